This design comes from an exercise in tuning for small area on the open sky130 flow, not from production work.
The RTL was checked by simulation tests, not by an equivalence proof against the original design.
The runs stand in the order in which they began. Some may have run side by side, so a run need not build on the results above it, and the first need not be the original design.
Not every run is shown, and edits may drop behaviour that the tests do not exercise.
The clock cells of runs 5 to 8 come from the design's own scripts or RTL, not from TritonCTS.
The clock port is modelled as an ideal driver, which makes a skipped or thinned clock tree look cheaper than it is; a real chip needs a root buffer or a tree.
Power figures rest on the tool's default switching activity, not on a simulated workload.

===== flow/run.sh =====
#!/bin/bash
# synth_recipe.tcl (not shown) runs the flow's synth.tcl, then flattens the netlist and writes it again
# the make line also repeats each setting of config.mk as NAME=value (left out here)
make -C /OpenROAD-flow-scripts/flow DESIGN_CONFIG=/design/flow/config.mk WORK_HOME=/design/flow/orfs CLKGATE_MAP_FILE= SYNTH_SCRIPT=/design/flow/synth_recipe.tcl finish

===== flow/design.v =====
module maze_display(
	 input              clk,
	 input      [15:0]  cmd,
	 input      [9:0]   pixel_x,
	 input      [9:0]   pixel_y,
	 input              maze_done,
	 output     [7:0]   pixel_color
);
	 reg [7:0] grid [3:0] [4:0];
	 reg [3:0] wall_pos[3:0][4:0];
	 wire [7:0] unvisited;
	 wire [7:0] visited;
	 wire [7:0] wall;
	 wire [7:0] seven;
	 wire [7:0] twelve;
	 wire [7:0] seventeen;
	 wire [7:0] current;
	 wire [7:0] black;
	 wire [7:0] done;
	 wire [15:0] out;
	 wire 		DONE;
    wire [9:0]  PIXEL_COORD_X;  
    wire [9:0]  PIXEL_COORD_Y;  
    reg [7:0]  PIXEL_COLOR;    
	 assign out = cmd;
	 assign PIXEL_COORD_X = pixel_x;
	 assign PIXEL_COORD_Y = pixel_y;
	 assign DONE = maze_done;
	 assign pixel_color = PIXEL_COLOR;
	 assign unvisited = 8'b11111111;  
	 assign visited 	= 8'b11111100;  
	 assign wall 		= 8'b10001000;  
	 assign seven 		= 8'b11100000;  
	 assign twelve 	= 8'b00011100;  
	 assign seventeen = 8'b00000011;  
	 assign current 	= 8'b00111110;  
	 assign black  	= 8'b00000000;  
	 assign done 		= 8'b11101000;
    always @ (posedge clk) begin
		if (out[15:14] <= 2'd3 && out[13:11] < 3'd5) begin
			if (out[10:8] == 3'b000) begin
				grid[out[15:14]][out[13:11]] <= unvisited;
			end
			else if (out[10:8] == 3'b001) begin
				grid[out[15:14]][out[13:11]] <= visited;
			end
			else if (out[10:8] == 3'b010) begin
				grid[out[15:14]][out[13:11]] <= wall;
			end
			else if (out[10:8] == 3'b011) begin
				grid[out[15:14]][out[13:11]] <= seven;
			end
			else if (out[10:8] == 3'b100) begin
				grid[out[15:14]][out[13:11]] <= twelve;
			end
			else if (out[10:8] == 3'b101) begin
				grid[out[15:14]][out[13:11]] <= seventeen;
			end
			else if (out[10:8] == 3'b110) begin
				grid[out[15:14]][out[13:11]] <= current;
			end
			wall_pos[out[15:14]][out[13:11]] <= out[7:4];
		end
		if(PIXEL_COORD_X <= 10'd4 && PIXEL_COORD_Y >= 10'd0  && PIXEL_COORD_Y <= 10'd320)begin
			PIXEL_COLOR <= wall; 
		end
		else if (PIXEL_COORD_X >= 10'd254 && PIXEL_COORD_X <= 10'd258 && PIXEL_COORD_Y >= 10'd4 && PIXEL_COORD_Y <= 10'd317)begin
			PIXEL_COLOR <= wall; 
		end
		else if(PIXEL_COORD_X >= 10'd0 && PIXEL_COORD_X <= 10'd256	&& PIXEL_COORD_Y <= 10'd4 ) begin
			PIXEL_COLOR <= wall; 
		end
		else if (PIXEL_COORD_X >= 10'd0 && PIXEL_COORD_X <= 10'd256 && PIXEL_COORD_Y >= 10'd318 && PIXEL_COORD_Y <= 10'd320)begin
			PIXEL_COLOR <= wall; 
		end
		else if(PIXEL_COORD_X < 10'd64 &&  PIXEL_COORD_Y < 10'd64)begin  
			PIXEL_COLOR <= grid[2][0];
			if(wall_pos[2][0][2] ==  1'b1) begin 
				if (PIXEL_COORD_X >= 10'd0 && PIXEL_COORD_X <= 10'd64 && PIXEL_COORD_Y >= 10'd60 && PIXEL_COORD_Y <= 10'd64)begin
					PIXEL_COLOR <= wall; 
				end			
			end
			if(wall_pos[2][0][1] ==  1'b1) begin 
				if (PIXEL_COORD_X >= 10'd60 && PIXEL_COORD_X <= 10'd64 && PIXEL_COORD_Y >= 10'd0 && PIXEL_COORD_Y <= 10'd64)begin
					PIXEL_COLOR <= wall; 
				end
			end
		end
		else if(PIXEL_COORD_X < 10'd128 && PIXEL_COORD_X >= 10'd64 && PIXEL_COORD_Y < 10'd64) begin  
			PIXEL_COLOR <= grid[1][0];
			if(wall_pos[1][0][2] ==  1'b1) begin 
				if (PIXEL_COORD_X >= 10'd64 && PIXEL_COORD_X <= 10'd128 && PIXEL_COORD_Y >= 10'd60 && PIXEL_COORD_Y <= 10'd64)begin
					PIXEL_COLOR <= wall; 
				end
			end
			if(wall_pos[1][0][1] ==  1'b1) begin 
				if (PIXEL_COORD_X >= 10'd124 && PIXEL_COORD_X <= 10'd128 && PIXEL_COORD_Y >= 10'd0 && PIXEL_COORD_Y < 10'd64)begin
					PIXEL_COLOR <= wall; 
				end
			end
			if(wall_pos[1][0][3] ==  1'b1) begin 
				if (PIXEL_COORD_X >= 10'd64 && PIXEL_COORD_X <= 10'd68 && PIXEL_COORD_Y >= 10'd0 && PIXEL_COORD_Y < 10'd64)begin
					PIXEL_COLOR <= wall; 
				end
			end
		end
		else if(PIXEL_COORD_X < 10'd192 && PIXEL_COORD_X >= 10'd128 && PIXEL_COORD_Y < 10'd64) begin  
			PIXEL_COLOR <= grid[0][0];
			if(wall_pos[0][0][2] ==  1'b1) begin 
				if (PIXEL_COORD_X >= 10'd128 && PIXEL_COORD_X <= 10'd192 && PIXEL_COORD_Y >= 10'd60 && PIXEL_COORD_Y <= 10'd64)begin
					PIXEL_COLOR <= wall; 
				end
			end
			if(wall_pos[0][0][1] ==  1'b1) begin 
				if (PIXEL_COORD_X >= 10'd188 && PIXEL_COORD_X <= 10'd192 && PIXEL_COORD_Y >= 10'd0 && PIXEL_COORD_Y < 10'd64)begin
					PIXEL_COLOR <= wall; 
				end
			end
			if(wall_pos[0][0][3] ==  1'b1) begin 
				if (PIXEL_COORD_X >= 10'd128 && PIXEL_COORD_X <= 10'd132 && PIXEL_COORD_Y >= 10'd0 && PIXEL_COORD_Y < 10'd64)begin
					PIXEL_COLOR <= wall; 
				end
			end
		end
		else if(PIXEL_COORD_X < 10'd256 && PIXEL_COORD_X >= 10'd192 && PIXEL_COORD_Y < 10'd64)begin  
			PIXEL_COLOR <= grid[3][0];
			if(wall_pos[3][0][2] ==  1'b1) begin 
				if (PIXEL_COORD_X >= 10'd192 && PIXEL_COORD_X <= 10'd256 && PIXEL_COORD_Y >= 10'd60 && PIXEL_COORD_Y <= 10'd64)begin
					PIXEL_COLOR <= wall; 
				end
			end
			if(wall_pos[3][0][3] ==  1'b1) begin 
				if (PIXEL_COORD_X >= 10'd192 && PIXEL_COORD_X <= 10'd196 && PIXEL_COORD_Y >= 10'd0 && PIXEL_COORD_Y < 10'd64)begin
					PIXEL_COLOR <= wall; 
				end
			end
		end
		else if(PIXEL_COORD_X <= 10'd64 && PIXEL_COORD_Y <= 10'd128 && PIXEL_COORD_Y >= 10'd64)begin  
			PIXEL_COLOR <= grid[2][1];
			if(wall_pos[2][1][0] ==  1'b1) begin 
				if (PIXEL_COORD_X >= 10'd0 && PIXEL_COORD_X <= 10'd64 && PIXEL_COORD_Y >= 10'd64 && PIXEL_COORD_Y <= 10'd68)begin
					PIXEL_COLOR <= wall; 
				end
			end
			if(wall_pos[2][1][2] ==  1'b1) begin 
				if (PIXEL_COORD_X >= 10'd0 && PIXEL_COORD_X <= 10'd64 && PIXEL_COORD_Y >= 10'd124 && PIXEL_COORD_Y <= 10'd128)begin
					PIXEL_COLOR <= wall; 
				end
			end
			if(wall_pos[2][1][1] ==  1'b1) begin 
				if (PIXEL_COORD_X >= 10'd60 && PIXEL_COORD_X <= 10'd64 && PIXEL_COORD_Y >= 10'd64 && PIXEL_COORD_Y < 10'd128)begin
					PIXEL_COLOR <= wall; 
				end
			end			
		end
		else if(PIXEL_COORD_X < 10'd128 && PIXEL_COORD_X >= 10'd64 && PIXEL_COORD_Y < 10'd128 && PIXEL_COORD_Y >= 10'd64)begin  
			PIXEL_COLOR <= grid[1][1];
			if(wall_pos[1][1][0] ==  1'b1) begin 
				if (PIXEL_COORD_X >= 10'd64 && PIXEL_COORD_X <= 10'd128 && PIXEL_COORD_Y >= 10'd64 && PIXEL_COORD_Y <= 10'd68)begin
					PIXEL_COLOR <= wall; 
				end
			end
			if(wall_pos[1][1][2] ==  1'b1) begin 
				if (PIXEL_COORD_X >= 10'd64 && PIXEL_COORD_X <= 10'd128 && PIXEL_COORD_Y >= 10'd124 && PIXEL_COORD_Y <= 10'd128)begin
					PIXEL_COLOR <= wall; 
				end
			end
			if(wall_pos[1][1][1] ==  1'b1) begin 
				if (PIXEL_COORD_X >= 10'd124 && PIXEL_COORD_X <= 10'd128 && PIXEL_COORD_Y >= 10'd64 && PIXEL_COORD_Y < 10'd128)begin
					PIXEL_COLOR <= wall; 
				end
			end
			if(wall_pos[1][1][3] ==  1'b1) begin 
				if (PIXEL_COORD_X >= 10'd64 && PIXEL_COORD_X <= 10'd68 && PIXEL_COORD_Y >= 10'd64 && PIXEL_COORD_Y < 10'd128)begin
					PIXEL_COLOR <= wall; 
				end
			end			
		end
		else if(PIXEL_COORD_X < 10'd192 && PIXEL_COORD_X >= 10'd128 && PIXEL_COORD_Y <= 10'd128 && PIXEL_COORD_Y >= 10'd64)begin  
			PIXEL_COLOR <= grid[0][1];
			if(wall_pos[0][1][0] ==  1'b1) begin 
				if (PIXEL_COORD_X >= 10'd128 && PIXEL_COORD_X <= 10'd192 && PIXEL_COORD_Y >= 10'd64 && PIXEL_COORD_Y <= 10'd68)begin
					PIXEL_COLOR <= wall; 
				end
			end
			if(wall_pos[0][1][2] ==  1'b1) begin 
				if (PIXEL_COORD_X >= 10'd128 && PIXEL_COORD_X <= 10'd192 && PIXEL_COORD_Y >= 10'd124 && PIXEL_COORD_Y <= 10'd128)begin
					PIXEL_COLOR <= wall; 
				end
			end
			if(wall_pos[0][1][1] ==  1'b1) begin 
				if (PIXEL_COORD_X >= 10'd188 && PIXEL_COORD_X <= 10'd192 && PIXEL_COORD_Y >= 10'd64 && PIXEL_COORD_Y <= 10'd128)begin
					PIXEL_COLOR <= wall; 
				end
			end
			if(wall_pos[0][1][3] ==  1'b1) begin 
				if (PIXEL_COORD_X >= 10'd128 && PIXEL_COORD_X <= 10'd132 && PIXEL_COORD_Y >= 10'd64 && PIXEL_COORD_Y <= 10'd128)begin
					PIXEL_COLOR <= wall; 
				end
			end			
		end
		else if(PIXEL_COORD_X <= 10'd256 && PIXEL_COORD_X >= 10'd192 && PIXEL_COORD_Y <= 10'd128 && PIXEL_COORD_Y >= 10'd64)begin  
			PIXEL_COLOR <= grid[3][1];
			if(wall_pos[3][1][0] ==  1'b1) begin 
				if (PIXEL_COORD_X >= 10'd192 && PIXEL_COORD_X <= 10'd256 && PIXEL_COORD_Y >= 10'd64 && PIXEL_COORD_Y <= 10'd68)begin
					PIXEL_COLOR <= wall; 
				end
			end
			if(wall_pos[3][1][2] ==  1'b1) begin 
				if (PIXEL_COORD_X >= 10'd192 && PIXEL_COORD_X <= 10'd256 && PIXEL_COORD_Y >= 10'd124 && PIXEL_COORD_Y <= 10'd128)begin
					PIXEL_COLOR <= wall; 
				end
			end
			if(wall_pos[3][1][3] ==  1'b1) begin 
				if (PIXEL_COORD_X >= 10'd192 && PIXEL_COORD_X <= 10'd196 && PIXEL_COORD_Y >= 10'd64 && PIXEL_COORD_Y < 10'd128)begin
					PIXEL_COLOR <= wall; 
				end
			end
		end
		else if(PIXEL_COORD_X <= 10'd64 && PIXEL_COORD_Y <= 10'd192 && PIXEL_COORD_Y >= 10'd128)begin  
			PIXEL_COLOR <= grid[2][2];
			if(wall_pos[2][2][0] ==  1'b1) begin 
				if (PIXEL_COORD_X >= 10'd0 && PIXEL_COORD_X <= 10'd64 && PIXEL_COORD_Y >= 10'd128 && PIXEL_COORD_Y <= 10'd132)begin
					PIXEL_COLOR <= wall; 
				end
			end
			if(wall_pos[2][2][2] ==  1'b1) begin 
				if (PIXEL_COORD_X >= 10'd0 && PIXEL_COORD_X <= 10'd64 && PIXEL_COORD_Y >= 10'd188 && PIXEL_COORD_Y <= 10'd192)begin
					PIXEL_COLOR <= wall; 
				end
			end
			if(wall_pos[2][2][1] ==  1'b1) begin 
				if (PIXEL_COORD_X >= 10'd60 && PIXEL_COORD_X <= 10'd64 && PIXEL_COORD_Y >= 10'd128 && PIXEL_COORD_Y < 10'd192)begin
					PIXEL_COLOR <= wall; 
				end
			end
		end
		else if(PIXEL_COORD_X <= 10'd128 && PIXEL_COORD_X >= 10'd64 && PIXEL_COORD_Y <= 10'd192 && PIXEL_COORD_Y >= 10'd128)begin  
			PIXEL_COLOR <= grid[1][2];
			if(wall_pos[1][2][0] ==  1'b1) begin 
				if (PIXEL_COORD_X >= 10'd64 && PIXEL_COORD_X <= 10'd128 && PIXEL_COORD_Y >= 10'd128 && PIXEL_COORD_Y <= 10'd132)begin
					PIXEL_COLOR <= wall; 
				end
			end
			if(wall_pos[1][2][2] ==  1'b1) begin 
				if (PIXEL_COORD_X >= 10'd64 && PIXEL_COORD_X <= 10'd128 && PIXEL_COORD_Y >= 10'd188 && PIXEL_COORD_Y <= 10'd192)begin
					PIXEL_COLOR <= wall; 
				end
			end
			if(wall_pos[1][2][1] ==  1'b1) begin 
				if (PIXEL_COORD_X >= 10'd124 && PIXEL_COORD_X <= 10'd128 && PIXEL_COORD_Y >= 10'd128 && PIXEL_COORD_Y <= 10'd192)begin
					PIXEL_COLOR <= wall; 
				end
			end
			if(wall_pos[1][2][3] ==  1'b1) begin 
				if (PIXEL_COORD_X >= 10'd64 && PIXEL_COORD_X <= 10'd68 && PIXEL_COORD_Y >= 10'd128 && PIXEL_COORD_Y <= 10'd192)begin
					PIXEL_COLOR <= wall; 
				end
			end
		end
		else if(PIXEL_COORD_X < 10'd192 && PIXEL_COORD_X >= 10'd128 && PIXEL_COORD_Y < 10'd192 && PIXEL_COORD_Y >= 10'd128)begin  
			PIXEL_COLOR <= grid[0][2];
			if(wall_pos[0][2][0] ==  1'b1) begin 
				if (PIXEL_COORD_X >= 10'd128 && PIXEL_COORD_X <= 10'd192 && PIXEL_COORD_Y >= 10'd128 && PIXEL_COORD_Y <= 10'd132)begin
					PIXEL_COLOR <= wall; 
				end
			end
			if(wall_pos[0][2][2] ==  1'b1) begin 
				if (PIXEL_COORD_X >= 10'd128 && PIXEL_COORD_X <= 10'd192 && PIXEL_COORD_Y >= 10'd188 && PIXEL_COORD_Y <= 10'd192)begin
					PIXEL_COLOR <= wall; 
				end
			end
			if(wall_pos[0][2][1] ==  1'b1) begin 
				if (PIXEL_COORD_X >= 10'd188 && PIXEL_COORD_X <= 10'd192 && PIXEL_COORD_Y >= 10'd128 && PIXEL_COORD_Y <= 10'd192)begin
					PIXEL_COLOR <= wall; 
				end
			end
			if(wall_pos[0][2][3] ==  1'b1) begin 
				if (PIXEL_COORD_X >= 10'd128 && PIXEL_COORD_X <= 10'd132 && PIXEL_COORD_Y >= 10'd128 && PIXEL_COORD_Y <= 10'd192)begin
					PIXEL_COLOR <= wall; 
				end
			end
		end
		else if(PIXEL_COORD_X < 10'd256 && PIXEL_COORD_X >= 10'd192 && PIXEL_COORD_Y < 10'd192 && PIXEL_COORD_Y >= 10'd128)begin  
			PIXEL_COLOR <= grid[3][2];
			if(wall_pos[3][2][0] ==  1'b1) begin 
				if (PIXEL_COORD_X >= 10'd192 && PIXEL_COORD_X <= 10'd256 && PIXEL_COORD_Y >= 10'd128 && PIXEL_COORD_Y <= 10'd132)begin
					PIXEL_COLOR <= wall; 
				end
			end
			if(wall_pos[3][2][2] ==  1'b1) begin 
				if (PIXEL_COORD_X >= 10'd192 && PIXEL_COORD_X <= 10'd256 && PIXEL_COORD_Y >= 10'd188 && PIXEL_COORD_Y <= 10'd192)begin
					PIXEL_COLOR <= wall; 
				end
			end
			if(wall_pos[3][2][3] ==  1'b1) begin 
				if (PIXEL_COORD_X >= 10'd192 && PIXEL_COORD_X <= 10'd196 && PIXEL_COORD_Y >= 10'd128 && PIXEL_COORD_Y <= 10'd192)begin
					PIXEL_COLOR <= wall; 
				end
			end
		end
		else if(PIXEL_COORD_X < 10'd64 && PIXEL_COORD_Y < 10'd256 && PIXEL_COORD_Y >= 10'd192)begin  
			PIXEL_COLOR <= grid[2][3];
			if(wall_pos[2][3][0] ==  1'b1) begin 
				if (PIXEL_COORD_X >= 10'd0 && PIXEL_COORD_X <= 10'd64 && PIXEL_COORD_Y >= 10'd192 && PIXEL_COORD_Y <= 10'd196)begin
					PIXEL_COLOR <= wall; 
				end
			end
			if(wall_pos[2][3][2] ==  1'b1) begin 
				if (PIXEL_COORD_X >= 10'd0 && PIXEL_COORD_X <= 10'd64 && PIXEL_COORD_Y >= 10'd252 && PIXEL_COORD_Y <= 10'd256)begin
					PIXEL_COLOR <= wall; 
				end
			end
			if(wall_pos[2][3][1] ==  1'b1) begin 
				if (PIXEL_COORD_X >= 10'd60 && PIXEL_COORD_X <= 10'd64 && PIXEL_COORD_Y >= 10'd192 && PIXEL_COORD_Y < 10'd256)begin
					PIXEL_COLOR <= wall; 
				end
			end
		end
		else if(PIXEL_COORD_X < 10'd128 && PIXEL_COORD_X >= 10'd64 && PIXEL_COORD_Y < 10'd256 && PIXEL_COORD_Y >= 10'd192)begin  
			PIXEL_COLOR <= grid[1][3];
			if(wall_pos[1][3][0] ==  1'b1) begin 
				if (PIXEL_COORD_X >= 10'd64 && PIXEL_COORD_X <= 10'd128 && PIXEL_COORD_Y >= 10'd192 && PIXEL_COORD_Y <= 10'd196)begin
					PIXEL_COLOR <= wall; 
				end
			end
			if(wall_pos[1][3][2] ==  1'b1) begin 
				if (PIXEL_COORD_X >= 10'd64 && PIXEL_COORD_X <= 10'd128 && PIXEL_COORD_Y >= 10'd252 && PIXEL_COORD_Y <= 10'd256)begin
					PIXEL_COLOR <= wall; 
				end
			end
			if(wall_pos[1][3][1] ==  1'b1) begin 
				if (PIXEL_COORD_X >= 10'd124 && PIXEL_COORD_X <= 10'd128 && PIXEL_COORD_Y >= 10'd192 && PIXEL_COORD_Y <= 10'd256)begin
					PIXEL_COLOR <= wall; 
				end
			end
			if(wall_pos[1][3][3] ==  1'b1) begin 
				if (PIXEL_COORD_X >= 10'd64 && PIXEL_COORD_X <= 10'd68 && PIXEL_COORD_Y >= 10'd192&& PIXEL_COORD_Y <= 10'd256)begin
					PIXEL_COLOR <= wall; 
				end
			end
		end
		else if(PIXEL_COORD_X < 10'd192 && PIXEL_COORD_X >= 10'd128 && PIXEL_COORD_Y < 10'd256 && PIXEL_COORD_Y >= 10'd192)begin  
			PIXEL_COLOR <= grid[0][3];
			if(wall_pos[0][3][0] ==  1'b1) begin 
				if (PIXEL_COORD_X >= 10'd128 && PIXEL_COORD_X <= 10'd192 && PIXEL_COORD_Y >= 10'd192 && PIXEL_COORD_Y <= 10'd196)begin
					PIXEL_COLOR <= wall; 
				end
			end
			if(wall_pos[0][3][2] ==  1'b1) begin 
				if (PIXEL_COORD_X >= 10'd128 && PIXEL_COORD_X <= 10'd192 && PIXEL_COORD_Y >= 10'd252 && PIXEL_COORD_Y <= 10'd256)begin
					PIXEL_COLOR <= wall; 
				end
			end
			if(wall_pos[0][3][1] ==  1'b1) begin 
				if (PIXEL_COORD_X >= 10'd188 && PIXEL_COORD_X <= 10'd192 && PIXEL_COORD_Y >= 10'd192 && PIXEL_COORD_Y <= 10'd256)begin
					PIXEL_COLOR <= wall; 
				end
			end
			if(wall_pos[0][3][3] ==  1'b1) begin 
				if (PIXEL_COORD_X >= 10'd128 && PIXEL_COORD_X <= 10'd132 && PIXEL_COORD_Y >= 10'd192 && PIXEL_COORD_Y <= 10'd256)begin
					PIXEL_COLOR <= wall; 
				end
			end
		end
		else if(PIXEL_COORD_X < 10'd256 && PIXEL_COORD_X >= 10'd192 && PIXEL_COORD_Y < 10'd256 && PIXEL_COORD_Y >= 10'd192)begin  
			PIXEL_COLOR <= grid[3][3];
			if(wall_pos[3][3][0] ==  1'b1) begin 
				if (PIXEL_COORD_X >= 10'd192 && PIXEL_COORD_X <= 10'd256 && PIXEL_COORD_Y >= 10'd192 && PIXEL_COORD_Y <= 10'd196)begin
					PIXEL_COLOR <= wall; 
				end
			end
			if(wall_pos[3][3][2] ==  1'b1) begin 
				if (PIXEL_COORD_X >= 10'd192 && PIXEL_COORD_X <= 10'd256 && PIXEL_COORD_Y >= 10'd252 && PIXEL_COORD_Y <= 10'd256)begin
					PIXEL_COLOR <= wall; 
				end
			end
			if(wall_pos[3][3][3] ==  1'b1) begin 
				if (PIXEL_COORD_X >= 10'd192 && PIXEL_COORD_X <= 10'd196 && PIXEL_COORD_Y >= 10'd192 && PIXEL_COORD_Y <= 10'd256)begin
					PIXEL_COLOR <= wall; 
				end
			end
		end
		else if(PIXEL_COORD_X < 10'd64 && PIXEL_COORD_Y < 10'd320 && PIXEL_COORD_Y >= 10'd256)begin  
			PIXEL_COLOR <= grid[2][4];
			if(wall_pos[2][4][0] ==  1'b1) begin 
				if (PIXEL_COORD_X >= 10'd0 && PIXEL_COORD_X <= 10'd64 && PIXEL_COORD_Y >= 10'd256 && PIXEL_COORD_Y <= 10'd260)begin
					PIXEL_COLOR <= wall; 
				end
			end
			if(wall_pos[2][4][1] ==  1'b1) begin 
				if (PIXEL_COORD_X >= 10'd60 && PIXEL_COORD_X <= 10'd64 && PIXEL_COORD_Y >= 10'd256 && PIXEL_COORD_Y < 10'd320)begin
					PIXEL_COLOR <= wall; 
				end
			end
		end
		else if(PIXEL_COORD_X < 10'd128 && PIXEL_COORD_X >= 10'd64 && PIXEL_COORD_Y < 10'd320 && PIXEL_COORD_Y >= 10'd256)begin  
			PIXEL_COLOR <= grid[1][4];
			if(wall_pos[1][4][0] ==  1'b1) begin 
				if (PIXEL_COORD_X >= 10'd64 && PIXEL_COORD_X <= 10'd128 && PIXEL_COORD_Y >= 10'd256 && PIXEL_COORD_Y <= 10'd260)begin
					PIXEL_COLOR <= wall; 
				end
			end
			if(wall_pos[1][4][1] ==  1'b1) begin 
				if (PIXEL_COORD_X >= 10'd124 && PIXEL_COORD_X <= 10'd128 && PIXEL_COORD_Y >= 10'd256 && PIXEL_COORD_Y <= 10'd320)begin
					PIXEL_COLOR <= wall; 
				end
			end
			if(wall_pos[1][4][3] == 1'b1) begin 
				if (PIXEL_COORD_X >= 10'd64 && PIXEL_COORD_X <= 10'd68 && PIXEL_COORD_Y >= 10'd256 && PIXEL_COORD_Y <= 10'd320)begin
					PIXEL_COLOR <= wall; 
				end
			end
		end
		else if(PIXEL_COORD_X < 10'd192 && PIXEL_COORD_X >= 10'd128 && PIXEL_COORD_Y < 10'd320 && PIXEL_COORD_Y >= 10'd256)begin  
			PIXEL_COLOR <= grid[0][4];
			if(wall_pos[0][4][0] ==  1'b1) begin 
				if (PIXEL_COORD_X >= 10'd128 && PIXEL_COORD_X <= 10'd192 && PIXEL_COORD_Y >= 10'd256 && PIXEL_COORD_Y <= 10'd260)begin
					PIXEL_COLOR <= wall; 
				end
			end
			if(wall_pos[0][4][1] ==  1'b1) begin 
				if (PIXEL_COORD_X >= 10'd188 && PIXEL_COORD_X <= 10'd192 && PIXEL_COORD_Y >= 10'd256 && PIXEL_COORD_Y <= 10'd320)begin
					PIXEL_COLOR <= wall; 
				end
			end
			if(wall_pos[0][4][3] ==  1'b1) begin 
				if (PIXEL_COORD_X >= 10'd128 && PIXEL_COORD_X <= 10'd132 && PIXEL_COORD_Y >= 10'd256 && PIXEL_COORD_Y <= 10'd320)begin
					PIXEL_COLOR <= wall; 
				end
			end
		end
		else if(PIXEL_COORD_X < 10'd256 && PIXEL_COORD_X >= 10'd192 && PIXEL_COORD_Y < 10'd320 && PIXEL_COORD_Y >= 10'd256)begin  
			PIXEL_COLOR <= grid[3][4];
			if(wall_pos[3][4][0] ==  1'b1) begin 
				if (PIXEL_COORD_X >= 10'd192 && PIXEL_COORD_X <= 10'd256 && PIXEL_COORD_Y >= 10'd256 && PIXEL_COORD_Y <= 10'd260)begin
					PIXEL_COLOR <= wall; 
				end
			end
			if(wall_pos[3][4][3] ==  1'b1) begin 
				if (PIXEL_COORD_X >= 10'd192 && PIXEL_COORD_X <= 10'd196 && PIXEL_COORD_Y >= 10'd256 && PIXEL_COORD_Y <= 10'd320)begin
					PIXEL_COLOR <= wall; 
				end
			end
		end
		else if (PIXEL_COORD_X >= 10'd384 && PIXEL_COORD_X < 10'd448 && PIXEL_COORD_Y <= 10'd192 && PIXEL_COORD_Y >= 10'd128) begin
			if (DONE) begin
				PIXEL_COLOR <= done;
			end
			else begin
				PIXEL_COLOR <= black;
			end
		end
		else begin
			PIXEL_COLOR <=  8'b000_000_00;  
		end
	 end
endmodule

===== flow/config.mk =====
export PLATFORM = sky130hd
export DESIGN_NAME = maze_display
export DESIGN_NICKNAME = maze_display
export VERILOG_FILES = /design/flow/design.v
export SDC_FILE = /design/flow/constraint.sdc
export NUM_CORES = 4
export LEC_CHECK = 0
export CAP_MARGIN = 20
export CORE_MARGIN = 2
export CORE_UTILIZATION = 40
export SLEW_MARGIN = 20

===== flow/constraint.sdc =====
create_clock -name core_clock -period 10.0 [get_ports {clk}]
set_input_delay 2.0000 -clock core_clock [delete_from_list [all_inputs] [get_ports {clk}]]
set_output_delay 2.0000 -clock core_clock [all_outputs]
set_load 0.01 [all_outputs]

==> results by group, run 1 <==
Finish
  – Layout Nets: approximately 890
  – Final instance area: around 11000 um^2
  – Diode count: 0
  – Fraction of layout instances using a drive strength above 1: about 8.7%
  – Area growth, synth to finish: 15.5%

Synthesis
  – Post-synthesis register bit count: roughly 210
  – Post-synthesis sequential area ratio: 63.6%
  – Post-synth top area cell: edfxtp_1
  – Share of flip-flops with an asynchronous set or reset: 0%
  – Mean Syn Cell Area: approximately 12 um^2
  – Distinct cells, synth: 86
  – Synth warnings: 1
  – Top_reg_cell synth: edfxtp_1
  – Post-Syn Area: between 9000 and 10000 um^2
  – Post-synth top area share: between 60 and 70%
  – Post-Syn Instances: between 700 and 800
  – Syn nets: about 840
  – Dominant cells by area after synthesis: edfxtp_1 62%, nor2_1 2.9%, nand2_1 2.4%
  – EDFF count, synth: just over 200

Drt
  – DR iter-0 viols: 884
  – DR WL met2: between 10000 and 15000 um
  – Via count: ~7400
  – Vias per cell: approximately 6.2
  – Top Layer Used: met4
  – Met1 Wirelength: approximately 13000 um
  – Post-route ant nets: 0
  – Drt wl/cell: ~26 um
  – Routed WL: 30700 um
  – # DRC: 0
  – First drt pass iteration count: 6
  – Metal3 WL: about 2700 um

Placed design
  – I/O Buffers: 41
  – Hpwl dp: between 20000 and 25000 um
  – Gp weighted congestion: around 1.0
  – Area post-placement: between 10000 and 15000 um^2

Timing
  – Final setup viols: 0
  – Clock Skew: ~12 ps
  – Setup tns final: 0 ps
  – Tcrit/Tclk final: between 50% and 60%
  – Final min period: between 5000 and 6000 ps
  – Final Hold Violating Endpoints: 0
  – Achievable Freq: between 0.15 and 0.2 GHz
  – Worst-margin pin slew: around 1200 ps
  – Final Max Tran Viols: 0
  – Headroom to the max-slew limit: 22.8%
  – RSZ-0062 raised after global routing: no

Worst setup path
  – Startpoint Class: input port
  – Crit Path Max Fanout: 18
  – Worst path bufs/invs: 1
  – Worst setup EP type: flop
  – Slowest-stage cell, CP: clkdlybuf4s50_1
  – Worst EP required: between 10000 and 15000 ps
  – Critical path class: in2reg
  – Critical path's largest stage delay: between 1000 and 1500 ps
  – Top delay family on crit path: compound AO/OA/AOI/OAI gates
  – CP Data Arrival Time: 5800 ps
  – CP cell instances: clkdlybuf4s50_1, a21boi_1, nor3_1, a2111oi_2, a22oi_1, a41oi_1, o21ai_0, o211ai_1

Floorplan
  – Row cnt: 57
  – Ports: 46
  – Core box area: between 20000 and 25000 um^2
  – Initial Util: 40.5%
  – Full die area: roughly 26000 um^2
  – Die Ht: between 150 and 200 um
  – Die Wd: roughly 160 um

Clock network
  – Clk sinks: around 210
  – Clock Latency Late Sink: ~500 ps
  – Worst-path clk slew: around 60 ps
  – Setup Fix Bufs, Post-CTS: 0
  – CTS tree: yes
  – Post-CTS sizing: 0
  – Maximum clock path buffer count: 3
  – CTS Root Cell: clkbuf_16
  – CTS Hold Bufs: 0
  – TritonCTS Buffers: 23
  – H-tree levels: 1

Power
  – Leak: ~3.8 nW
  – Switching part of the total power: between 20% and 30%
  – Internal: approximately 1.6 mW
  – Switching pwr: around 0.49 mW
  – Flop pwr share: about half
  – Peak supply drop: ~100 uV
  – Pwr/cell area: about 180 nW/um^2
  – Clk pwr share: 41.2%
  – Logic pwr share: between 8 and 9%

Status
  – Status: no timing/DRC/antenna violations

Global route
  – Initial antenna violation count: 0
  – All-Layer GR Usage: 23.9%
  – Largest net degree at the start of global routing: 21
  – Grt total ovfl: 0
  – Vias in the first global route: a little over 7000
  – First-pass GRT wire length: about 46000 um

Job
  – Maxcap violations: 0

Hold path
  – Min-Delay Path Class: reg2reg
-- cells by family (layout without fill, tap and decap cells) --
family                     count (synthesis)  after routing  share of synthesized area, %
DFF                                      209            209                          63.6
and+or+nand+nor                          331            331                          18.4
adders and majority gates                  9              9                          1.23
xor gates and xnor gates                   4              4                         0.359
buffers and inverters                     47            111                          2.08
AOI/OAI and AO/OA                        191            191                          14.3
-- path summary, 6_finish.rpt --
path / to / start / cells after the start / slack (ps)
hold reg to reg: PIXEL_COLOR[4] / grid[13][4] / 2 / 640
setup / recovery: PIXEL_COLOR[6] / pixel_y[6] / 8 / 4620
hold / removal: PIXEL_COLOR[4] / grid[13][4] / 2 / 640
setup reg to reg: PIXEL_COLOR[5] / wall_pos[15][1] / 7 / 7490
-- flip-flops by register name (all words and copies together) (netlist names) --
name / cells
PIXEL_COLOR: 7
grid: 140
wall_pos: 62
-- layout by cell type (no fill, tap or decap), types with 4 or more instances in the layout --
master           instances
a31oi_1                 14
a21oi_1                 30
nand2b_1                 6
a32o_1                   8
nand4_1                 22
o31ai_1                  5
clkbuf_16               23
a222oi_1                 5
and2_1                   8
nor4b_2                  4
nand3_1                 46
a22oi_1                 11
o211ai_1                 7
a32oi_1                  8
a2111oi_0                4
and3_1                  15
clkinv_2                 6
a221oi_1                 6
o21ai_1                 11
o21ai_0                 29
or3_1                   10
dfxtp_1                  7
nor2_1                  75
ha_1                     8
a211oi_1                 5
buf_4                   13
inv_1                   16
nor4_1                  12
clkdlybuf4s50_1         41
nor2b_1                 10
edfxtp_1               202
nand2_1                 62
nor3_1                  22
a221o_1                  5
-- cell type report --
class                   count  area (um^2)
flip-flops and latches    209         6210
fillers                  2228        12800
clock buffers              26          587
clock inverters            15          160
repair buffers             54          508
multi-input cells         535         3350
well taps                 324          405
inverters                  16         60.1
-- synthesized netlist by cell type, drive strengths merged (9+ instances only) --
cell and n:
edfxtp 202, nor2 75, nand2 63, nand3 46, o21ai 40, a21oi 31, nor3 24, nand4 22
clkbuf 17, inv 16, and3 15, a31oi 14, buf 14, nor4 14, a22oi 11, nor2b 10
or3 10, a32o 9, and2 9
-- power by group through the flow --
stage	combinational [mW]	clock (mW)	sequential (mW)
detailed placement	0.168	0	1.05
global placement	0.166	0	1.05
finish	0.173	0.845	1.03
global route	0.184	0.889	1.04
CTS	0.169	0.851	1.03
floorplan	0.0880	0	1.05
-- worst min-delay path: cells and delay by family (launching register included) --
family         cells  cell delay [ps]
AO/OA/AOI/OAI      2              280
flip-flops         1              320
-- per-stage QoR --
stage	power (mW)	instances	hold slack (ps)	setup WS, ps	util, %
after detailed placement	1.22	1138	640	4140	43.7
after CTS	2.05	1179	653	4650	46.8
after floorplan	1.13	791	507	5400	-
after global placement	1.22	1138	616	4170	43.7
final	2.05	1179	643	4620	46.8
after global routing	2.11	1179	674	4420	46.8
-- routing by layer --
layer / up-vias / GRT usage (%)
li1: 3265 / -
met1: 3642 / 33.0
met2: 386 / 38.4
met3: 71 / 4.99
met4: 0 / 7.33
met5: - / 0
==> run 2, diff against run 1 <==
==> flow/design.v (replaced) <==
module maze_display(
    input              clk,
    input      [15:0]  cmd,
    input      [9:0]   pixel_x,
    input      [9:0]   pixel_y,
    input              maze_done,
    output     [7:0]   pixel_color
);
    function [3:0] wmask(input integer c, input integer r);
        begin
            wmask = 4'b1111;
            if (r == 0) wmask[0] = 1'b0;
            if (r == 4) wmask[2] = 1'b0;
            if (c == 2) wmask[3] = 1'b0;
            if (c == 3) wmask[1] = 1'b0;
        end
    endfunction
    reg [2:0] colr [0:19];
    reg [3:0] wall [0:19];
    wire [2:0] code = cmd[10:8];
    genvar gc, gr;
    generate
        for (gr = 0; gr < 5; gr = gr + 1) begin : row
            for (gc = 0; gc < 4; gc = gc + 1) begin : col
                wire we = (cmd[15:14] == gc) && (cmd[13:11] == gr);
                always @(posedge clk)
                    if (we && code != 3'd7) colr[gr*4+gc] <= code;
                always @(posedge clk)
                    if (we) wall[gr*4+gc] <= cmd[7:4];
            end
        end
    endgenerate
    wire [9:0] x = pixel_x;
    wire [9:0] y = pixel_y;
    wire [5:0] xl = x[5:0];
    wire [5:0] yl = y[5:0];
    wire x64  = (x == 10'd64);
    wire x128 = (x == 10'd128);
    wire y128 = (y == 10'd128);
    wire y192 = (y == 10'd192);
    wire xlt65  = (x < 10'd65);
    wire xlt128 = (x < 10'd128);
    wire xlt129 = (x < 10'd129);
    wire ymid1 = (y >= 10'd64)  && (y < 10'd193);    
    wire ymid2 = (y >= 10'd129) && (y < 10'd193);    
    wire sc0 = (x < 10'd64) || (x64 && ymid1);
    wire sc1 = (x > 10'd64 && x < 10'd128) || (x64 && !ymid1) || (x128 && ymid2);
    wire sc2 = (x > 10'd128 && x < 10'd192) || (x128 && !ymid2);
    wire sc3 = (x >= 10'd192) && (x < 10'd257);
    wire y128a = y128 && (xlt65 || !xlt128);    
    wire y128b = y128 && !xlt65 && xlt128;      
    wire r0 = (y < 10'd64);
    wire r1 = (y >= 10'd64 && y < 10'd128) || y128a;
    wire r2 = (y > 10'd128 && y < 10'd192) || y128b || (y192 && xlt129);
    wire r3 = (y > 10'd192 && y < 10'd256) || (y192 && !xlt129);
    wire r4 = (y >= 10'd256) && (y < 10'd318);
    wire [3:0] sc = {sc3, sc2, sc1, sc0};
    wire [4:0] rr = {r4, r3, r2, r1, r0};
    localparam [7:0] MAPC = {2'd3, 2'd0, 2'd1, 2'd2};
    reg [2:0] mc;
    reg [3:0] mw;
    integer i, j;
    always @* begin
        mc = 3'd0;
        mw = 4'd0;
        for (j = 0; j < 5; j = j + 1)
            for (i = 0; i < 4; i = i + 1)
                if (rr[j] && sc[i]) begin
                    mc = mc | colr[j*4 + MAPC[2*i +: 2]];
                    mw = mw | (wall[j*4 + MAPC[2*i +: 2]] & wmask(MAPC[2*i +: 2], j));
                end
    end
    wire incell = (|rr) && (|sc);
    wire yq = y128a || (y192 && xlt129);
    wire dN = (yl <= 6'd4) && !yq;
    wire dS = (yl >= 6'd60) || yq;
    wire dE = ((xl >= 6'd60) && !((y128 || y192) && xlt65))
            || (x64 && ymid1 && !y128 && !y192)
            || (x128 && ymid2);
    wire dW = (xl <= 6'd4) && !(x128 && ymid2) && !(y128 && x >= 10'd192);
    wire hit = (dN && mw[0]) || (dE && mw[1]) || (dS && mw[2]) || (dW && mw[3]);
    wire ww = (x <= 10'd4 && y <= 10'd320)
           || (x >= 10'd254 && x <= 10'd258 && y >= 10'd4 && y <= 10'd317)
           || (x <= 10'd256 && y <= 10'd4)
           || (x <= 10'd256 && y >= 10'd318 && y <= 10'd320);
    wire dn = (x >= 10'd384) && (x < 10'd448) && (y >= 10'd128) && (y <= 10'd192);
    reg [2:0] k;
    reg       z;
    always @(posedge clk) begin
        z <= !(ww || incell || (dn && maze_done));
        k <= (ww || hit) ? 3'd2 : (incell ? mc : 3'd7);
    end
    reg [7:0] pc;
    always @* begin
        case (k)
            3'd0: pc = 8'hFF;
            3'd1: pc = 8'hFC;
            3'd2: pc = 8'h88;
            3'd3: pc = 8'hE0;
            3'd4: pc = 8'h1C;
            3'd5: pc = 8'h03;
            3'd6: pc = 8'h3E;
            default: pc = 8'hE8;
        endcase
    end
    assign pixel_color = z ? 8'h00 : pc;
endmodule
==> run 2 against run 1 <==
Area after synthesis fell by 42%; largest power group is now clock; critical path type unchanged; clock skew fell by 8.1 ps; critical endpoint is now k[2]; core utilization rose by 2.7 points; still clean; clock power fell by 29%; largest cell class unchanged.
==> results by group, run 2 <==
Synthesis
  – Largest family of logic cells by synthesized area: compound AO/OA/AOI/OAI gates
  – Mean Syn Cell Area: 12.6 um^2 (+1.9%)
  – Syn nets: 488 (-42%)
  – Post-Syn Area: 5660 um^2 (-42%)
  – Share of flip-flops with an asynchronous set or reset: 0% (unchanged)
  – Distinct cells, synth: 62 (-28%)
  – Compound-cell area share of the yosys netlist: 16.0% (+1.7 points)
  – Mux cell area share after synthesis: 0.575% (+0.57 points)
  – Adder-Cell Fraction of Synth Area: 0% (-1.2 points)
  – Post-Synth Simple-Gate Area: 15.2% (-3.2 points)
  – Post-synthesis register bit count: 126 (-40%)
  – Post-synth top area share: 64.7% (+2.6 points)
  – EDFF count, synth: 122 (-40%)
  – Top_reg_cell synth: edfxtp_1
  – Most frequent cells after synthesis: 122 x edfxtp_1, 70 x nor2_1, 25 x nand2_1
  – Top-count cell post-synth: edfxtp_1
  – Post-synthesis sequential area ratio: 66.1% (+2.6 points)
  – Dominant cells by area after synthesis: edfxtp_1 65%, nor2_1 4.6%, a22oi_1 2.8%
  – Post-Syn Instances: 450 (-43%)
  – Synth warnings: 3 (+2)
  – Post-Synth XOR/XNOR Area: 0.309% (-0.049 points)
  – Post-synth top area cell: edfxtp_1

Worst setup path
  – Crit Path Max Fanout: 13 (-5)
  – Critical path class: in2reg
  – Startpoint Class: input port
  – Cells on worst reg2reg path: 7 (unchanged)
  – Worst EP required: 10270 ps (-150 ps)
  – CP Data Arrival Time: 6050 ps (+250 ps)
  – Worst setup EP type: flop

Clock network
  – CTS Hold Bufs: 0 (unchanged)
  – Post-CTS sizing: 0 (unchanged)
  – Worst-path clk slew: 60 ps (about the same)
  – Clock Latency Late Sink: 410 ps (-100 ps)
  – Clk sinks: 126 (-40%)
  – Maximum clock path buffer count: 2 (-1)
  – CTS tree: yes
  – TritonCTS Buffers: 17 (-26%)
  – Setup Fix Bufs, Post-CTS: 0 (unchanged)
  – CTS Root Cell: clkbuf_16
  – H-tree levels: 4 (+3)

Global route
  – First-pass GRT wire length: 24000 um (-48%)
  – All-Layer GR Usage: 22.1% (-1.9 points)
  – Initial antenna violation count: 0 (unchanged)
  – Vias in the first global route: 4211 (-41%)
  – Grt total ovfl: 0 (unchanged)
  – Largest net degree at the start of global routing: 22 (+4.8%)

Finish
  – Commonest non-fill, non-tap cell in the layout: edfxtp_1
  – Layout Nets: 533 (-40%)
  – Fraction of layout instances using a drive strength above 1: 10.8% (+2.2 points)
  – Filler Cell Count: 1187 (-47%)
  – Core Util, Final: 49.5% (+2.7 points)
  – Final instance area: 6850 um^2 (-39%)
  – Most frequent cells in the layout: 122 x edfxtp_1, 70 x nor2_1, 41 x clkdlybuf4s50_1
  – Area growth, synth to finish: 20.9%
  – Number of flip-flops under the largest register name: 62 (-56%)
  – Diode count: 0 (unchanged)

Timing
  – Final Hold Violating Endpoints: 0 (unchanged)
  – Final min period: 5780 ps (+396 ps)
  – Achievable Freq: 0.173 GHz (-6.8%)
  – Worst-margin pin slew: 1110 ps (-47.1 ps)
  – Final setup viols: 0 (unchanged)
  – RSZ-0062 raised after global routing: no
  – Clock Skew: 4.24 ps (-8.07 ps)
  – Final Max Tran Viols: 0 (unchanged)
  – Headroom to the max-slew limit: 25.8% (+3.0 points)
  – Setup tns final: 0 ps (unchanged)
  – Tcrit/Tclk final: 57.8% (+4.0 points)
  – Hold WS: 764 ps (+122 ps)

Drt
  – Vias per cell: 6.14 (-1.7%)
  – DR iter-0 viols: 692 (-22%)
  – # DRC: 0 (unchanged)
  – Routed WL: 15900 um (-48%)
  – Drt wl/cell: 23.2 um (-11%)
  – First drt pass iteration count: 10 (+4)
  – Post-route ant nets: 0 (unchanged)
  – Via count: 4226 (-43%)

Power
  – Peak supply drop: 85.2 uV (-17%)
  – Leak: 2.03 nW (-46%)
  – Pwr/cell area: 186 nW/um^2 (+2.3%)
  – Total power: 1.27 mW (-38%)

Placed design
  – Gp weighted congestion: 0.901 (-11%)
  – I/O Buffers: 41 (unchanged)
  – Hpwl dp: 10900 um (-50%)
  – Area post-placement: 6260 um^2 (-41%)

Hold path
  – Depth of the worst hold-timing path: 4 (+2)
  – Min-Delay Path Class: reg2reg

Floorplan
  – Die Wd: 123 um (-23%)
  – Initial Util: 40.9% (+0.45 points)
  – Ports: 46 (unchanged)
  – Core box area: 13800 um^2 (-43%)
  – Die Ht: 123 um (-23%)
  – Row cnt: 43 (-25%)
  – Full die area: 15100 um^2 (-41%)

Status
  – Status: no timing/DRC/antenna violations

Job
  – Maxcap violations: 0 (unchanged)
[run 2: cell types whose count changed after synthesis, sizes merged, moves of 12 or more]
cell,change
and3,-13
nor3,-16
nand2,-38
buf,-12
inv,-13
nand3,-36
edfxtp,-80
nand4,-16
o21ai,-28
[run 2: stage by stage]
step,cells,worst slack (ps)
after floorplan,450,5310
after global routing,688,4160
after CTS,688,4390
after detailed placement,656,3970
after global placement,656,3900
final,688,4220
[run 2: layout make-up]
type                    instances  area (um^2)  share of cell area (%)
clock inverters                15          163                    2.38
flip-flops and latches        126         3740                    54.7
inverters                       3         11.3                   0.164
multi-input cells             301         1830                    26.7
well taps                     180          225                    3.29
repair buffers                 46          448                    6.54
clock buffers                  17          425                    6.21
[run 2: worst paths after layout]
path                                   from  slack [ps]   end
worst min register to register  colr[18][1]         760  k[1]
worst min-delay path            colr[18][1]         760  k[1]
worst max-delay path             pixel_x[7]        4220  k[2]
worst max register to register   wall[4][3]        7260  k[1]
[run 2: layer usage]
| metal | GRT usage [%] | routed length [um] |
|---|---|---|
| met4 | 8.88 | 416 |
| met5 | 0 | 0 |
| met3 | 5.95 | 1400 |
| met1 | 29.6 | 6670 |
| met2 | 34.2 | 7450 |
[run 2: critical path, cell delays in order]
cell and delay [ps]:
clkdlybuf4s50_1 640, nor4b_2 960, o21ai_0 410, a21boi_0 900, o21ai_0 330, a21oi_1 220, nor4_1 80, o221ai_1 370
nor4_1 130
[run 2: power breakdown]
part	internal (mW)	leakage, nW	switching (mW)
sequential	0.591	1.13	0.00490
clock	0.369	0.280	0.232
combinational	0.0282	0.620	0.0491
[run 2: cell families (layout without fill, tap and decap cells)]
kind of cell / Yosys count / in the layout
flip-flops: 126 / 126
AO/OA/AOI/OAI: 125 / 125
XOR/XNOR: 2 / 2
buffers and inverters: 23 / 81
AND/OR/NAND/NOR: 171 / 171
multiplexers: 3 / 3
==> run 3, diff against run 2 <==
--- a/flow/design.v
+++ b/flow/design.v
@@ -31,28 +31,38 @@
         end
     endgenerate
-    wire [9:0] x = pixel_x;
-    wire [9:0] y = pixel_y;
-    wire [5:0] xl = x[5:0];
-    wire [5:0] yl = y[5:0];
-    wire x64  = (x == 10'd64);
-    wire x128 = (x == 10'd128);
-    wire y128 = (y == 10'd128);
-    wire y192 = (y == 10'd192);
-    wire xlt65  = (x < 10'd65);
-    wire xlt128 = (x < 10'd128);
-    wire xlt129 = (x < 10'd129);
-    wire ymid1 = (y >= 10'd64)  && (y < 10'd193);    
-    wire ymid2 = (y >= 10'd129) && (y < 10'd193);    
-    wire sc0 = (x < 10'd64) || (x64 && ymid1);
-    wire sc1 = (x > 10'd64 && x < 10'd128) || (x64 && !ymid1) || (x128 && ymid2);
-    wire sc2 = (x > 10'd128 && x < 10'd192) || (x128 && !ymid2);
-    wire sc3 = (x >= 10'd192) && (x < 10'd257);
-    wire y128a = y128 && (xlt65 || !xlt128);    
-    wire y128b = y128 && !xlt65 && xlt128;      
-    wire r0 = (y < 10'd64);
-    wire r1 = (y >= 10'd64 && y < 10'd128) || y128a;
-    wire r2 = (y > 10'd128 && y < 10'd192) || y128b || (y192 && xlt129);
-    wire r3 = (y > 10'd192 && y < 10'd256) || (y192 && !xlt129);
-    wire r4 = (y >= 10'd256) && (y < 10'd318);
+    wire [3:0] bx = pixel_x[9:6];
+    wire [3:0] by = pixel_y[9:6];
+    wire [5:0] xl = pixel_x[5:0];
+    wire [5:0] yl = pixel_y[5:0];
+    wire bx0 = (bx == 4'd0), bx1 = (bx == 4'd1), bx2 = (bx == 4'd2), bx3 = (bx == 4'd3);
+    wire bx4 = (bx == 4'd4), bx6 = (bx == 4'd6);
+    wire by0 = (by == 4'd0), by1 = (by == 4'd1), by2 = (by == 4'd2), by3 = (by == 4'd3);
+    wire by4 = (by == 4'd4), by5 = (by == 4'd5);
+    wire xl0   = (xl == 6'd0);
+    wire xlle4 = (xl[5:3] == 3'd0) && !(xl[2] && (xl[1] || xl[0]));
+    wire xlge60 = (xl[5:2] == 4'hF);
+    wire yl0   = (yl == 6'd0);
+    wire ylle4 = (yl[5:3] == 3'd0) && !(yl[2] && (yl[1] || yl[0]));
+    wire ylge60 = (yl[5:2] == 4'hF);
+    wire x64  = bx1 && xl0;
+    wire x128 = bx2 && xl0;
+    wire y128 = by2 && yl0;
+    wire y192 = by3 && yl0;
+    wire xlt65  = bx0 || x64;
+    wire xlt128 = bx0 || bx1;
+    wire xlt129 = xlt128 || x128;
+    wire ymid1 = by1 || by2 || y192;            
+    wire ymid2 = (by2 && !yl0) || y192;         
+    wire sc0 = bx0 || (x64 && ymid1);
+    wire sc1 = (bx1 && !(x64 && ymid1)) || (x128 && ymid2);
+    wire sc2 = bx2 && !(x128 && ymid2);
+    wire sc3 = bx3;
+    wire y128a = y128 && !(!xlt65 && xlt128);   
+    wire yq = y128a || (y192 && xlt129);        
+    wire r0 = by0;
+    wire r1 = by1 || y128a;
+    wire r2 = (by2 && !y128a) || (y192 && xlt129);
+    wire r3 = by3 && !(y192 && xlt129);
+    wire r4 = by4;
     wire [3:0] sc = {sc3, sc2, sc1, sc0};
     wire [4:0] rr = {r4, r3, r2, r1, r0};
@@ -72,17 +82,18 @@
     end
     wire incell = (|rr) && (|sc);
-    wire yq = y128a || (y192 && xlt129);
-    wire dN = (yl <= 6'd4) && !yq;
-    wire dS = (yl >= 6'd60) || yq;
-    wire dE = ((xl >= 6'd60) && !((y128 || y192) && xlt65))
+    wire dN = ylle4 && !yq;
+    wire dS = ylge60 || yq;
+    wire dE = (xlge60 && !((y128 || y192) && xlt65))
             || (x64 && ymid1 && !y128 && !y192)
             || (x128 && ymid2);
-    wire dW = (xl <= 6'd4) && !(x128 && ymid2) && !(y128 && x >= 10'd192);
+    wire dW = xlle4 && !(x128 && ymid2) && !(y128 && bx3);
     wire hit = (dN && mw[0]) || (dE && mw[1]) || (dS && mw[2]) || (dW && mw[3]);
-    wire ww = (x <= 10'd4 && y <= 10'd320)
-           || (x >= 10'd254 && x <= 10'd258 && y >= 10'd4 && y <= 10'd317)
-           || (x <= 10'd256 && y <= 10'd4)
-           || (x <= 10'd256 && y >= 10'd318 && y <= 10'd320);
-    wire dn = (x >= 10'd384) && (x < 10'd448) && (y >= 10'd128) && (y <= 10'd192);
+    wire ylt5 = by0 || by1 || by2 || by3 || by4;
+    wire xle256 = bx0 || bx1 || bx2 || bx3 || (bx4 && xl0);
+    wire ww = (bx0 && xlle4 && (ylt5 || (by5 && yl0)))
+           || (((bx3 && xl[5:1] == 5'h1F) || (bx4 && xl[5:2] == 4'd0 && !(xl[1] && xl[0])))
+               && !(by0 && yl[5:2] == 4'd0) && (by0 || by1 || by2 || by3 || (by4 && !(yl[5:1] == 5'h1F))))
+           || (xle256 && ((by0 && ylle4) || (by4 && yl[5:1] == 5'h1F) || (by5 && yl0)));
+    wire dn = bx6 && (by2 || y192);
     reg [2:0] k;
     reg       z;
==> flow/flow/run.sh (new file) <==
#!/bin/bash
# Own layout flow: the standard flow (standard.sh) with
#  - synthesis: the standard script, but ABC maps the logic for area (flow/synth.tcl);
#  - port buffers: the smallest buffer (buf_1) instead of the default choice;
#  - clock tree: small clock buffers and no dummy loads.
# Each step's full output goes to a log file in the work folder.
set -euo pipefail
W=$PWD
F=$W/flow
export MY_ABC_SCRIPTS="$F/a_amap2.abc $F/a_mapa.abc $F/a_nfa.abc"
bash standard.sh SYNTH_SCRIPT=$F/synth.tcl synth > $W/log_synth.txt 2>&1
bash standard.sh SYNTH_SCRIPT=$F/synth.tcl \
  BUFFER_PORTS_ARGS="-buffer_cell sky130_fd_sc_hd__buf_1" \
  CTS_ARGS="-sink_clustering_enable -repair_clock_nets -dont_use_dummy_load -buf_list {sky130_fd_sc_hd__clkbuf_2 sky130_fd_sc_hd__clkbuf_4}" \
  finish > $W/log_layout.txt 2>&1
==> flow/flow/a_amap2.abc (new file) <==
strash
balance
rewrite
refactor
balance
rewrite
rewrite -z
balance
refactor -z
rewrite -z
balance
balance
rewrite
refactor
balance
rewrite
rewrite -z
balance
refactor -z
rewrite -z
balance
dch -f
amap
==> flow/flow/a_mapa.abc (new file) <==
strash
dch -f
map -a
==> flow/flow/a_nfa.abc (new file) <==
&get -n
&st
&dch -f
&nf -R 1000
&put
==> flow/flow/synth.tcl (new file) <==
# synth_recipe.tcl (the standard synthesis) with one change: the ABC step maps the
# combinational logic with each script in MY_ABC_SCRIPTS and keeps the smallest result.
# Flip-flops are mapped by dfflibmap before ABC runs, so their cells and names are the
# standard synthesis's.
proc synth {args} { yosys synth -nofsm -noshare {*}$args }
proc abc {args} {
  set i [lsearch -exact $args -script]
  set libs {}
  foreach lib $::env(LIB_FILES) { append libs "-liberty $lib " }
  set best ""; set bestarea 1e18
  yosys design -save preabc
  foreach s $::env(MY_ABC_SCRIPTS) {
    yosys design -load preabc
    set a2 [lreplace $args [expr {$i+1}] [expr {$i+1}] $s]
    if {[catch {yosys abc {*}$a2} err]} { puts "MYABC $s failed"; continue }
    yosys opt_clean -purge
    set st [yosys tee -q -s result.string stat {*}$libs]
    if {![regexp {Chip area for module '\\[^']*': ([0-9.]+)} $st -> area]} { continue }
    puts "MYABC $s area $area"
    if {$area < $bestarea} { set bestarea $area; set best $s }
  }
  puts "MYABC best $best $bestarea"
  yosys design -load preabc
  set a2 [lreplace $args [expr {$i+1}] [expr {$i+1}] $best]
  yosys abc {*}$a2
}
source $::env(SCRIPTS_DIR)/synth.tcl
# left out here: clear keep_hierarchy, flatten, clean up, hide names made inside functions, write 1_2_yosys.v
==> flow/standard.sh (new file) <==
#!/bin/bash
# synth_recipe.tcl (not shown) runs the flow's synth.tcl, then flattens the netlist and writes it again
# the make line also repeats each setting of config.mk as NAME=value (left out here)
make -C /OpenROAD-flow-scripts/flow DESIGN_CONFIG=/design/flow/config.mk WORK_HOME=/design/flow/orfs CLKGATE_MAP_FILE= SYNTH_SCRIPT=/design/flow/synth_recipe.tcl "${@:-finish}"
removed: flow/run.sh
==> run 3 against run 2 <==
Still clean; non-clock buffer count is 2 lower; global-route usage decreased by 2.6 points; setup slack improved by 230 ps; area after synthesis decreased by 9.2%; power down 32%; highest routed layer unchanged.
==> results by group, run 3 <==
Synthesis
  – Synth warnings: 3 (unchanged)
  – Post-Syn Area: 5140 um^2 (-9.2%)
  – Distinct cells, synth: 36 (-42%)
  – Top-count cell post-synth: edfxtp_1
  – Post-Syn Instances: 379 (-16%)
  – Post-synth top area share: 71.2% (+6.5 points)
  – Post-synth top area cell: edfxtp_1
  – Syn nets: 417 (-15%)
  – EDFF count, synth: 122 (unchanged)
  – Share of flip-flops with an asynchronous set or reset: 0% (unchanged)
  – Post-synthesis sequential area ratio: 72.8% (+6.7 points)
  – Mean Syn Cell Area: 13.6 um^2 (+7.8%)
  – Post-synthesis register bit count: 126 (unchanged)
  – Most frequent cells after synthesis: 122 x edfxtp_1, 70 x nor2_1, 30 x nor3_1
  – Dominant cells by area after synthesis: edfxtp_1 71%, nor2_1 5.1%, a222oi_1 3.7%
  – Top_reg_cell synth: edfxtp_1

Floorplan
  – Die Wd: 117 um (-4.5%)
  – Die Ht: 117 um (-4.5%)
  – Row cnt: 41 (-4.7%)
  – Initial Util: 40.9% (about the same)
  – Full die area: 13800 um^2 (-8.9%)
  – Core box area: 12600 um^2 (-9.1%)
  – Ports: 46 (unchanged)

Job
  – Maxcap violations: 0 (unchanged)

Global route
  – Largest net degree at the start of global routing: 22 (unchanged)
  – Met1 usage in global routing: 26.1% (-3.6 points)
  – Met3 usage: 6.27% (+0.32 points)
  – GRT Max-Usage Layer: met2
  – All-Layer GR Usage: 19.4% (-2.6 points)
  – Initial antenna violation count: 1 (+1)
  – Vias in the first global route: 3557 (-16%)
  – Routing usage on met2: 30.1% (-4.1 points)
  – First-pass GRT wire length: 20000 um (-17%)
  – Grt total ovfl: 0 (unchanged)

Worst setup path
  – Crit Path Max Fanout: 7 (-6)
  – Top delay family on crit path: simple AND/OR/NAND/NOR gates
  – CP cell instances: buf_1, clkinv_1, nand4_1, nor3_1, clkinv_1, nor3_1, nor3_1, nor3_1, clkinv_1, a31oi_1, nor2_1, a222oi_1, nand3_1, a2111oi_0, o311ai_1, or4_1
  – Worst path bufs/invs: 4 (+3)
  – Cells on worst reg2reg path: 6 (-1)
  – Worst EP required: 10400 ps (+130 ps)
  – CP most frequent cell: nor3_1
  – Critical path class: in2reg
  – Slowest-stage cell, CP: or4_1
  – Startpoint Class: input port
  – Number of cells on the critical path: 16 (+7)
  – Critical path's largest stage delay: 490 ps (-470 ps)
  – CP Data Arrival Time: 5950 ps (-100 ps)
  – Worst setup EP type: flop

Timing
  – Tcrit/Tclk final: 55.5% (-2.3 points)
  – RSZ-0062 raised after global routing: no
  – Worst-margin pin slew: 860 ps (-248 ps)
  – Final Worst Setup Slack: 4450 ps (+226 ps)
  – Final Hold Violating Endpoints: 0 (unchanged)
  – Final Max Tran Viols: 0 (unchanged)
  – Setup tns final: 0 ps (unchanged)
  – Final setup viols: 0 (unchanged)
  – Clock Skew: 34.8 ps (+30.5 ps)
  – Achievable Freq: 0.180 GHz (+4.1%)
  – Final min period: 5550 ps (-226 ps)
  – Headroom to the max-slew limit: 42.5% (+17 points)

Drt
  – Post-route ant nets: 0 (unchanged)
  – Drt wl/cell: 21.1 um (-9.0%)
  – Routed WL: 12900 um (-19%)
  – First drt pass iteration count: 5 (-5)
  – # DRC: 0 (unchanged)
  – DR iter-0 viols: 433 (-37%)
  – Via count: 3659 (-13%)
  – Vias per cell: 5.98 (-2.7%)

Finish
  – Layout Nets: 479 (-10%)
  – Fraction of layout instances using a drive strength above 1: 4.56% (-6.3 points)
  – Filler Cell Count: 1141 (-3.9%)
  – Area growth, synth to finish: 10.0%
  – Most frequent cells in the layout: 122 x edfxtp_1, 70 x nor2_1, 41 x buf_1
  – Multi-input gate area: 1300 um^2 (-29%)
  – Core Util, Final: 45.0% (-4.5 points)
  – Number of flip-flops under the largest register name: 62 (unchanged)
  – Commonest non-fill, non-tap cell in the layout: edfxtp_1
  – Seq. cell area: 3740 um^2 (unchanged)

Placed design
  – Gp weighted congestion: 0.898 (-0.33%)
  – Hpwl dp: 9050 um (-17%)
  – I/O Buffers: 41 (unchanged)
  – Setup WS pre-CTS: 3860 ps (-112 ps)

Status
  – Status: no timing/DRC/antenna violations

Clock network
  – Clk sinks: 126 (unchanged)
  – Worst-path clk slew: 110 ps (+50 ps)
  – Clock Latency Late Sink: 520 ps (+110 ps)
  – Maximum clock path buffer count: 2 (unchanged)
  – CTS tree: yes
  – CTS Hold Bufs: 0 (unchanged)
  – H-tree levels: 4 (unchanged)
  – Post-CTS sizing: 0 (unchanged)
  – CTS Root Cell: clkbuf_4
  – TritonCTS Buffers: 17 (unchanged)
  – Setup Fix Bufs, Post-CTS: 0 (unchanged)

Power
  – Leak: 1.66 nW (-18%)
  – Pwr/cell area: 152 nW/um^2 (-18%)
  – Peak supply drop: 45.0 uV (-47%)

Hold path
  – Min-Delay Path Class: reg2reg
  – Depth of the worst hold-timing path: 2 (-2)
[run 3: changes by cell type in the layout (fill, tap and decap cells not counted), sizes merged, moves of 6 or more]
cell / delta
buf: +39
nor3: +22
clkdlybuf4s50: -41
nor4b: -6
clkinv: +17
a222oi: +9
a22oi: -6
nor4: -7
a21oi: -17
o22ai: -6
inv: -6
o21ai: -8
[run 3: area by class of cell]
class	count	share of cell area, %
Multi-Input combinational cell	228	23.0
Clock buffer	17	2.26
Timing Repair Buffer	44	3.12
Antenna cell	1	0.0442
Sequential cell	126	66.2
Tap cell	172	3.80
Inverter	24	1.59
[run 3: worst min-delay path, stage by stage (launching register included)]
cell and delay [ps]:
edfxtp_1 330, nand2_1 40, a31oi_1 130
[run 3: path summary, 6_finish.rpt]
check	slack [ps]	to	from
max reg2reg	7670	k[1]	wall[16][0]
max	4450	k[1]	pixel_y[4]
min	520	k[2]	colr[10][2]
min reg2reg	520	k[2]	colr[10][2]
[run 3: report_power, final]
group          internal, mW  leakage (nW)  switching, mW
combinational       0.00988         0.451         0.0327
clock                0.0775        0.0782          0.149
sequential            0.589          1.13        0.00323
total                 0.676          1.66          0.185
[run 3: routing by layer]
layer  part of all wire [%]  up-vias
met1                     42     1809
met5                      0        -
met4                    1.7        0
met3                    9.5       16
li1                       -     1642
met2                     47      192
[run 3: per-stage QoR]
stage	instance area [um^2]	power (mW)	hold slack (ps)	cells
floorplan	5140	0.622	477	379
CTS	5650	0.863	524	611
finish	5660	0.861	520	612
global placement	5530	0.645	519	594
global route	5660	0.894	586	612
detailed placement	5530	0.646	517	594
[run 3: cell families after synthesis]
logic type	count (synthesis)	share of synthesized area [%]
compound gates	77	12.2
simple gates	151	13.1
buf+inv	25	1.90
flops	126	72.8
==> run 4, diff against run 3 <==
--- a/flow/design.v
+++ b/flow/design.v
@@ -18,5 +18,17 @@
     reg [2:0] colr [0:19];
     reg [3:0] wall [0:19];
-    wire [2:0] code = cmd[10:8];
+    reg [2:0] code;
+    always @* begin
+        case (cmd[10:8])
+            3'd0: code = 3'd5;    
+            3'd1: code = 3'd1;    
+            3'd2: code = 3'd7;    
+            3'd3: code = 3'd3;    
+            3'd4: code = 3'd6;    
+            3'd5: code = 3'd2;    
+            3'd6: code = 3'd4;    
+            default: code = 3'bxxx;   
+        endcase
+    end
     genvar gc, gr;
     generate
@@ -25,5 +37,5 @@
                 wire we = (cmd[15:14] == gc) && (cmd[13:11] == gr);
                 always @(posedge clk)
-                    if (we && code != 3'd7) colr[gr*4+gc] <= code;
+                    if (we && cmd[10:8] != 3'd7) colr[gr*4+gc] <= code;
                 always @(posedge clk)
                     if (we) wall[gr*4+gc] <= cmd[7:4];
@@ -68,18 +80,107 @@
     wire [4:0] rr = {r4, r3, r2, r1, r0};
     localparam [7:0] MAPC = {2'd3, 2'd0, 2'd1, 2'd2};
-    reg [2:0] mc;
-    reg [3:0] mw;
-    integer i, j;
-    always @* begin
-        mc = 3'd0;
-        mw = 4'd0;
-        for (j = 0; j < 5; j = j + 1)
-            for (i = 0; i < 4; i = i + 1)
-                if (rr[j] && sc[i]) begin
-                    mc = mc | colr[j*4 + MAPC[2*i +: 2]];
-                    mw = mw | (wall[j*4 + MAPC[2*i +: 2]] & wmask(MAPC[2*i +: 2], j));
-                end
-    end
-    wire incell = (|rr) && (|sc);
+    wire [19:0] sel;
+    genvar si, sj;
+    generate for (sj = 0; sj < 5; sj = sj + 1) begin : sr
+        for (si = 0; si < 4; si = si + 1) begin : sc_
+            assign sel[sj*4+si] = rr[sj] & sc[si];
+        end
+    end endgenerate
+    wire [2:0] mc;
+    wire [3:0] mw;
+    wire g0_0;
+    maze_aoi222 u_g0_0 (.a0(sel[0]), .b0(colr[2][0]), .a1(sel[1]), .b1(colr[1][0]), .a2(sel[2]), .b2(colr[0][0]), .y(g0_0));
+    wire g0_1;
+    maze_aoi222 u_g0_1 (.a0(sel[3]), .b0(colr[3][0]), .a1(sel[4]), .b1(colr[6][0]), .a2(sel[5]), .b2(colr[5][0]), .y(g0_1));
+    wire g0_2;
+    maze_aoi222 u_g0_2 (.a0(sel[6]), .b0(colr[4][0]), .a1(sel[7]), .b1(colr[7][0]), .a2(sel[8]), .b2(colr[10][0]), .y(g0_2));
+    wire g0_3;
+    maze_aoi222 u_g0_3 (.a0(sel[9]), .b0(colr[9][0]), .a1(sel[10]), .b1(colr[8][0]), .a2(sel[11]), .b2(colr[11][0]), .y(g0_3));
+    wire g0_4;
+    maze_aoi222 u_g0_4 (.a0(sel[12]), .b0(colr[14][0]), .a1(sel[13]), .b1(colr[13][0]), .a2(sel[14]), .b2(colr[12][0]), .y(g0_4));
+    wire g0_5;
+    maze_aoi222 u_g0_5 (.a0(sel[15]), .b0(colr[15][0]), .a1(sel[16]), .b1(colr[18][0]), .a2(sel[17]), .b2(colr[17][0]), .y(g0_5));
+    wire g0_6;
+    maze_aoi22 u_g0_6 (.a0(sel[18]), .b0(colr[16][0]), .a1(sel[19]), .b1(colr[19][0]), .y(g0_6));
+    assign mc[0] = !(g0_0 & g0_1 & g0_2 & g0_3 & g0_4 & g0_5 & g0_6);
+    wire g1_0;
+    maze_aoi222 u_g1_0 (.a0(sel[0]), .b0(colr[2][1]), .a1(sel[1]), .b1(colr[1][1]), .a2(sel[2]), .b2(colr[0][1]), .y(g1_0));
+    wire g1_1;
+    maze_aoi222 u_g1_1 (.a0(sel[3]), .b0(colr[3][1]), .a1(sel[4]), .b1(colr[6][1]), .a2(sel[5]), .b2(colr[5][1]), .y(g1_1));
+    wire g1_2;
+    maze_aoi222 u_g1_2 (.a0(sel[6]), .b0(colr[4][1]), .a1(sel[7]), .b1(colr[7][1]), .a2(sel[8]), .b2(colr[10][1]), .y(g1_2));
+    wire g1_3;
+    maze_aoi222 u_g1_3 (.a0(sel[9]), .b0(colr[9][1]), .a1(sel[10]), .b1(colr[8][1]), .a2(sel[11]), .b2(colr[11][1]), .y(g1_3));
+    wire g1_4;
+    maze_aoi222 u_g1_4 (.a0(sel[12]), .b0(colr[14][1]), .a1(sel[13]), .b1(colr[13][1]), .a2(sel[14]), .b2(colr[12][1]), .y(g1_4));
+    wire g1_5;
+    maze_aoi222 u_g1_5 (.a0(sel[15]), .b0(colr[15][1]), .a1(sel[16]), .b1(colr[18][1]), .a2(sel[17]), .b2(colr[17][1]), .y(g1_5));
+    wire g1_6;
+    maze_aoi22 u_g1_6 (.a0(sel[18]), .b0(colr[16][1]), .a1(sel[19]), .b1(colr[19][1]), .y(g1_6));
+    assign mc[1] = !(g1_0 & g1_1 & g1_2 & g1_3 & g1_4 & g1_5 & g1_6);
+    wire g2_0;
+    maze_aoi222 u_g2_0 (.a0(sel[0]), .b0(colr[2][2]), .a1(sel[1]), .b1(colr[1][2]), .a2(sel[2]), .b2(colr[0][2]), .y(g2_0));
+    wire g2_1;
+    maze_aoi222 u_g2_1 (.a0(sel[3]), .b0(colr[3][2]), .a1(sel[4]), .b1(colr[6][2]), .a2(sel[5]), .b2(colr[5][2]), .y(g2_1));
+    wire g2_2;
+    maze_aoi222 u_g2_2 (.a0(sel[6]), .b0(colr[4][2]), .a1(sel[7]), .b1(colr[7][2]), .a2(sel[8]), .b2(colr[10][2]), .y(g2_2));
+    wire g2_3;
+    maze_aoi222 u_g2_3 (.a0(sel[9]), .b0(colr[9][2]), .a1(sel[10]), .b1(colr[8][2]), .a2(sel[11]), .b2(colr[11][2]), .y(g2_3));
+    wire g2_4;
+    maze_aoi222 u_g2_4 (.a0(sel[12]), .b0(colr[14][2]), .a1(sel[13]), .b1(colr[13][2]), .a2(sel[14]), .b2(colr[12][2]), .y(g2_4));
+    wire g2_5;
+    maze_aoi222 u_g2_5 (.a0(sel[15]), .b0(colr[15][2]), .a1(sel[16]), .b1(colr[18][2]), .a2(sel[17]), .b2(colr[17][2]), .y(g2_5));
+    wire g2_6;
+    maze_aoi22 u_g2_6 (.a0(sel[18]), .b0(colr[16][2]), .a1(sel[19]), .b1(colr[19][2]), .y(g2_6));
+    assign mc[2] = !(g2_0 & g2_1 & g2_2 & g2_3 & g2_4 & g2_5 & g2_6);
+    wire g3_0;
+    maze_aoi222 u_g3_0 (.a0(sel[4]), .b0(wall[6][0]), .a1(sel[5]), .b1(wall[5][0]), .a2(sel[6]), .b2(wall[4][0]), .y(g3_0));
+    wire g3_1;
+    maze_aoi222 u_g3_1 (.a0(sel[7]), .b0(wall[7][0]), .a1(sel[8]), .b1(wall[10][0]), .a2(sel[9]), .b2(wall[9][0]), .y(g3_1));
+    wire g3_2;
+    maze_aoi222 u_g3_2 (.a0(sel[10]), .b0(wall[8][0]), .a1(sel[11]), .b1(wall[11][0]), .a2(sel[12]), .b2(wall[14][0]), .y(g3_2));
+    wire g3_3;
+    maze_aoi222 u_g3_3 (.a0(sel[13]), .b0(wall[13][0]), .a1(sel[14]), .b1(wall[12][0]), .a2(sel[15]), .b2(wall[15][0]), .y(g3_3));
+    wire g3_4;
+    maze_aoi222 u_g3_4 (.a0(sel[16]), .b0(wall[18][0]), .a1(sel[17]), .b1(wall[17][0]), .a2(sel[18]), .b2(wall[16][0]), .y(g3_4));
+    wire g3_5;
+    assign g3_5 = !(sel[19] & wall[19][0]);
+    assign mw[0] = !(g3_0 & g3_1 & g3_2 & g3_3 & g3_4 & g3_5);
+    wire g4_0;
+    maze_aoi222 u_g4_0 (.a0(sel[0]), .b0(wall[2][1]), .a1(sel[1]), .b1(wall[1][1]), .a2(sel[2]), .b2(wall[0][1]), .y(g4_0));
+    wire g4_1;
+    maze_aoi222 u_g4_1 (.a0(sel[4]), .b0(wall[6][1]), .a1(sel[5]), .b1(wall[5][1]), .a2(sel[6]), .b2(wall[4][1]), .y(g4_1));
+    wire g4_2;
+    maze_aoi222 u_g4_2 (.a0(sel[8]), .b0(wall[10][1]), .a1(sel[9]), .b1(wall[9][1]), .a2(sel[10]), .b2(wall[8][1]), .y(g4_2));
+    wire g4_3;
+    maze_aoi222 u_g4_3 (.a0(sel[12]), .b0(wall[14][1]), .a1(sel[13]), .b1(wall[13][1]), .a2(sel[14]), .b2(wall[12][1]), .y(g4_3));
+    wire g4_4;
+    maze_aoi222 u_g4_4 (.a0(sel[16]), .b0(wall[18][1]), .a1(sel[17]), .b1(wall[17][1]), .a2(sel[18]), .b2(wall[16][1]), .y(g4_4));
+    assign mw[1] = !(g4_0 & g4_1 & g4_2 & g4_3 & g4_4);
+    wire g5_0;
+    maze_aoi222 u_g5_0 (.a0(sel[0]), .b0(wall[2][2]), .a1(sel[1]), .b1(wall[1][2]), .a2(sel[2]), .b2(wall[0][2]), .y(g5_0));
+    wire g5_1;
+    maze_aoi222 u_g5_1 (.a0(sel[3]), .b0(wall[3][2]), .a1(sel[4]), .b1(wall[6][2]), .a2(sel[5]), .b2(wall[5][2]), .y(g5_1));
+    wire g5_2;
+    maze_aoi222 u_g5_2 (.a0(sel[6]), .b0(wall[4][2]), .a1(sel[7]), .b1(wall[7][2]), .a2(sel[8]), .b2(wall[10][2]), .y(g5_2));
+    wire g5_3;
+    maze_aoi222 u_g5_3 (.a0(sel[9]), .b0(wall[9][2]), .a1(sel[10]), .b1(wall[8][2]), .a2(sel[11]), .b2(wall[11][2]), .y(g5_3));
+    wire g5_4;
+    maze_aoi222 u_g5_4 (.a0(sel[12]), .b0(wall[14][2]), .a1(sel[13]), .b1(wall[13][2]), .a2(sel[14]), .b2(wall[12][2]), .y(g5_4));
+    wire g5_5;
+    assign g5_5 = !(sel[15] & wall[15][2]);
+    assign mw[2] = !(g5_0 & g5_1 & g5_2 & g5_3 & g5_4 & g5_5);
+    wire g6_0;
+    maze_aoi222 u_g6_0 (.a0(sel[1]), .b0(wall[1][3]), .a1(sel[2]), .b1(wall[0][3]), .a2(sel[3]), .b2(wall[3][3]), .y(g6_0));
+    wire g6_1;
+    maze_aoi222 u_g6_1 (.a0(sel[5]), .b0(wall[5][3]), .a1(sel[6]), .b1(wall[4][3]), .a2(sel[7]), .b2(wall[7][3]), .y(g6_1));
+    wire g6_2;
+    maze_aoi222 u_g6_2 (.a0(sel[9]), .b0(wall[9][3]), .a1(sel[10]), .b1(wall[8][3]), .a2(sel[11]), .b2(wall[11][3]), .y(g6_2));
+    wire g6_3;
+    maze_aoi222 u_g6_3 (.a0(sel[13]), .b0(wall[13][3]), .a1(sel[14]), .b1(wall[12][3]), .a2(sel[15]), .b2(wall[15][3]), .y(g6_3));
+    wire g6_4;
+    maze_aoi222 u_g6_4 (.a0(sel[17]), .b0(wall[17][3]), .a1(sel[18]), .b1(wall[16][3]), .a2(sel[19]), .b2(wall[19][3]), .y(g6_4));
+    assign mw[3] = !(g6_0 & g6_1 & g6_2 & g6_3 & g6_4);
+    wire incell = (bx[3:2] == 2'd0) && (by0 || by1 || by2 || by3 || by4);
     wire dN = ylle4 && !yq;
     wire dS = ylge60 || yq;
@@ -100,19 +201,25 @@
     always @(posedge clk) begin
         z <= !(ww || incell || (dn && maze_done));
-        k <= (ww || hit) ? 3'd2 : (incell ? mc : 3'd7);
+        k <= mc | {3{ww || hit}};
     end
     reg [7:0] pc;
     always @* begin
         case (k)
-            3'd0: pc = 8'hFF;
+            3'd0: pc = 8'hE8;
             3'd1: pc = 8'hFC;
-            3'd2: pc = 8'h88;
+            3'd2: pc = 8'h03;
             3'd3: pc = 8'hE0;
-            3'd4: pc = 8'h1C;
-            3'd5: pc = 8'h03;
-            3'd6: pc = 8'h3E;
-            default: pc = 8'hE8;
+            3'd4: pc = 8'h3E;
+            3'd5: pc = 8'hFF;
+            3'd6: pc = 8'h1C;
+            default: pc = 8'h88;
         endcase
     end
     assign pixel_color = z ? 8'h00 : pc;
 endmodule
+module maze_aoi222(input a0, input b0, input a1, input b1, input a2, input b2, output y);
+    assign y = !((a0 & b0) | (a1 & b1) | (a2 & b2));
+endmodule
+module maze_aoi22(input a0, input b0, input a1, input b1, output y);
+    assign y = !((a0 & b0) | (a1 & b1));
+endmodule
==> flow/flow/run.sh (replaced) <==
#!/bin/bash
# Own layout flow: the standard flow (standard.sh) with
#  - synthesis: the standard script, but ABC maps the logic for area (flow/synth.tcl);
#  - port buffers: the smallest buffer (buf_1) instead of the default choice;
#  - clock tree: small clock buffers and no dummy loads.
# Each step's full output goes to a log file in the work folder.
set -euo pipefail
W=$PWD
F=$W/flow
DEF_CTS='-sink_clustering_enable -repair_clock_nets -dont_use_dummy_load -buf_list {sky130_fd_sc_hd__clkbuf_2 sky130_fd_sc_hd__clkbuf_4}'
export MY_ABC_SCRIPTS="$(ls $F/x_*.abc | tr "\n" " ")"
bash standard.sh SYNTH_SCRIPT=$F/synth.tcl SYNTH_HIERARCHICAL=1 synth > $W/log_synth.txt 2>&1
bash standard.sh SYNTH_SCRIPT=$F/synth.tcl SYNTH_HIERARCHICAL=1 \
  BUFFER_PORTS_ARGS="-buffer_cell sky130_fd_sc_hd__buf_1" \
  CTS_ARGS="${MY_CTS_ARGS:-$DEF_CTS}" \
  "${@:-finish}" > $W/log_layout.txt 2>&1
--- a/flow/flow/synth.tcl
+++ b/flow/flow/synth.tcl
@@ -16,5 +16,7 @@
     yosys opt_clean -purge
     set st [yosys tee -q -s result.string stat {*}$libs]
-    if {![regexp {Chip area for module '\\[^']*': ([0-9.]+)} $st -> area]} { continue }
+    if {![regexp {Chip area for top module '\\[^']*': ([0-9.]+)} $st -> area]} {
+      if {![regexp {Chip area for module '\\[^']*': ([0-9.]+)} $st -> area]} { continue }
+    }
     puts "MYABC $s area $area"
     if {$area < $bestarea} { set bestarea $area; set best $s }
==> flow/flow/x_c2_amap.abc (new file) <==
strash
balance
rewrite -l
refactor -l
balance -l
rewrite -l
rewrite -z -l
balance -l
refactor -z -l
rewrite -z -l
balance -l
dch -f
amap
==> flow/flow/x_c2_nf.abc (new file) <==
strash
balance
rewrite -l
refactor -l
balance -l
rewrite -l
rewrite -z -l
balance -l
refactor -z -l
rewrite -z -l
balance -l
&get -n
&dch -f
&nf -R 1000
&put
==> flow/flow/x_g_nf.abc (new file) <==
strash
&get -n
&st
&syn2
&synch2
&put
&get -n
&dch -f
&nf -R 1000
&put
==> flow/flow/x_gd_nf.abc (new file) <==
strash
&get -n
&st
&dc2
&put
&get -n
&dch -f
&nf -R 1000
&put
==> flow/flow/x_ifr_nf.abc (new file) <==
strash
ifraig
dc2
balance
rewrite
refactor
balance
rewrite
rewrite -z
balance
refactor -z
rewrite -z
balance
&get -n
&dch -f
&nf -R 1000
&put
==> flow/flow/x_ifr_nfp.abc (new file) <==
strash
ifraig
dc2
balance
rewrite
refactor
balance
rewrite
rewrite -z
balance
refactor -z
rewrite -z
balance
&get -n
&nf -p -R 1000
&put
==> flow/flow/x_r1_nf.abc (new file) <==
strash
balance
rewrite
refactor
balance
rewrite
rewrite -z
balance
refactor -z
rewrite -z
balance
&get -n
&dch -f
&nf -R 1000
&put
==> flow/flow/x_r2_nfp.abc (new file) <==
strash
balance
rewrite
refactor
balance
rewrite
rewrite -z
balance
refactor -z
rewrite -z
balance
balance
rewrite
refactor
balance
rewrite
rewrite -z
balance
refactor -z
rewrite -z
balance
&get -n
&nf -p -R 1000
&put
removed: flow/flow/a_amap2.abc
removed: flow/flow/a_mapa.abc
removed: flow/flow/a_nfa.abc
==> run 4 against run 3 <==
Largest cell class unchanged; largest power group unchanged; critical path type unchanged; cell count is 5.7% lower; still clean; synthesized cell count decreased by 8.2%; first-iteration DRC count fell by 2.1%.
==> results by group, run 4 <==
Status
  – Status: no timing/DRC/antenna violations

Timing
  – Clock Skew: 20.1 ps (-14.7 ps)
  – Final Worst Setup Slack: 4520 ps (+74.6 ps)
  – Final Max Tran Viols: 0 (unchanged)
  – Tcrit/Tclk final: 54.8% (-0.75 points)
  – Final setup viols: 0 (unchanged)
  – Final min period: 5480 ps (-74.6 ps)
  – Final Hold Violating Endpoints: 0 (unchanged)
  – Worst-margin pin slew: 890 ps (+30.4 ps)
  – Setup tns final: 0 ps (unchanged)
  – Achievable Freq: 0.183 GHz (+1.4%)
  – RSZ-0062 raised after global routing: no
  – Headroom to the max-slew limit: 40.6% (-1.9 points)

Hold path
  – Hold Path End: k[0]
  – Min-Delay Path Class: reg2reg
  – Min-delay src: colr[13][0]
  – Depth of the worst hold-timing path: 3 (+1)

Clock network
  – Setup Fix Bufs, Post-CTS: 0 (unchanged)
  – TritonCTS Buffers: 17 (unchanged)
  – Clk sinks: 126 (unchanged)
  – CTS tree: yes
  – Maximum clock path buffer count: 2 (unchanged)
  – Post-CTS sizing: 0 (unchanged)
  – CTS Root Cell: clkbuf_4
  – H-tree levels: 4 (unchanged)
  – Worst-path clk slew: 80 ps (-30 ps)
  – CTS Hold Bufs: 0 (unchanged)
  – Clock Latency Late Sink: 490 ps (-30 ps)

Drt
  – First drt pass iteration count: 5 (unchanged)
  – Post-route ant nets: 0 (unchanged)
  – Vias per cell: 5.92 (-0.98%)
  – Routed WL: 11900 um (-7.7%)
  – DR iter-0 viols: 424 (-2.1%)
  – # DRC: 0 (unchanged)
  – Via count: 3416 (-6.6%)
  – Drt wl/cell: 20.6 um (-2.1%)

Worst setup path
  – Cells on worst reg2reg path: 7 (+1)
  – Crit Path Max Fanout: 7 (unchanged)
  – RR Startpoint: wall[13][3]
  – CP most frequent cell: a21oi_1
  – CP Data Arrival Time: 5860 ps (-90 ps)
  – R2r setup slk: 7820 ps (+150 ps)
  – CP cell instances: buf_1, or3_1, or4_1, a21oi_1, a21oi_1, nor3_1, o21a_1, nor2_1, a222oi_1, and3_1, a31oi_1, o311a_1, a21oi_1, nand4_1, or3_1
  – Startpoint Class: input port
  – Critical path's largest stage delay: 480 ps (about the same)
  – Worst path bufs/invs: 1 (-3)
  – Worst setup EP type: flop
  – Critical path class: in2reg
  – Slowest-stage cell, CP: or4_1
  – Worst EP required: 10380 ps (-20 ps)
  – FF-to-FF End: k[2]
  – Top delay family on crit path: simple AND/OR/NAND/NOR gates

Finish
  – Core Util, Final: 44.6% (-0.42 points)
  – Post-route insts no fill: 577 (-5.7%)
  – Area growth, synth to finish: 9.81%
  – Final instance area: 5560 um^2 (-1.7%)
  – Diode count: 0 (-1)
  – Fraction of layout instances using a drive strength above 1: 4.44% (-0.11 points)
  – Filler Cell Count: 1143 (+0.18%)
  – Layout Nets: 445 (-7.1%)
  – Most frequent cells in the layout: 122 x edfxtp_1, 50 x nor2_1, 41 x buf_1
  – Multi-input gate area: 1310 um^2 (+0.38%)
  – Seq. cell area: 3740 um^2 (unchanged)
  – Number of flip-flops under the largest register name: 62 (unchanged)
  – Commonest non-fill, non-tap cell in the layout: edfxtp_1

Global route
  – Largest net degree at the start of global routing: 21 (-4.5%)
  – All-Layer GR Usage: 18.8% (-0.68 points)
  – Vias in the first global route: 3293 (-7.4%)
  – First-pass GRT wire length: 18000 um (-9.8%)
  – Grt total ovfl: 0 (unchanged)
  – Initial antenna violation count: 0 (-1)

Synthesis
  – Distinct cells, synth: 32 (-11%)
  – Post-synth top area cell: edfxtp_1
  – Post-synthesis register bit count: 126 (unchanged)
  – Syn nets: 386 (-7.4%)
  – EDFF count, synth: 122 (unchanged)
  – Synth warnings: 11 (+8)
  – Most frequent cells after synthesis: 122 x edfxtp_1, 50 x nor2_1, 38 x a222oi_1
  – Dominant cells by area after synthesis: edfxtp_1 72%, a222oi_1 7.5%, nor2_1 3.7%
  – Post-synthesis sequential area ratio: 74.0% (+1.2 points)
  – Share of flip-flops with an asynchronous set or reset: 0% (unchanged)
  – Post-Syn Instances: 348 (-8.2%)
  – Post-Syn Area: 5060 um^2 (-1.6%)
  – Top_reg_cell synth: edfxtp_1
  – Post-synth top area share: 72.4% (+1.1 points)
  – Mean Syn Cell Area: 14.5 um^2 (+7.2%)
  – Top-count cell post-synth: edfxtp_1

Floorplan
  – Die Ht: 116 um (-0.77%)
  – Full die area: 13600 um^2 (-1.5%)
  – Ports: 46 (unchanged)
  – Core box area: 12500 um^2 (-0.82%)
  – Row cnt: 41 (unchanged)
  – Initial Util: 40.6% (-0.32 points)
  – Die Wd: 116 um (-0.77%)

Power
  – Leak: 1.62 nW (-2.9%)
  – Peak supply drop: 71.4 uV (+59%)
  – Pwr/cell area: 154 nW/um^2 (+1.4%)

Placed design
  – Area post-placement: 5430 um^2 (-1.7%)
  – Setup WS pre-CTS: 4110 ps (+257 ps)
  – I/O Buffers: 41 (unchanged)
  – Hpwl dp: 8530 um (-5.8%)
  – Inst Count DP: 560 (-5.7%)
  – Gp weighted congestion: 0.850 (-5.4%)

Job
  – Maxcap violations: 0 (unchanged)
[run 4: worst max-delay path by stage]
stage / start / endpoint / slack, ps / cells after the start
finish: pixel_y[3] / k[2] / 4520 / 15
global route: pixel_y[3] / k[0] / 4400 / 15
CTS: pixel_y[3] / k[2] / 4650 / 15
detailed placement: pixel_y[3] / k[2] / 4110 / 15
global placement: pixel_y[3] / k[2] / 4100 / 15
floorplan: pixel_y[3] / k[0] / 4960 / 14
[run 4: where the power goes]
group / switching, mW / internal, mW
clock network: 0.143 / 0.0775
registers: 0.00334 / 0.591
logic: 0.0338 / 0.00961
total: 0.180 / 0.679
[run 4: worst register-to-register path, stage by stage (launching register included)]
cell and delay [ps]:
edfxtp_1 400, a222oi_1 400, and3_1 270, a31oi_1 100, o311a_1 130, a21oi_1 130
nand4_1 200, or3_1 420
[run 4: Yosys stat by module (local to each module, per instance)]
module,cell area (um^2),cells inside,flops+latches
maze_display,4660,307,126
maze_aoi22,7.51,1,0
maze_aoi222,10.0,1,0
[run 4: cell type report]
cell class / count / area share (%)
Clock buffer: 17 / 2.30
Tap cell: 172 / 3.87
Inverter: 3 / 0.203
Sequential cell: 126 / 67.4
Timing Repair Buffer: 41 / 2.77
Multi-Input combinational cell: 218 / 23.5
[run 4: routing by layer]
layer / wire length, um / vias up / track usage [%] / share of wire (%)
met2: 5780 / 131 / 30.1 / 49
met4: 306 / 0 / 9.76 / 2.6
met5: 0 / - / 0 / 0
met3: 852 / 25 / 4.46 / 7.2
met1: 4970 / 1679 / 23.8 / 42
li1: - / 1581 / - / -
[run 4: logic make-up (layout without fill, tap and decap cells)]
group                     Yosys count  after routing  synth area share [%]
xor gates and xnor gates            1              1                 0.173
AOI/OAI and AO/OA                  71             71                  11.5
buffers and inverters               4             61                 0.371
and+or+nand+nor                   146            146                  14.0
DFF                               126            126                  74.0
[run 4: stage by stage]
stage | hold slack, ps | power [mW]
5_1_grt | 601 | 0.893
4_1_cts | 566 | 0.866
3_5_place_dp | 570 | 0.650
3_3_place_gp | 570 | 0.649
6_report | 567 | 0.858
2_1_floorplan | 519 | 0.625
==> run 5, diff against run 4 <==
==> flow/flow/run.sh (replaced) <==
#!/bin/bash
# Own layout flow: the standard flow (standard.sh) with
#  - synthesis: the standard script, but ABC maps the logic for area (flow/synth.tcl);
#  - port buffers: the smallest buffer (buf_1) instead of the default choice;
#  - clock tree: built by flow/cts.tcl: the flip-flops are split into four
#    groups by location, each driven by one clkbuf_16 that the clock port drives.
# Each step's full output goes to a log file in the work folder.
set -euo pipefail
W=$PWD
F=$W/flow
export MY_ABC_SCRIPTS="$(ls $F/x_*.abc | tr "\n" " ")"
bash standard.sh SYNTH_SCRIPT=$F/synth.tcl SYNTH_HIERARCHICAL=1 synth > $W/log_synth.txt 2>&1
ARGS=(SYNTH_SCRIPT=$F/synth.tcl SYNTH_HIERARCHICAL=1 BUFFER_PORTS_ARGS="-buffer_cell sky130_fd_sc_hd__buf_1")
bash standard.sh "${ARGS[@]}" place > $W/log_place.txt 2>&1
MY_RESULTS=$W/orfs/results/sky130hd/maze_display/base MY_LIB=$FLOW_HOME/platforms/sky130hd/lib/sky130_fd_sc_hd__tt_025C_1v80.lib \
  MY_PLATFORM_DIR=$FLOW_HOME/platforms/sky130hd MY_CLK=clk MY_CLKBUF=sky130_fd_sc_hd__clkbuf_16 MY_NGROUP=4 \
  openroad -no_init -exit $F/cts.tcl > $W/log_cts.txt 2>&1
bash standard.sh "${ARGS[@]}" finish > $W/log_layout.txt 2>&1
==> flow/flow/cts.tcl (new file) <==
# Clock tree step in place of ORFS's CTS: reads the placed design, builds the
# clock tree by hand (below), legalizes the placement and writes what ORFS's
# CTS step writes (4_1_cts.odb, 4_cts.sdc).
set R $::env(MY_RESULTS)
read_liberty $::env(MY_LIB)
read_db $R/3_place.odb
read_sdc $R/3_place.sdc
source $::env(MY_PLATFORM_DIR)/setRC.tcl
# Clock tree made by hand: the flip-flops are split into NGROUP groups by
# recursive bisection of their placed locations, and each group is driven by
# one clock buffer placed at the group's centre; the clock port drives the
# NGROUP buffers.
proc split_groups {flops n} {
  if {$n <= 1 || [llength $flops] < 2} { return [list $flops] }
  set xs {}; set ys {}
  foreach f $flops { set l [$f getLocation]; lappend xs [lindex $l 0]; lappend ys [lindex $l 1] }
  set w [expr {[tcl::mathfunc::max {*}$xs] - [tcl::mathfunc::min {*}$xs]}]
  set h [expr {[tcl::mathfunc::max {*}$ys] - [tcl::mathfunc::min {*}$ys]}]
  set k [expr {$w >= $h ? 0 : 1}]
  set sorted [lsort -command [list cmp_loc $k] $flops]
  set n1 [expr {$n / 2}]
  set cut [expr {int(round([llength $sorted] * double($n1) / $n))}]
  return [concat [split_groups [lrange $sorted 0 [expr {$cut-1}]] $n1] \
                 [split_groups [lrange $sorted $cut end] [expr {$n - $n1}]]]
}
proc cmp_loc {k a b} {
  set la [lindex [$a getLocation] $k]; set lb [lindex [$b getLocation] $k]
  if {$la < $lb} { return -1 } elseif {$la > $lb} { return 1 }
  return [string compare [$a getName] [$b getName]]
}
set block [ord::get_db_block]
set db [ord::get_db]
set clknet [$block findNet $::env(MY_CLK)]
set flops {}
foreach it [$clknet getITerms] {
  lappend flops [$it getInst]
}
set flops [lsort -command {cmp_loc 0} $flops]
puts "clock sinks: [llength $flops]"
set master [$db findMaster $::env(MY_CLKBUF)]
set groups [split_groups $flops $::env(MY_NGROUP)]
set gi 0
foreach g $groups {
  set sx 0; set sy 0
  foreach f $g { set l [$f getLocation]; incr sx [lindex $l 0]; incr sy [lindex $l 1] }
  set cx [expr {$sx / [llength $g]}]; set cy [expr {$sy / [llength $g]}]
  set buf [odb::dbInst_create $block $master "clkbuf_manual_$gi"]
  set net [odb::dbNet_create $block "clk_manual_$gi"]
  $net setSigType CLOCK
  [$buf findITerm A] connect $clknet
  [$buf findITerm X] connect $net
  foreach f $g {
    set it [$f findITerm CLK]
    $it disconnect
    $it connect $net
  }
  $buf setLocation $cx $cy
  $buf setPlacementStatus PLACED
  puts "group $gi: [llength $g] flops, buffer at $cx $cy"
  incr gi
}

set_propagated_clock [all_clocks]
detailed_placement
check_placement -verbose
estimate_parasitics -placement
report_clock_skew
report_worst_slack -min
report_worst_slack -max
report_check_types -max_slew -max_capacitance -violators
write_db $R/4_1_cts.odb
write_sdc -no_timestamp $R/4_cts.sdc
==> flow/flow/x_ifrdeep.abc (new file) <==
strash
ifraig
dc2
balance
rewrite
refactor
balance
rewrite
rewrite -z
balance
refactor -z
rewrite -z
balance
&get -n
&deepsyn -I 10 -J 20 -S 1
&put
&get -n
&dch -f
&nf -R 1000
&put
==> run 5 against run 4 <==
Cell count down 3.3%; hold slack improved by 10 ps; clock power down 12%; sequential power is essentially flat.
==> results by group, run 5 <==
Status
  – Status: no timing/DRC/antenna violations

Clock network
  – Clock Latency Late Sink: 170 ps (-320 ps)
  – Worst-path clk slew: 110 ps (+30 ps)

Worst setup path
  – Worst EP required: 10060 ps (-320 ps)
  – CP cell instances: buf_1, or3_1, nor4_1, nor2b_1, o311a_1, nor2_1, a211o_1, a21boi_0, nor4_1, a21oi_1, nor2_1, a222oi_1, nand4_1, a21oi_1, a21oi_1, a311oi_1, o221ai_1, or3_1
  – CP most frequent cell: a21oi_1
  – R2r setup slk: 7640 ps (-180 ps)
  – Crit Path Max Fanout: 7 (unchanged)
  – Startpoint Class: input port
  – FF-to-FF End: k[2]
  – Worst path bufs/invs: 1 (unchanged)
  – CP Data Arrival Time: 7370 ps (+1510 ps)
  – Worst setup EP type: flop
  – Critical path class: in2reg
  – RR Startpoint: wall[6][0]
  – Crit path from: pixel_y[3]
  – Slowest-stage cell, CP: a21boi_0
  – Cells on worst reg2reg path: 7 (unchanged)
  – Top delay family on crit path: compound AO/OA/AOI/OAI gates
  – Critical path's largest stage delay: 540 ps (+60 ps)

Synthesis
  – EDFF count, synth: 122 (unchanged)
  – Synth warnings: 11 (unchanged)
  – Syn nets: 379 (-1.8%)
  – Dominant cells by area after synthesis: edfxtp_1 73%, a222oi_1 7.5%, nor2_1 3.6%
  – Post-synth top area cell: edfxtp_1
  – Top_reg_cell synth: edfxtp_1
  – Mean Syn Cell Area: 14.8 um^2 (+1.7%)
  – Post-Syn Instances: 341 (-2.0%)
  – Distinct cells, synth: 35 (+9.4%)
  – Share of flip-flops with an asynchronous set or reset: 0% (unchanged)
  – Post-synthesis sequential area ratio: 74.2% (+0.28 points)
  – Post-Syn Area: 5040 um^2 (-0.37%)
  – Top-count cell post-synth: edfxtp_1
  – Post-synthesis register bit count: 126 (unchanged)
  – Post-synth top area share: 72.7% (+0.27 points)
  – Most frequent cells after synthesis: 122 x edfxtp_1, 49 x nor2_1, 38 x a222oi_1

Power
  – Peak supply drop: 115 uV (+61%)
  – Logic pwr share: 5.3% (+0.2 points)
  – Leak: 1.59 nW (-1.5%)
  – Internal: 0.676 mW (-0.38%)
  – Switching pwr: 0.156 mW (-13%)
  – Total power: 0.832 mW (-3.1%)
  – Switching part of the total power: 18.7% (-2.2 points)
  – Pwr/cell area: 151 nW/um^2 (-2.3%)
  – Clk pwr share: 23.2% (-2.4 points)
  – Flop pwr share: 71.5% (+2.2 points)

Finish
  – Commonest non-fill, non-tap cell in the layout: edfxtp_1
  – Most frequent cells in the layout: 122 x edfxtp_1, 49 x nor2_1, 41 x buf_1
  – Fraction of layout instances using a drive strength above 1: 1.30% (-3.1 points)
  – Layout Nets: 426 (-4.3%)
  – Area growth, synth to finish: 9.31%
  – Post-route insts no fill: 558 (-3.3%)
  – Diode count: 0 (unchanged)
  – Core Util, Final: 44.2% (-0.37 points)
  – Number of flip-flops under the largest register name: 62 (unchanged)

Hold path
  – Depth of the worst hold-timing path: 3 (unchanged)
  – Min-Delay Path Class: reg2reg
  – Hold Path End: k[1]
  – Min-delay src: colr[13][1]

Timing
  – Final setup viols: 0 (unchanged)
  – RSZ-0062 raised after global routing: no
  – Headroom to the max-slew limit: 44.4% (+3.8 points)
  – Final Max Tran Viols: 0 (unchanged)
  – Achievable Freq: 0.137 GHz (-25%)
  – Setup tns final: 0 ps (unchanged)
  – Tcrit/Tclk final: 73.0% (+18 points)
  – Clock Skew: 8.95 ps (-11.1 ps)
  – Final Hold Violating Endpoints: 0 (unchanged)
  – Worst-margin pin slew: 834 ps (-56.0 ps)
  – Final min period: 7300 ps (+1830 ps)

Placed design
  – Gp weighted congestion: 0.850 (about the same)
  – Hpwl dp: 8210 um (-3.7%)
  – I/O Buffers: 41 (unchanged)
  – Inst Count DP: 554 (-1.1%)

Floorplan
  – Die Wd: 116 um (-0.18%)
  – Die Ht: 116 um (-0.18%)
  – Ports: 46 (unchanged)
  – Full die area: 13500 um^2 (-0.36%)
  – Core box area: 12500 um^2 (unchanged)
  – Row cnt: 41 (unchanged)
  – Initial Util: 40.4% (-0.15 points)

Job
  – Maxcap violations: 0 (unchanged)

Drt
  – Post-route ant nets: 0 (unchanged)
  – # DRC: 0 (unchanged)
  – First drt pass iteration count: 5 (unchanged)
  – Routed WL: 11400 um (-4.4%)
  – Via count: 3331 (-2.5%)
  – DR iter-0 viols: 478 (+13%)
  – Drt wl/cell: 20.4 um (-1.1%)
  – Vias per cell: 5.97 (+0.83%)

Global route
  – Vias in the first global route: 3197 (-2.9%)
  – Initial antenna violation count: 0 (unchanged)
  – All-Layer GR Usage: 16.9% (-1.8 points)
  – Largest net degree at the start of global routing: 33 (+57%)
  – Grt total ovfl: 0 (unchanged)
  – First-pass GRT wire length: 17500 um (-2.9%)
run 5: cell types whose count changed in the layout (fill, tap and decap cells not counted), moves of 4 or more:
cell | before | now
clkbuf_16 | 0 | 4
or3_1 | 5 | 9
nand2_1 | 20 | 14
a21oi_1 | 15 | 9
clkbuf_4 | 17 | 0
run 5: metrics by stage:
stage	hold WS, ps	setup slack [ps]	instance area [um^2]
finish	578	2700	5510
global route	624	2230	5510
detailed placement	556	2590	5410
global placement	561	2680	5410
floorplan	519	3860	5040
run 5: layer usage:
metal | wire length (um) | GRT usage [%]
met1 | 5160 | 25.8
met4 | 248 | 2.86
met2 | 5050 | 27.1
met5 | 0 | 0
met3 | 923 | 1.50
run 5: how the worst max path moves through the flow:
stage / end / cells after the start / slack, ps
3_3_place_gp: k[2] / 18 / 2680
5_1_grt: k[2] / 18 / 2230
2_1_floorplan: k[0] / 18 / 3860
6_report: k[2] / 18 / 2700
3_5_place_dp: k[2] / 18 / 2590
run 5: modules after synthesis (local to each module, per instance):
module,cells inside,flip-flops and latches,area [um^2],copies in the design
maze_display,300,126,4640,1
maze_aoi222,1,0,10.0,38
maze_aoi22,1,0,7.51,3
run 5: power by group through the flow:
stage / registers [mW] / clock network, mW / logic (mW)
floorplan: 0.606 / 0 / 0.0202
global placement: 0.607 / 0 / 0.0433
detailed placement: 0.607 / 0 / 0.0440
global route: 0.596 / 0.215 / 0.0489
finish: 0.595 / 0.193 / 0.0440
run 5: area by class of cell:
cell class                      count  area, um^2
Multi-Input combinational cell    211        1280
Inverter                            3        11.3
Fill cell                        1160        6950
Sequential cell                   126        3740
Tap cell                          172         215
Buffer                              4         100
Timing Repair Buffer               42         161
run 5: worst reg2reg max path, delay by kind of cell (launching register included):
kind	cells	cell delay (ps)
AO/OA/AOI/OAI	5	1270
AND/OR/NAND/NOR	2	600
flip-flops	1	380
run 5: kinds of logic (layout without fill, tap and decap cells):
kind of cell / count (synthesis) / in the layout / synth area share (%)
compound gates: 66 / 66 / 11.2
xor+xnor: 1 / 1 / 0.174
buf+inv: 4 / 49 / 0.372
flops: 126 / 126 / 74.2
simple gates: 144 / 144 / 14.0
==> run 6, diff against run 5 <==
--- a/flow/design.v
+++ b/flow/design.v
@@ -182,5 +182,4 @@
     maze_aoi222 u_g6_4 (.a0(sel[17]), .b0(wall[17][3]), .a1(sel[18]), .b1(wall[16][3]), .a2(sel[19]), .b2(wall[19][3]), .y(g6_4));
     assign mw[3] = !(g6_0 & g6_1 & g6_2 & g6_3 & g6_4);
-    wire incell = (bx[3:2] == 2'd0) && (by0 || by1 || by2 || by3 || by4);
     wire dN = ylle4 && !yq;
     wire dS = ylge60 || yq;
@@ -190,15 +189,16 @@
     wire dW = xlle4 && !(x128 && ymid2) && !(y128 && bx3);
     wire hit = (dN && mw[0]) || (dE && mw[1]) || (dS && mw[2]) || (dW && mw[3]);
-    wire ylt5 = by0 || by1 || by2 || by3 || by4;
     wire xle256 = bx0 || bx1 || bx2 || bx3 || (bx4 && xl0);
-    wire ww = (bx0 && xlle4 && (ylt5 || (by5 && yl0)))
-           || (((bx3 && xl[5:1] == 5'h1F) || (bx4 && xl[5:2] == 4'd0 && !(xl[1] && xl[0])))
-               && !(by0 && yl[5:2] == 4'd0) && (by0 || by1 || by2 || by3 || (by4 && !(yl[5:1] == 5'h1F))))
-           || (xle256 && ((by0 && ylle4) || (by4 && yl[5:1] == 5'h1F) || (by5 && yl0)));
+    wire yle320 = by0 || by1 || by2 || by3 || by4 || (by5 && yl0);
+    wire x257 = bx4 && (xl == 6'd1 || xl == 6'd2);
+    wire y4to317 = !(by0 && yl[5:2] == 4'd0) && (by0 || by1 || by2 || by3 || (by4 && !(yl[5:1] == 5'h1F)));
+    wire pic = (xle256 && yle320) || (x257 && y4to317);
+    wire ww = (bx0 && xlle4) || (bx3 && xl[5:1] == 5'h1F) || bx4
+           || (by0 && ylle4) || (by4 && yl[5:1] == 5'h1F) || by5;
     wire dn = bx6 && (by2 || y192);
     reg [2:0] k;
     reg       z;
     always @(posedge clk) begin
-        z <= !(ww || incell || (dn && maze_done));
+        z <= !(pic || (dn && maze_done));
         k <= mc | {3{ww || hit}};
     end
==> run 6 against run 5 <==
Still clean on timing, DRC and antenna; wire length shrank 0.38%; register-to-register slack worse by 300 ps; core utilization is essentially flat; via count grew 0.27%; setup slack gained 300 ps; combinational power grew 4%; global-route usage decreased by 0.15 points; critical path depth is 4 higher; sequential power about the same; cell area about the same; clock skew down 1.2 ps; power rose by 0.30%; largest cell class unchanged; highest routed layer unchanged.
==> results by group, run 6 <==
Floorplan
  – Core box area: 12500 um^2 (unchanged)
  – Row cnt: 41 (unchanged)
  – Die Wd: 116 um (about the same)
  – Die Ht: 116 um (about the same)
  – Full die area: 13500 um^2 (about the same)
  – Initial Util: 40.5% (about the same)
  – Ports: 46 (unchanged)

Synthesis
  – Syn nets: 390 (+2.9%)
  – Most frequent cells after synthesis: 122 x edfxtp_1, 59 x nor2_1, 38 x a222oi_1
  – Top-count cell post-synth: edfxtp_1
  – Top_reg_cell synth: edfxtp_1
  – Dominant cells by area after synthesis: edfxtp_1 73%, a222oi_1 7.5%, nor2_1 4.4%
  – Post-synthesis register bit count: 126 (unchanged)
  – EDFF count, synth: 122 (unchanged)
  – Post-synthesis sequential area ratio: 74.2% (about the same)
  – Post-synth top area cell: edfxtp_1
  – Synth warnings: 11 (unchanged)
  – Post-synth top area share: 72.6% (about the same)
  – Post-Syn Instances: 352 (+3.2%)
  – Share of flip-flops with an asynchronous set or reset: 0% (unchanged)
  – Distinct cells, synth: 30 (-14%)
  – Post-Syn Area: 5040 um^2 (about the same)
  – Mean Syn Cell Area: 14.3 um^2 (-3.1%)

Timing
  – Final Worst Setup Slack: 3000 ps (+301 ps)
  – Final Hold Violating Endpoints: 0 (unchanged)
  – Headroom to the max-slew limit: 46.4% (+2.0 points)
  – Setup tns final: 0 ps (unchanged)
  – Achievable Freq: 0.143 GHz (+4.3%)
  – RSZ-0062 raised after global routing: no
  – Final min period: 7000 ps (-301 ps)
  – Final Max Tran Viols: 0 (unchanged)
  – Final setup viols: 0 (unchanged)
  – Worst-margin pin slew: 804 ps (-29.9 ps)
  – Tcrit/Tclk final: 70.0% (-3.0 points)
  – Clock Skew: 7.74 ps (-1.21 ps)

Clock network
  – Clock Latency Late Sink: 170 ps (about the same)
  – Worst-path clk slew: 110 ps (about the same)

Power
  – Leak: 1.58 nW (-0.70%)
  – Total power: 0.834 mW (+0.30%)
  – Pwr/cell area: 151 nW/um^2 (+0.28%)
  – Peak supply drop: 86.8 uV (-24%)

Worst setup path
  – Critical path's largest stage delay: 550 ps (about the same)
  – Crit Path Max Fanout: 7 (unchanged)
  – Worst EP required: 10040 ps (-20 ps)
  – Critical path class: in2reg
  – CP cell instances: buf_1, nor2_1, nand2_1, nor4_1, nor2_1, a21oi_1, nor2_1, a21oi_1, clkinv_1, a21oi_1, nor2_1, a21oi_1, nor2_1, a222oi_1, nand4_1, a21oi_1, nand2_1, nand2_1, a21oi_1, or4_1, a311oi_1, nand2_1
  – Worst setup EP type: flop
  – CP most frequent cell: a21oi_1
  – Startpoint Class: input port
  – Slowest-stage cell, CP: or4_1
  – CP Data Arrival Time: 7050 ps (-320 ps)

Finish
  – Diode count: 0 (unchanged)
  – Most frequent cells in the layout: 122 x edfxtp_1, 59 x nor2_1, 41 x buf_1
  – Number of flip-flops under the largest register name: 62 (unchanged)
  – Core Util, Final: 44.2% (about the same)
  – Layout Nets: 437 (+2.6%)
  – Commonest non-fill, non-tap cell in the layout: edfxtp_1
  – Area growth, synth to finish: 9.30% (about the same)
  – Fraction of layout instances using a drive strength above 1: 1.26% (-0.036 points)
  – Filler Cell Count: 1130 (-2.6%)

Job
  – Maxcap violations: 0 (unchanged)

Drt
  – Via count: 3340 (+0.27%)
  – # DRC: 0 (unchanged)
  – DR iter-0 viols: 355 (-26%)
  – Drt wl/cell: 19.9 um (-2.3%)
  – Post-route ant nets: 0 (unchanged)
  – Vias per cell: 5.87 (-1.7%)
  – Routed WL: 11300 um (-0.38%)
  – First drt pass iteration count: 6 (+1)

Global route
  – All-Layer GR Usage: 16.8% (-0.15 points)
  – Grt total ovfl: 0 (unchanged)
  – Vias in the first global route: 3255 (+1.8%)
  – First-pass GRT wire length: 17500 um (-0.43%)
  – Initial antenna violation count: 0 (unchanged)
  – Largest net degree at the start of global routing: 33 (unchanged)

Status
  – Status: no timing/DRC/antenna violations

Hold path
  – Min-Delay Path Class: reg2reg

Placed design
  – Setup WS pre-CTS: 2810 ps (+221 ps)
  – Gp weighted congestion: 0.832 (-2.1%)
  – I/O Buffers: 41 (unchanged)
  – Hpwl dp: 8330 um (+1.5%)
[run 6: changes by cell type after synthesis, sizes merged, moves of 3 or more]
cell / before / now
or3: 9 / 2
nor2b: 5 / 2
nand2: 14 / 24
nor2: 49 / 59
o21ai: 3 / 6
a21oi: 9 / 15
[run 6: modules after synthesis (local to each module, per instance)]
| module | times used | area, um^2 |
|---|---|---|
| maze_aoi22 | 3 | 7.51 |
| maze_aoi222 | 38 | 10.0 |
| maze_display | 1 | 4640 |
[run 6: metal layers]
layer,GRT usage (%),vias to the layer above,routed length [um]
li1,-,1548,-
met1,23.5,1639,4890
met2,29.3,139,5410
met3,1.04,14,822
met4,3.33,0,213
met5,0,-,0
[run 6: per-stage QoR]
stage                     hold slack [ps]  instances  area (um^2)
after floorplan                       524        352         5040
after global placement                608        565         5410
after detailed placement              609        565         5410
after global routing                  693        569         5510
final                                 639        569         5510
[run 6: worst max-delay path: cells and delay by family]
kind	cells	cell delay [ps]
AND/OR/NAND/NOR	12	2450
AO/OA/AOI/OAI	8	2380
buffers and inverters	2	200
[run 6: area by class of cell]
type                            count  area (um^2)  area share (%)
Buffer                              4          100            1.82
Inverter                            3         11.3           0.204
Multi-Input combinational cell    222         1280            23.2
Sequential cell                   126         3740            67.9
Tap cell                          172          215            3.90
Timing Repair Buffer               42          161            2.93
[run 6: path summary, 6_finish.rpt]
kind	from	to	slack, ps	depth (start not counted)
setup reg to reg	wall[6][0]	k[2]	7340	9
hold reg to reg	colr[6][0]	k[0]	640	4
setup / recovery	pixel_y[8]	k[2]	3000	22
hold / removal	colr[6][0]	k[0]	640	4
[run 6: power by group]
group | switching (mW) | internal [mW]
clock network | 0.118 | 0.0744
registers | 0.00372 | 0.592
logic | 0.0351 | 0.0109
total | 0.157 | 0.677
[run 6: cell families (layout without fill, tap and decap cells)]
family                 count (synthesis)  after routing  synth area share, %
AO/OA/AOI/OAI                         67             67                 10.8
buffers and inverters                  4             49                0.372
XOR/XNOR                               1              1                0.174
flip-flops                           126            126                 74.2
AND/OR/NAND/NOR                      154            154                 14.4
==> run 7, diff against run 6 <==
--- a/flow/flow/run.sh
+++ b/flow/flow/run.sh
@@ -4,5 +4,5 @@
 #  - port buffers: the smallest buffer (buf_1) instead of the default choice;
 #  - clock tree: built by flow/cts.tcl: the flip-flops are split into four
-#    groups by location, each driven by one clkbuf_16 that the clock port drives.
+#    groups by location, each driven by one buf_12 that the clock port drives.
 # Each step's full output goes to a log file in the work folder.
 set -euo pipefail
@@ -14,5 +14,5 @@
 bash standard.sh "${ARGS[@]}" place > $W/log_place.txt 2>&1
 MY_RESULTS=$W/orfs/results/sky130hd/maze_display/base MY_LIB=$FLOW_HOME/platforms/sky130hd/lib/sky130_fd_sc_hd__tt_025C_1v80.lib \
-  MY_PLATFORM_DIR=$FLOW_HOME/platforms/sky130hd MY_CLK=clk MY_CLKBUF=sky130_fd_sc_hd__clkbuf_16 MY_NGROUP=4 \
+  MY_PLATFORM_DIR=$FLOW_HOME/platforms/sky130hd MY_CLK=clk MY_CLKBUF=sky130_fd_sc_hd__buf_12 MY_NGROUP=4 \
   openroad -no_init -exit $F/cts.tcl > $W/log_cts.txt 2>&1
 bash standard.sh "${ARGS[@]}" finish > $W/log_layout.txt 2>&1
==> run 7 against run 6 <==
Combinational power barely moved; still clean on timing, DRC and antenna; setup slack got worse by 1.1 ps; core utilization fell by 0.16 points; area after synthesis did not move; largest power group unchanged; sequential power barely moved; critical path type unchanged.
==> results by group, run 7 <==
Power
  – Pwr/cell area: 150 nW/um^2 (-0.70%)
  – Internal: 0.668 mW (-1.3%)
  – Leak: 1.57 nW (-0.74%)
  – Flop pwr share: 72.1% (+0.7 points)
  – Switching pwr: 0.157 mW (+0.13%)
  – Logic pwr share: 5.6% (about the same)
  – Peak supply drop: 82.3 uV (-5.3%)
  – Clk pwr share: 22.3% (-0.8 points)
  – Switching part of the total power: 19.1% (+0.23 points)

Timing
  – Headroom to the max-slew limit: 46.5% (+0.084 points)
  – Final Max Tran Viols: 0 (unchanged)
  – Clock Skew: 6.69 ps (-1.05 ps)
  – Achievable Freq: 0.143 GHz (about the same)
  – Final Worst Setup Slack: 3000 ps (-1.05 ps)
  – Setup tns final: 0 ps (unchanged)
  – Tcrit/Tclk final: 70.0% (about the same)
  – Final setup viols: 0 (unchanged)
  – RSZ-0062 raised after global routing: no
  – Final Hold Violating Endpoints: 0 (unchanged)
  – Worst-margin pin slew: 803 ps (-1.27 ps)
  – Final min period: 7000 ps (+1.05 ps)

Finish
  – Core Util, Final: 44.1% (-0.16 points)
  – Most frequent cells in the layout: 122 x edfxtp_1, 59 x nor2_1, 41 x buf_1
  – Fraction of layout instances using a drive strength above 1: 1.26% (unchanged)
  – Area growth, synth to finish: 8.91%
  – Layout Nets: 437 (unchanged)
  – Commonest non-fill, non-tap cell in the layout: edfxtp_1
  – Number of flip-flops under the largest register name: 62 (unchanged)
  – Diode count: 0 (unchanged)

Synthesis
  – Most frequent cells after synthesis: 122 x edfxtp_1, 59 x nor2_1, 38 x a222oi_1
  – Post-synthesis register bit count: 126 (unchanged)
  – EDFF count, synth: 122 (unchanged)
  – Post-Syn Instances: 352 (unchanged)
  – Post-synth top area cell: edfxtp_1
  – Synth warnings: 11 (unchanged)
  – Top-count cell post-synth: edfxtp_1
  – Mean Syn Cell Area: 14.3 um^2 (unchanged)
  – Dominant cells by area after synthesis: edfxtp_1 73%, a222oi_1 7.5%, nor2_1 4.4%
  – Post-Syn Area: 5040 um^2 (unchanged)
  – Syn nets: 390 (unchanged)
  – Distinct cells, synth: 30 (unchanged)
  – Top_reg_cell synth: edfxtp_1
  – Post-synth top area share: 72.6% (unchanged)
  – Post-synthesis sequential area ratio: 74.2% (unchanged)
  – Share of flip-flops with an asynchronous set or reset: 0% (unchanged)

Worst setup path
  – Worst EP required: 10020 ps (-20 ps)
  – Startpoint Class: input port
  – CP Data Arrival Time: 7020 ps (-30 ps)
  – Cells on worst reg2reg path: 9 (unchanged)
  – FF-to-FF End: k[2]
  – Crit Path Max Fanout: 7 (unchanged)
  – Critical path class: in2reg
  – CP most frequent cell: a21oi_1
  – CP cell instances: buf_1, nor2_1, nand2_1, nor4_1, nor2_1, a21oi_1, nor2_1, a21oi_1, clkinv_1, a21oi_1, nor2_1, a21oi_1, nor2_1, a222oi_1, nand4_1, a21oi_1, nand2_1, nand2_1, a21oi_1, or4_1, a311oi_1, nand2_1
  – RR Startpoint: wall[6][0]
  – R2r setup slk: 7340 ps (about the same)
  – Worst setup EP type: flop
  – Critical path's largest stage delay: 550 ps (about the same)
  – Slowest-stage cell, CP: or4_1

Drt
  – Via count: 3339 (-0.030%)
  – DR iter-0 viols: 359 (+1.1%)
  – Drt wl/cell: 20.1 um (+0.66%)
  – Post-route ant nets: 0 (unchanged)
  – Routed WL: 11400 um (+0.66%)
  – First drt pass iteration count: 5 (-1)
  – Vias per cell: 5.87 (about the same)
  – # DRC: 0 (unchanged)

Hold path
  – Min-delay src: colr[6][0]
  – Depth of the worst hold-timing path: 4 (unchanged)
  – Min-Delay Path Class: reg2reg
  – Hold Path End: k[0]

Placed design
  – I/O Buffers: 41 (unchanged)
  – Setup WS pre-CTS: 2810 ps (unchanged)
  – Gp weighted congestion: 0.832 (unchanged)
  – Hpwl dp: 8330 um (unchanged)

Floorplan
  – Die Ht: 116 um (unchanged)
  – Die Wd: 116 um (unchanged)
  – Full die area: 13500 um^2 (unchanged)
  – Core box area: 12500 um^2 (unchanged)
  – Ports: 46 (unchanged)
  – Initial Util: 40.5% (unchanged)
  – Row cnt: 41 (unchanged)

Job
  – Maxcap violations: 0 (unchanged)

Global route
  – First-pass GRT wire length: 17500 um (about the same)
  – Largest net degree at the start of global routing: 33 (unchanged)
  – Initial antenna violation count: 0 (unchanged)
  – Vias in the first global route: 3251 (-0.12%)
  – Grt total ovfl: 0 (unchanged)
  – All-Layer GR Usage: 16.8% (+0.022 points)

Status
  – Status: no timing/DRC/antenna violations

Clock network
  – Clock Latency Late Sink: 150 ps (-20 ps)
  – Worst-path clk slew: 120 ps (about the same)
run 7: cell types whose count changed in the layout (fill, tap and decap cells not counted):
| cell | delta |
|---|---|
| clkbuf_16 | -4 |
| buf_12 | +4 |
run 7: metrics by stage:
| step | cell area (um^2) | std cells | hold slack [ps] | power, mW |
|---|---|---|---|---|
| floorplan | 5040 | 352 | 524 | 0.628 |
| global placement | 5410 | 565 | 608 | 0.653 |
| detailed placement | 5410 | 565 | 609 | 0.654 |
| global route | 5490 | 569 | 696 | 0.852 |
| finish | 5490 | 569 | 636 | 0.826 |
run 7: cell type report:
| class | instances | area [um^2] |
|---|---|---|
| Fill cell | 1132 | 6970 |
| Sequential cell | 126 | 3740 |
| Multi-Input combinational cell | 222 | 1280 |
| Tap cell | 172 | 215 |
| Timing Repair Buffer | 42 | 161 |
| Buffer | 4 | 80.1 |
| Inverter | 3 | 11.3 |
run 7: power groups by stage:
stage | clock network [mW] | logic [mW] | registers, mW
after floorplan | 0 | 0.0223 | 0.606
after global placement | 0 | 0.0454 | 0.607
after detailed placement | 0 | 0.0460 | 0.608
after global routing | 0.204 | 0.0514 | 0.596
final | 0.184 | 0.0461 | 0.596
run 7: worst max-delay path: cells and delay by family:
family	cells	cell delay, ps
and+or+nand+nor	12	2440
AOI/OAI and AO/OA	8	2370
buffers and inverters	2	200
run 7: worst max path at each step:
stage / start / end / slack, ps / cells past startpoint
after floorplan: pixel_y[8] / k[0] / 4180 / 20
after global placement: pixel_y[8] / k[2] / 2920 / 22
after detailed placement: pixel_y[8] / k[2] / 2810 / 22
after global routing: pixel_y[8] / k[2] / 2360 / 22
final: pixel_y[8] / k[2] / 3000 / 22
run 7: metal layers:
layer	global-route usage, %	routed length (um)
met5	0	0
met3	1.04	773
met1	23.6	4980
met4	3.33	232
met2	29.3	5430
run 7: logic make-up after synthesis:
| group | Yosys count | synth area share (%) |
|---|---|---|
| compound gates | 67 | 10.8 |
| xor+xnor | 1 | 0.174 |
| buf+inv | 4 | 0.372 |
| flops | 126 | 74.2 |
| simple gates | 154 | 14.4 |
run 7: Yosys stat by module (local to each module, per instance):
module	copies in the design	cells inside	area (um^2)	flops+latches
maze_aoi222	38	1	10.0	0
maze_aoi22	3	1	7.51	0
maze_display	1	311	4640	126
==> run 8, diff against run 7 <==
--- a/flow/design.v
+++ b/flow/design.v
@@ -197,13 +197,9 @@
            || (by0 && ylle4) || (by4 && yl[5:1] == 5'h1F) || by5;
     wire dn = bx6 && (by2 || y192);
-    reg [2:0] k;
-    reg       z;
-    always @(posedge clk) begin
-        z <= !(pic || (dn && maze_done));
-        k <= mc | {3{ww || hit}};
-    end
+    wire [2:0] kd = mc | {3{ww || hit}};
+    wire       zd = !(pic || (dn && maze_done));
     reg [7:0] pc;
     always @* begin
-        case (k)
+        case (kd)
             3'd0: pc = 8'hE8;
             3'd1: pc = 8'hFC;
@@ -215,6 +211,9 @@
             default: pc = 8'h88;
         endcase
+        if (zd) pc = 8'h00;
     end
-    assign pixel_color = z ? 8'h00 : pc;
+    reg [6:0] pcr;
+    always @(posedge clk) pcr <= {pc[7:3], pc[1:0]};
+    assign pixel_color = {pcr[6:2], pcr[3], pcr[1:0]};
 endmodule
 module maze_aoi222(input a0, input b0, input a1, input b1, input a2, input b2, output y);
==> run 8 against run 7 <==
Register-to-register slack lost 250 ps; sequential cell count grew 3; cell area grew 0.96%; setup slack gained 260 ps; sequential share of layout area grew 0.44 points; cell count shrank 0.70%; core utilization grew 0.24 points; critical endpoint is now pcr[1].
==> results by group, run 8 <==
Synthesis
  – Share of flip-flops with an asynchronous set or reset: 0% (unchanged)
  – Mean Syn Cell Area: 14.6 um^2 (+2.2%)
  – Dominant cells by area after synthesis: edfxtp_1 72%, a222oi_1 7.5%, nor2_1 4.1%
  – Post-synth top area cell: edfxtp_1
  – Post-Syn Area: 5100 um^2 (+1.0%)
  – Largest family of logic cells by synthesized area: simple AND/OR/NAND/NOR gates
  – Synth warnings: 11 (unchanged)
  – EDFF count, synth: 122 (unchanged)
  – Syn nets: 386 (-1.0%)
  – Top-count cell post-synth: edfxtp_1
  – Compound-cell area share of the yosys netlist: 10.8% (-0.038 points)
  – Post-Synth Simple-Gate Area: 14.0% (-0.37 points)
  – Post-synthesis sequential area ratio: 74.6% (+0.41 points)
  – Adder-Cell Fraction of Synth Area: 0% (unchanged)
  – Post-synth top area share: 71.9% (-0.75 points)
  – Mux cell area share after synthesis: 0% (unchanged)
  – Distinct cells, synth: 30 (unchanged)
  – Post-synthesis register bit count: 129 (+2.4%)
  – Most frequent cells after synthesis: 122 x edfxtp_1, 56 x nor2_1, 38 x a222oi_1
  – Top_reg_cell synth: edfxtp_1
  – Post-Synth XOR/XNOR Area: 0.172% (-0.0018 points)
  – Post-Syn Instances: 348 (-1.1%)

Placed design
  – Hpwl dp: 8450 um (+1.4%)
  – Setup WS pre-CTS: 3170 ps (+360 ps)
  – Inst Count DP: 561 (-0.71%)
  – I/O Buffers: 41 (unchanged)
  – Gp weighted congestion: 0.883 (+6.1%)
  – Area post-placement: 5470 um^2 (+0.97%)

Floorplan
  – Core box area: 12500 um^2 (+0.41%)
  – Full die area: 13700 um^2 (+1.0%)
  – Die Ht: 117 um (+0.50%)
  – Ports: 46 (unchanged)
  – Row cnt: 41 (unchanged)
  – Die Wd: 117 um (+0.50%)
  – Initial Util: 40.7% (+0.25 points)

Timing
  – Clock Skew: 10.9 ps (+4.21 ps)
  – Worst-margin pin slew: 1050 ps (+250 ps)
  – Final Hold Violating Endpoints: 0 (unchanged)
  – Final min period: 6740 ps (-259 ps)
  – Hold WS: 734 ps (+97.7 ps)
  – Final Worst Setup Slack: 3260 ps (+259 ps)
  – Final Max Tran Viols: 0 (unchanged)
  – RSZ-0062 raised after global routing: no
  – Setup tns final: 0 ps (unchanged)
  – Headroom to the max-slew limit: 29.2% (-17 points)
  – Final setup viols: 0 (unchanged)
  – Achievable Freq: 0.148 GHz (+3.8%)
  – Tcrit/Tclk final: 67.4% (-2.6 points)

Finish
  – Layout Nets: 433 (-0.92%)
  – Most frequent cells in the layout: 122 x edfxtp_1, 56 x nor2_1, 41 x buf_1
  – Number of flip-flops under the largest register name: 62 (unchanged)
  – Core Util, Final: 44.3% (+0.24 points)
  – Commonest non-fill, non-tap cell in the layout: edfxtp_1
  – Final instance area: 5550 um^2 (+0.96%)
  – Post-route insts no fill: 565 (-0.70%)
  – Fraction of layout instances using a drive strength above 1: 1.27% (+0.013 points)
  – Diode count: 0 (unchanged)
  – Area growth, synth to finish: 8.81% (about the same)

Job
  – Maxcap violations: 0 (unchanged)

Clock network
  – Clock Latency Late Sink: 150 ps (about the same)
  – Worst-path clk slew: 120 ps (about the same)

Hold path
  – Min-delay src: colr[13][1]
  – Min-Delay Path Class: reg2reg

Power
  – Pwr/cell area: 151 nW/um^2 (+0.76%)
  – Peak supply drop: 102 uV (+24%)
  – Total power: 0.840 mW (+1.7%)
  – Leak: 1.60 nW (+2.3%)

Drt
  – Vias per cell: 6.13 (+4.5%)
  – Drt wl/cell: 20.9 um (+4.2%)
  – DR iter-0 viols: 529 (+47%)
  – # DRC: 0 (unchanged)
  – First drt pass iteration count: 5 (unchanged)
  – Via count: 3464 (+3.7%)
  – Routed WL: 11800 um (+3.4%)
  – Post-route ant nets: 0 (unchanged)

Worst setup path
  – CP Data Arrival Time: 6820 ps (-200 ps)
  – Worst EP required: 10080 ps (+60 ps)
  – Critical path class: in2reg
  – Worst setup EP type: flop
  – Worst path bufs/invs: 1 (-1)
  – Crit Path Max Fanout: 6 (-1)
  – CP most frequent cell: nor2_1
  – Top delay family on crit path: simple AND/OR/NAND/NOR gates
  – CP cell instances: buf_1, nor2_1, nand2_1, or3_1, a21o_1, nand2_1, nand2_1, o21ai_0, nor2_1, a222oi_1, and3_1, nand3_1, a21oi_1, a21oi_1, a2111oi_0, o311ai_0, or3_1, nor2_1, nor2_1, o22ai_1
  – Crit path from: pixel_y[8]
  – Slowest-stage cell, CP: o21ai_0
  – Startpoint Class: input port
  – RR Startpoint: wall[2][2]
  – Critical path's largest stage delay: 610 ps (+60 ps)

Global route
  – Largest net degree at the start of global routing: 34 (+3.0%)
  – Initial antenna violation count: 0 (unchanged)
  – First-pass GRT wire length: 17800 um (+1.8%)
  – Vias in the first global route: 3193 (-1.8%)
  – All-Layer GR Usage: 17.1% (+0.35 points)
  – Grt total ovfl: 0 (unchanged)

Status
  – Status: no timing/DRC/antenna violations
==> run 8: cell types whose count changed after synthesis, moves of 3 or more <==
cell     change
o21ai_0      -3
a21oi_1      -5
nand2_1      -6
nor2_1       -3
dfxtp_1      +3
==> run 8: layout make-up <==
type / count / area [um^2]
Inverter: 3 / 11.3
Multi-Input combinational cell: 215 / 1270
Tap cell: 172 / 215
Fill cell: 1164 / 6970
Timing Repair Buffer: 42 / 161
Sequential cell: 129 / 3800
Buffer: 4 / 80.1
==> run 8: worst register-to-register path: stages, from the launching register on <==
cell,delay (ps)
edfxtp_1,380
a222oi_1,430
and3_1,250
nand3_1,100
a21oi_1,160
a21oi_1,50
a2111oi_0,360
o311ai_0,330
or3_1,490
nor2_1,110
nor2_1,60
o22ai_1,100
==> run 8: report_power, final <==
group | switching [mW] | internal [mW]
Sequential | 0.00275 | 0.603
Clock | 0.122 | 0.0655
Combinational | 0.0354 | 0.0107
==> run 8: final timing paths <==
kind                  to  slack (ps)  cells past startpoint
setup / recovery  pcr[1]        3260                     20
hold / removal    pcr[2]         730                      5
setup reg to reg  pcr[1]        7090                     11
hold reg to reg   pcr[2]         730                      5
==> run 8: cell families after synthesis <==
family	count (synthesis)
AOI/OAI and AO/OA	65
and+or+nand+nor	149
DFF	129
buffers and inverters	4
xor gates and xnor gates	1
==> run 8: modules after synthesis, one instance, submodules excluded <==
module | cells | area, um^2 | times used | flip-flops and latches
maze_aoi22 | 1 | 7.51 | 3 | 0
maze_display | 307 | 4690 | 1 | 129
maze_aoi222 | 1 | 10.0 | 38 | 0
==> run 8: layer usage <==
metal  vias up  GRT usage (%)  routed length [um]
li1       1546              -                   -
met4         0           2.51                 208
met5         -              0                   0
met2       194           28.4                5480
met3        19           2.16                1210
met1      1705           25.1                4910

==> what the ideal ports hide <==
In the flow no input, the clock included, has a driving cell. The finished layouts below were timed again as built, in two steps. Step 1 (the two cells are an assumption about what drives the block):
set clk [get_ports {clk}]
set_driving_cell -lib_cell sky130_fd_sc_hd__clkbuf_16 $clk
set_driving_cell -lib_cell sky130_fd_sc_hd__buf_2 [delete_from_list [all_inputs] $clk]
Step 2 moves the port delays by t, midway between the first and last clock arrival at a register: inputs arrive t later, outputs are due t later. That takes back most of the time a late clock gives input paths. Slacks: ideal / step 1 / step 2; pairs: ideal / step 1.
run	t (ns)	setup WS [ns]	hold WS [ns]	worst register clock-pin slew, ns	cell pins on the clock port's net
run 1	0.544	4.617 / 4.632 / 4.088	0.643 / 0.643 / 0.643	0.07 / 0.07	1
run 2	0.453	4.221 / 4.239 / 3.787	0.764 / 0.764 / 0.764	0.06 / 0.06	1
run 3	0.538	4.447 / 4.459 / 3.921	0.520 / 0.520 / 0.520	0.11 / 0.11	1
run 4	0.525	4.522 / 4.532 / 4.007	0.567 / 0.567 / 0.567	0.11 / 0.11	1
run 5	0.246	2.696 / 2.752 / 2.506	0.578 / 0.578 / 0.578	0.11 / 0.11	4
run 6	0.245	2.997 / 3.055 / 2.810	0.639 / 0.639 / 0.639	0.11 / 0.11	4
run 7	0.232	2.996 / 3.065 / 2.833	0.636 / 0.636 / 0.636	0.12 / 0.12	4
run 8	0.230	3.256 / 3.322 / 3.092	0.734 / 0.734 / 0.734	0.12 / 0.12	4
After both steps setup and hold are still met in every run listed. For run 1, which loses most, drivers alone change the setup slack by +0.015 ns; drivers and shift together by -0.529 ns.
